This design comes from an exercise in tuning for small area on the open sky130 flow, not from production work. At most, simulation tests tie the RTL to the original design; equivalence was not proved. The runs stand in the order in which they began. Some may have run side by side, so a run need not build on the results above it, and the first need not be the original design. Not every run is shown, and edits may drop behaviour that the tests do not exercise. Function not checked in run 5: the RTL went through the layout flow alone. Power and IR drop assume default switching activity.

===== flow/design.v =====
`timescale 1ns / 1ps
module parking_meter(
input		clk,	 
input		rst,
input		rst1,
input		rst2,
input		add1,
input		add2,
input		add3,
input		add4,
output	[3:0]	val1,		 
output	[3:0]	val2,        
output	[3:0]	val3,        
output	[3:0]	val4,        
output	reg[6:0]	led_seg,	 
output			a1,a2,a3,a4
    );
parameter idle  = 2'b00,low_180_s = 2'b01,grater_180 = 2'b10;	
reg		[1:0]	state;	
reg	[13:0]		time_counter;
reg	[6:0]		time_1s;
wire	key_en = rst2 | rst1 | add4 | add3 | add2 |add1;
always@(posedge clk )
begin
if(rst)
	begin
	state <= idle;
	end
else if(time_counter ==0)
	state <= idle;
else if(time_counter<180)
	state <= low_180_s;
else
	state <= grater_180;
end
always@(posedge clk )	
begin
if(rst)
	begin
	time_counter <= 14'd0;
	time_1s <= 0;
	end
else if(key_en)
	begin
		time_1s <= 0;
		if(rst1)
			time_counter <= 16;
		else if(rst2)
			time_counter <= 150;
		else if(add4)
			begin
			if(time_counter <= 14'd9699)
				time_counter <= time_counter + 300;
			else	
				time_counter <= 9999;
			end
		else if(add3)
			begin
			if(time_counter <= 14'd9819)
				time_counter <= time_counter + 180;
			else	
				time_counter <= 9999;
			end
		else if(add2)
			begin
			if(time_counter <= 14'd9879)
				time_counter <= time_counter + 120;
			else	
				time_counter <= 9999;
			end
		else if(add1)
			begin
			if(time_counter <= 14'd9939)
				time_counter <= time_counter + 60;
			else	
				time_counter <= 9999;
			end
	end
else 
	begin
	if(time_1s == 99)
		begin
		time_1s <=0;
		if(time_counter !=0)
			time_counter <= time_counter - 1;
		else
			time_counter <= 0;
		end
	else
		time_1s <= time_1s + 1;
	end
end
reg				seg_disp_en;	
always@(posedge clk )
begin
if(rst)
	seg_disp_en <= 1;
else if(state == idle)
	begin
	if(time_1s == 99)
		begin
		seg_disp_en <= 0;
		end
	else if(time_1s == 49)
		begin
		seg_disp_en <= 1;
		end
	end
else if(state == low_180_s)
	begin
	if(time_1s == 1)
		begin
		if(time_counter[0])
			seg_disp_en <= 0;
		else
			seg_disp_en <= 1;
		end
	end
else if(state == grater_180)
	begin
	seg_disp_en <= 1;
	end
end
wire [3:0]ones 		;
wire [3:0]tens 	    ;
wire [3:0]hundreds  ;
wire [3:0]thousands ;
assign ones 	=  time_counter% 10;
assign tens 	= (time_counter/ 10) % 10;
assign hundreds = (time_counter/ 100) % 10;
assign thousands= (time_counter/ 1000) % 10;	
assign val1=ones 	  ;
assign val2=tens 	  ;
assign val3=hundreds  ;
assign val4=thousands ;
reg	[1:0]	sen_num;
reg	[3:0]	an;
always@(posedge clk )
begin
if(rst)
	begin
	sen_num <= 0;
	an <= 4'b0;
	led_seg <= 7'b0;
	end
else
begin
sen_num <= sen_num + 1;
if(seg_disp_en)
	begin
	case(sen_num)
		0:
			begin
			an <= 4'b0111;
			led_seg <= seg(thousands);
			end
		1:
			begin
			an <= 4'b1011;
			led_seg <= seg(hundreds);
			end
		2:
			begin
			an <= 4'b1101;
			led_seg <= seg(tens);
			end
		3:
			begin
			an <= 4'b1110;
			led_seg <= seg(ones);
			end
	endcase
	end
else
	begin
	an <= 4'hf;
	end
end
end
assign {a4,a3,a2,a1} = an;
    function [6:0] seg (input [3:0] digit);
    begin
        case (digit)
            1: seg = 7'b1001111;
            2: seg = 7'b0010010;
            3: seg = 7'b0000110;
            4: seg = 7'b1001100;
            5: seg = 7'b0100100;
            6: seg = 7'b0100000;
            7: seg = 7'b0001111;
            8: seg = 7'b0000000;
            9: seg = 7'b0000100;
            default: seg = 7'b0000001; 
        endcase
    end 
    endfunction	
endmodule

===== flow/constraint.sdc =====
create_clock -name core_clock -period 12.0 [get_ports {clk}]
set_input_delay 2.4000 -clock core_clock [delete_from_list [all_inputs] [get_ports {clk}]]
set_output_delay 2.4000 -clock core_clock [all_outputs]
set_load 0.01 [all_outputs]

===== flow/config.mk =====
export PLATFORM = sky130hd
export DESIGN_NAME = parking_meter
export DESIGN_NICKNAME = parking_meter
export VERILOG_FILES = /design/flow/design.v
export SDC_FILE = /design/flow/constraint.sdc
export NUM_CORES = 4
export LEC_CHECK = 0
export CAP_MARGIN = 20
export CORE_MARGIN = 2
export CORE_UTILIZATION = 40
export SLEW_MARGIN = 20

===== flow/run.sh =====
#!/bin/bash
# synth_recipe.tcl (not shown) runs the flow's synth.tcl, then flattens the netlist and writes it again
# the make line also repeats each setting of config.mk as NAME=value (left out here)
make -C /OpenROAD-flow-scripts/flow DESIGN_CONFIG=/design/flow/config.mk WORK_HOME=/design/flow/orfs CLKGATE_MAP_FILE= SYNTH_SCRIPT=/design/flow/synth_recipe.tcl finish

==> impl_results.md, run 1 <==
* Post-detail-place hpwl at 31560 µm
* GRT Residual Overflow at 0
* RSZ-0062 raised after global routing: yes
* Top cells by area, synth: dfxtp_1, ha_1, a21oi_1
* DR WL/cell at 19.88 µm
* Worst skew pair latency at 0.30 ns
* Post-Layout Inst Area at 12840 µm²
* Sequential-to-total area share from yosys stat at 6.496%
* Number of flops mapped to enable cells by yosys at 0
* Synth unique cells at 114
* Synthesized area per cell at 6.591 µm²
* Ys flop type: dfxtp_1
* Post-DRT Antenna Nets at 0
* Die width at 172.8 µm
* Pre-antenna DRT Iters at 7
* Most common cell on crit path: buf_4
* # fillers at 2881
* Clock transition at the registers of the reported paths at 0.07 ns
* Area delta synth->final at 12.59%
* Post-synth top area share at 6.496%
* CTS Sinks at 37
* Total power at 1.998 mW
* Max Root-Sink Buffers at 2
* Rel. slew slack at 33.15%
* Worst clock skew at 0.009551 ns
* Vias in the first global route at 12880
* First-pass GRT wire length at 68250 µm
* Pin count of the biggest net entering global routing at 51
* Final hold vios at 0
* Antenna diodes at 0
* Core area at 27930 µm²
* Synth Cell Area at 11400 µm²
* Initial core utilization at 40.82%
* Final Max Tran Viols at 0
* Hold buffer count at cts at 0
* Hold/Removal Path Class: reg2reg
* Synth Instances at 1730
* Final wirelength at 42260 µm
* Share of layout cells above drive strength 1 at 12.87%
* Via count at 14010
* WP data required at 9.60 ns
* Die H at 172.8 µm
* Worst Tran Pin Value at 0.9983 ns
* PD cells at 155.7 nW/µm²
* Setup_tns at 0 ns
* H-Tree Depth at 2
* Slowest-stage cell, CP: or4b_4
* Max Cap Viol at 0
* Total GRT Usage at 26.97%
* Hold path start: time_1s[0]
* Vias per cell at 6.588
* Worst Path Class, Setup: reg2out
* Tcrit/Tclk final at 96.58%
* I/O Buffers at 34
* Root Buffer: clkbuf_16
* Startpoint Class: flop
* Num CTS Buffers at 5
* IO Pins at 35
* CTS tree: done
* Cell taking the most area after synthesis: dfxtp_1
* Critical path startpoint: time_counter[3]
* Number of synthesized register bits at 37
* Fmax at 86.29 MHz
* Outcome: complete, no violations
* Yosys warns at 1
* Antenna violations before repair at 0
* Worst Path Max Fanout at 14
* GP Congestion at 0.9618
* Max VDD drop at 0.0002293 V
* Final nets at 1812
* Min Tclk post-route at 11.59 ns
* DIE AREA at 29870 µm²
* Detailed Route Iter0 Violations at 1307
* Max incr delay on CP at 0.60 ns
* DRC Markers at 0
* Syn Nets at 1795
* P_leak at 4.791 nW
* Setup crit end kind: output port
* Crit path DAT at 9.19 ns
* DP Area at 12250 µm²
* Site Rows at 61
* Final setup fails at 0
* Post-synth ARST share at 0%
* Worst r2r src: time_counter[3]
## logic make-up (layout without fill, tap and decap cells)
group | count (synthesis) | after routing | share of synthesized area [%]
buf+inv | 166 | 183 | 5.936
fa+ha+maj | 67 | 67 | 7.144
mux | 33 | 33 | 3.029
simple gates | 696 | 697 | 30.55
xor+xnor | 74 | 74 | 5.750
compound gates | 657 | 657 | 41.10
flops | 37 | 37 | 6.496
## cells in the final DEF (no fill, tap or decap), types with 35 or more instances in the layout
cell type and instances:
dfxtp_1 35, ha_1 56, nor2_1 182, xnor2_1 59, buf_4 85, nand3_1 59
nand2_1 171, a21oi_1 138, o21ai_0 116, inv_1 43, nor3_1 66
## registers in the layout, indices dropped and copies added (netlist names)
| register | flops |
|---|---|
| sen_num | 2 |
| time_1s | 7 |
| state | 2 |
| time_counter | 14 |
| led_seg | 7 |
| an | 4 |
| seg_disp_en | 1 |
## cell usage after synthesis, types with 20 or more instances
cell and number:
dfxtp_1 37, nand4_1 22, o211ai_1 31, a31oi_1 33, nand3_1 60, clkbuf_1 72
o22ai_1 25, a21o_1 23, and3_1 23, buf_2 21, nor3_1 68, ha_1 57
and2_1 27, inv_1 44, a21oi_1 141, mux2i_1 21, nand2_1 176, o21ai_0 119
a211oi_1 21, o221ai_1 20, xnor2_1 62, or3_1 22, nor2_1 184
## worst paths after layout
check / slack [ns] / cells after the start / to
setup reg to reg: 2.24 / 35 / led_seg[1]
setup / recovery: 0.41 / 34 / val2[3]
hold reg to reg: 0.47 / 1 / time_1s[0]
hold / removal: 0.47 / 1 / time_1s[0]
## critical path, delay by kind of cell (launching register included)
kind                       cells  cell delay, ns
buffers and inverters          7            1.44
AOI/OAI and AO/OA             14            3.30
and+or+nand+nor               10            2.84
adders and majority gates      2            0.59
muxes                          1            0.30
DFF                            1            0.37
## area by class of cell
cell class	count	area (µm²)	share of cell area (%)
multi-input cells	1528	10250	79.83
clock buffers	6	138.9	1.082
repair buffers	119	978.4	7.622
inverters	56	217.7	1.696
flip-flops and latches	37	743.2	5.789
clock inverters	2	37.54	0.2924
well taps	378	473.0	3.684
## report_power, final
part           switching, mW  internal (mW)  total [mW]
logic                   1.03          0.665        1.70
clock network         0.0603          0.104       0.164
registers            0.00734          0.131       0.138
## through the flow
| step | worst slack, ns | utilization, % | instances | hold WS, ns |
|---|---|---|---|---|
| after floorplan | 1.512 | - | 1730 | 0.4334 |
| after global placement | 0.1600 | 43.86 | 2099 | 0.4437 |
| after detailed placement | -0.006593 | 43.86 | 2099 | 0.4555 |
| after CTS | 0.09817 | 44.67 | 2112 | 0.4704 |
| after global routing | -0.08337 | 45.96 | 2126 | 0.4957 |
| final | 0.4106 | 45.96 | 2126 | 0.4680 |
## layer usage
metal | vias to the layer above | GRT usage [%] | wire length (µm)
met1 | 6622 | 36.97 | 18730
met5 | - | 0 | 0
li1 | 6644 | - | -
met3 | 101 | 3.496 | 3202
met2 | 639 | 43.47 | 19110
met4 | 0 | 9.251 | 1219
## repair_timing
item | CTS | global route
gates resized for setup | 4 | 56
endpoints found under the hold margin | 0 | 0
setup endpoints to repair | 4 | 11
cloned | 0 | 1
setup buffers | 5 | 13
pin swaps | 2 | 8
==> run 2, diff against run 1 <==
==> flow/design.v (replaced) <==
module parking_meter(
input		clk,
input		rst,
input		rst1,
input		rst2,
input		add1,
input		add2,
input		add3,
input		add4,
output	[3:0]	val1,
output	[3:0]	val2,
output	[3:0]	val3,
output	[3:0]	val4,
output	[6:0]	led_seg,
output		a1,a2,a3,a4
);
reg [3:0] d0, d1, d2, d3;      
reg [6:0] p;                   
reg       hi_prev;             
reg       se;                  
reg [1:0] sen_num;
reg       en_prev;             
reg       rst_prev;            
reg [3:0] dreg;                
wire key_en = rst2 | rst1 | add4 | add3 | add2 | add1;
wire tick = (p == 7'd99);
wire z  = (d3 == 0) && (d2 == 0) && (d1 == 0) && (d0 == 0);
wire hi = (d3 != 0) || (d2 > 1) || (d2 == 1 && d1 >= 8);
reg [3:0] kt, kh;
always @* begin
	if (add4)      begin kt = 0; kh = 3; end
	else if (add3) begin kt = 8; kh = 1; end
	else if (add2) begin kt = 2; kh = 1; end
	else           begin kt = 6; kh = 0; end
end
wire [4:0] s1 = d1 + kt;
wire       c1 = s1 >= 10;
wire [3:0] n1 = c1 ? s1 - 10 : s1;
wire [4:0] s2 = d2 + kh + c1;
wire       c2 = s2 >= 10;
wire [3:0] n2 = c2 ? s2 - 10 : s2;
wire       c3 = c2 && (d3 == 9);
wire [3:0] n3 = c2 ? d3 + 1 : d3;
wire b0 = (d0 == 0);
wire b1 = b0 && (d1 == 0);
wire b2 = b1 && (d2 == 0);
wire [3:0] m0 = b0 ? 4'd9 : d0 - 1;
wire [3:0] m1 = b0 ? (d1 == 0 ? 4'd9 : d1 - 1) : d1;
wire [3:0] m2 = b1 ? (d2 == 0 ? 4'd9 : d2 - 1) : d2;
wire [3:0] m3 = b2 ? d3 - 1 : d3;
always @(posedge clk) begin
	if (rst) begin
		{d3, d2, d1, d0} <= 0;
		p <= 0;
	end else if (key_en) begin
		p <= 0;
		if (rst1)      {d3, d2, d1, d0} <= 16'h0016;
		else if (rst2) {d3, d2, d1, d0} <= 16'h0150;
		else if (c3)   {d3, d2, d1, d0} <= 16'h9999;
		else           {d3, d2, d1} <= {n3, n2, n1};
	end else if (tick) begin
		p <= 0;
		if (!z) {d3, d2, d1, d0} <= {m3, m2, m1, m0};
	end else
		p <= p + 1;
end
always @(posedge clk) begin
	if (rst) hi_prev <= 0;
	else     hi_prev <= hi;
end
always @(posedge clk) begin
	if (rst)
		se <= 1;
	else if (p == 0)
		se <= se | hi_prev;
	else if (hi)
		se <= 1;
	else if (z) begin
		if (tick) se <= 0;
		else if (p == 49) se <= 1;
	end else if (p == 1)
		se <= ~d0[0];
end
always @(posedge clk) begin
	rst_prev <= rst;
	en_prev <= se;
	if (rst) begin
		sen_num <= 0;
		dreg <= 8;
	end else begin
		sen_num <= sen_num + 1;
		if (se)
			case (sen_num)
				0: dreg <= d3;
				1: dreg <= d2;
				2: dreg <= d1;
				3: dreg <= d0;
			endcase
	end
end
wire [1:0] sp = sen_num - 1;
assign a4 = !rst_prev && !(en_prev && sp == 0);
assign a3 = !rst_prev && !(en_prev && sp == 1);
assign a2 = !rst_prev && !(en_prev && sp == 2);
assign a1 = !rst_prev && !(en_prev && sp == 3);
assign val1 = d0;
assign val2 = d1;
assign val3 = d2;
assign val4 = d3;
reg [6:0] sg;
always @* begin
	case (dreg)
		1: sg = 7'b1001111;
		2: sg = 7'b0010010;
		3: sg = 7'b0000110;
		4: sg = 7'b1001100;
		5: sg = 7'b0100100;
		6: sg = 7'b0100000;
		7: sg = 7'b0001111;
		8: sg = 7'b0000000;
		9: sg = 7'b0000100;
		default: sg = 7'b0000001;
	endcase
end
assign led_seg = sg;
endmodule
==> impl_results.md, run 2 <==
* CTS Sinks at 40 (+8.1%)
* Startpoint Class: input pin
* Min Tclk post-route at 7.329 ns (-4.260 ns)
* Antenna violations before repair at 0 (unchanged)
* Core area at 6756 µm² (-76%)
* Final wirelength at 7365 µm (-83%)
* Worst setup margin at 4.671 ns (+4.260 ns)
* Clock transition at the registers of the reported paths at 0.09 ns (+0.02 ns)
* Top cells by area, synth: dfxtp_1, ha_1, nor2_1
* Post-Place Worst Slack at 4.374 ns (+4.381 ns)
* Site Rows at 30 (-51%)
* CTS tree: done
* Root Buffer: clkbuf_8
* Initial core utilization at 40.96% (+0.15 points)
* Setup crit end kind: flop
* Buf/Inv on CP at 2 (-5)
* Vias in the first global route at 2554 (-80%)
* Syn Nets at 381 (-79%)
* Post-synth ARST share at 0% (unchanged)
* Internal at 0.2406 mW (-73%)
* Synth Instances at 346 (-80%)
* Seq pwr share at 42.9% (+36 points)
* DR WL/cell at 16.12 µm (-19%)
* Fmax at 136.4 MHz (+58%)
* Hold buffer count at cts at 0 (unchanged)
* Tcrit/Tclk final at 61.08% (-36 points)
* Crit path DAT at 7.52 ns (-1.67 ns)
* Power share of the combinational group at 22.1% (-63 points)
* GRT Residual Overflow at 0 (unchanged)
* Max Root-Sink Buffers at 2 (unchanged)
* Hold/Removal Path Class: reg2reg
* Outcome: complete, no violations
* DRC Markers at 0 (unchanged)
* Synth unique cells at 62 (-46%)
* Most common cell on crit path: fa_1
* Area delta synth->final at 18.72%
* Clock power share at 35.0% (+27 points)
* Final nets at 411 (-77%)
* Share of layout cells above drive strength 1 at 5.570% (-7.3 points)
* Worst r2r src: d1[1]
* Switching share of power at 30.16% (-25 points)
* Die width at 87.18 µm (-50%)
* # fillers at 679 (-76%)
* Number of synthesized register bits at 40 (+8.1%)
* CP Cell Sequence: clkdlybuf4s50_1 -> nor2_1 -> ha_1 -> inv_1 -> fa_1 -> ha_1 -> a22oi_1 -> a2111oi_1 -> fa_1 -> fa_1 -> or3_1 -> a22oi_1 -> o21ai_1 -> nor4b_1 -> a2111oi_0
* Num CTS Buffers at 5 (unchanged)
* Worst Path Max Fanout at 8 (-6)
* Resized cells post-CTS at 0 (-4)
* Vias per cell at 5.867 (-11%)
* Worst Tran Pin Value at 0.9188 ns (-0.07952 ns)
* Slowest-stage cell, CP: a2111oi_1
* Post-DRT Antenna Nets at 0 (unchanged)
* Cell taking the most area after synthesis: dfxtp_1
* Max VDD drop at 0.00005166 V (-77%)
* First-pass GRT wire length at 12310 µm (-82%)
* Synthesized area per cell at 7.999 µm² (+21%)
* Die H at 87.18 µm (-50%)
* Total GRT Usage at 20.32% (-6.7 points)
* Pre-antenna DRT Iters at 5 (-2)
* Yosys warns at 1 (unchanged)
* Sequential-to-total area share from yosys stat at 28.93% (+22 points)
* IO Pins at 35 (unchanged)
* Hold path start: sen_num[0]
* Post-detail-place hpwl at 5411 µm (-83%)
* Worst clock skew at 0.008783 ns (-0.0007683 ns)
* Final Max Tran Viols at 0 (unchanged)
* P_leak at 1.221 nW (-75%)
* Final setup fails at 0 (unchanged)
* Via count at 2681 (-81%)
* Synth cell count leaders: dfxtp_1, nor2_1, nand2_1
* WP data required at 12.19 ns (+2.59 ns)
* Synth Cell Area at 2768 µm² (-76%)
* Setup_tns at 0 ns (unchanged)
* Pin count of the biggest net entering global routing at 25 (-51%)
* Worst Path Class, Setup: in2reg
* H-Tree Depth at 2 (unchanged)
* Final hold vios at 0 (unchanged)
* Antenna diodes at 0 (unchanged)
* DIE AREA at 7600 µm² (-75%)
* Post-CTS setup buffer count at 0 (-5)
* I/O Buffers at 34 (unchanged)
* Most frequent cells in the layout: nor2_1, dfxtp_1, clkdlybuf4s50_1
* Sw Pwr at 0.1039 mW (-91%)
* Worst skew pair latency at 0.30 ns (about the same)
* PD cells at 104.9 nW/µm² (-33%)
* Max Cap Viol at 0 (unchanged)
* Max incr delay on CP at 0.84 ns (+0.24 ns)
* GP Congestion at 0.9030 (-6.1%)
* CP top delay family: adder cells
* Critical path startpoint: add4
* Detailed Route Iter0 Violations at 236 (-82%)
* Ys flop type: dfxtp_1
* Rel. slew slack at 38.59% (+5.4 points)
* Post-synth top area share at 28.93% (+22 points)
* RSZ-0062 raised after global routing: no
* Number of flops mapped to enable cells by yosys at 0 (unchanged)
run 2: logic make-up (layout without fill, tap and decap cells):
kind of cell    Yosys count  in the layout  synth area share [%]
flops                    40             40                 28.93
fa+ha+maj                27             27                 13.02
xor+xnor                 10             10                 3.164
mux                       8              8                 2.893
simple gates            129            129                 23.69
buf+inv                  38             69                 5.515
compound gates           94             94                 22.79
run 2: power by group through the flow:
stage	clock (mW)	sequential (mW)	combinational, mW
floorplan	0	0.149	0.0501
global placement	0	0.151	0.0747
detailed placement	0	0.151	0.0754
CTS	0.122	0.148	0.0759
global route	0.127	0.149	0.0858
finish	0.121	0.148	0.0763
run 2: routing by layer:
metal	share of wire (%)	global-route usage, %
met5	0	0
met1	47	27.46
met4	1.6	6.014
met3	6.4	4.171
met2	45	32.76
run 2: path summary, 6_finish.rpt:
kind	endpoint	slack, ns	cells past startpoint
setup / recovery	d2[0]	4.67	15
hold / removal	sen_num[0]	0.46	1
setup reg to reg	d2[0]	6.91	13
hold reg to reg	sen_num[0]	0.46	1
run 2: metrics by stage:
stage / hold slack (ns) / utilization, % / cell area (µm²) / total power [mW] / std cells
floorplan: 0.3290 / - / 2768 / 0.1987 / 346
global placement: 0.4388 / 46.83 / 3164 / 0.2254 / 449
detailed placement: 0.4559 / 46.83 / 3164 / 0.2261 / 449
CTS: 0.4656 / 48.63 / 3286 / 0.3450 / 457
global route: 0.5211 / 48.63 / 3286 / 0.3620 / 457
finish: 0.4615 / 48.63 / 3286 / 0.3445 / 457
run 2: layout make-up:
type / instances / area, µm² / share of cell area (%)
clock buffers: 6 / 82.58 / 2.513
clock inverters: 2 / 38.79 / 1.181
inverters: 25 / 93.84 / 2.856
multi-input cells: 268 / 1814 / 55.22
flip-flops and latches: 40 / 800.8 / 24.37
well taps: 80 / 100.1 / 3.046
repair buffers: 36 / 355.3 / 10.81
run 2: worst register-to-register path: stages (launching register included):
cell and delay (ns):
dfxtp_1 0.52, ha_1 0.25, inv_1 0.07, fa_1 0.57, ha_1 0.24, a22oi_1 0.12
a2111oi_1 0.84, fa_1 0.37, fa_1 0.49, or3_1 0.42, a22oi_1 0.20, o21ai_1 0.28
nor4b_1 0.24, a2111oi_0 0.36
==> run 3, diff against run 2 <==
==> flow/design.v (replaced) <==
module parking_meter(
input		clk,
input		rst,
input		rst1,
input		rst2,
input		add1,
input		add2,
input		add3,
input		add4,
output	[3:0]	val1,
output	[3:0]	val2,
output	[3:0]	val3,
output	[3:0]	val4,
output	[6:0]	led_seg,
output		a1,a2,a3,a4
);
reg [3:0] d0, d1, d2, d3;      
reg [6:0] p;                   
reg       hi_prev;             
reg       se;                  
reg [1:0] sen_num;
reg       en_prev;             
reg       rst_prev;            
reg [3:0] dreg;                
wire key_en = rst2 | rst1 | add4 | add3 | add2 | add1;
wire p99 = p[6] & p[5] & p[1] & p[0];
wire p49 = ~p[6] & p[5] & p[4] & ~p[3] & ~p[2] & ~p[1] & p[0];
wire p0  = ~|p;
wire p1  = ~|p[6:1] & p[0];
wire z   = ~|{d3, d2, d1, d0};
wire hi  = |d3 | d2[3] | d2[2] | d2[1] | (d2[0] & d1[3]);
reg [3:0] n1; reg c1;
always @* begin
	if (add4)      {c1, n1} = {1'b0, d1};
	else if (add3) case (d1)
		0: {c1, n1} = 5'h08; 1: {c1, n1} = 5'h09; 2: {c1, n1} = 5'h10; 3: {c1, n1} = 5'h11;
		4: {c1, n1} = 5'h12; 5: {c1, n1} = 5'h13; 6: {c1, n1} = 5'h14; 7: {c1, n1} = 5'h15;
		8: {c1, n1} = 5'h16; default: {c1, n1} = 5'h17; endcase
	else if (add2) case (d1)
		0: {c1, n1} = 5'h02; 1: {c1, n1} = 5'h03; 2: {c1, n1} = 5'h04; 3: {c1, n1} = 5'h05;
		4: {c1, n1} = 5'h06; 5: {c1, n1} = 5'h07; 6: {c1, n1} = 5'h08; 7: {c1, n1} = 5'h09;
		8: {c1, n1} = 5'h10; default: {c1, n1} = 5'h11; endcase
	else case (d1)
		0: {c1, n1} = 5'h06; 1: {c1, n1} = 5'h07; 2: {c1, n1} = 5'h08; 3: {c1, n1} = 5'h09;
		4: {c1, n1} = 5'h10; 5: {c1, n1} = 5'h11; 6: {c1, n1} = 5'h12; 7: {c1, n1} = 5'h13;
		8: {c1, n1} = 5'h14; default: {c1, n1} = 5'h15; endcase
end
wire [1:0] kh = add4 ? 2'd3 : (add3 | add2) ? 2'd1 : 2'd0;
reg [3:0] n2; reg c2;
always @* begin
	case ({kh, c1})
		3'b000: {c2, n2} = {1'b0, d2};
		3'b001, 3'b010: {c2, n2} = inc(d2);
		3'b011: {c2, n2} = inc2(d2);
		3'b110: {c2, n2} = inc3(d2);
		default: {c2, n2} = inc4(d2);
	endcase
end
wire [4:0] t3 = inc(d3);
wire c3 = c2 & t3[4];
wire [3:0] n3 = c2 ? t3[3:0] : d3;
function [4:0] inc (input [3:0] d);
	case (d)
		0: inc = 5'h01; 1: inc = 5'h02; 2: inc = 5'h03; 3: inc = 5'h04; 4: inc = 5'h05;
		5: inc = 5'h06; 6: inc = 5'h07; 7: inc = 5'h08; 8: inc = 5'h09; default: inc = 5'h10;
	endcase
endfunction
function [4:0] inc2 (input [3:0] d);
	case (d)
		0: inc2 = 5'h02; 1: inc2 = 5'h03; 2: inc2 = 5'h04; 3: inc2 = 5'h05; 4: inc2 = 5'h06;
		5: inc2 = 5'h07; 6: inc2 = 5'h08; 7: inc2 = 5'h09; 8: inc2 = 5'h10; default: inc2 = 5'h11;
	endcase
endfunction
function [4:0] inc3 (input [3:0] d);
	case (d)
		0: inc3 = 5'h03; 1: inc3 = 5'h04; 2: inc3 = 5'h05; 3: inc3 = 5'h06; 4: inc3 = 5'h07;
		5: inc3 = 5'h08; 6: inc3 = 5'h09; 7: inc3 = 5'h10; 8: inc3 = 5'h11; default: inc3 = 5'h12;
	endcase
endfunction
function [4:0] inc4 (input [3:0] d);
	case (d)
		0: inc4 = 5'h04; 1: inc4 = 5'h05; 2: inc4 = 5'h06; 3: inc4 = 5'h07; 4: inc4 = 5'h08;
		5: inc4 = 5'h09; 6: inc4 = 5'h10; 7: inc4 = 5'h11; 8: inc4 = 5'h12; default: inc4 = 5'h13;
	endcase
endfunction
function [3:0] dec (input [3:0] d);
	dec = {d[0] ? d[3] : ~|d[3:1],
	       d[0] ? d[2] : (d[3] | d[2] & d[1]),
	       d[0] ? d[1] : (~d[1] & (d[3] | d[2])),
	       ~d[0]};
endfunction
wire b0 = ~|d0;
wire b1 = b0 & ~|d1;
wire b2 = b1 & ~|d2;
always @(posedge clk) begin
	if (rst) begin
		{d3, d2, d1, d0} <= 0;
	end else if (key_en) begin
		if (rst1)      {d3, d2, d1, d0} <= 16'h0016;
		else if (rst2) {d3, d2, d1, d0} <= 16'h0150;
		else if (c3)   {d3, d2, d1, d0} <= 16'h9999;
		else           {d3, d2, d1} <= {n3, n2, n1};
	end else if (p99 & ~z) begin
		d0 <= dec(d0);
		if (b0) d1 <= dec(d1);
		if (b1) d2 <= dec(d2);
		if (b2) d3 <= dec(d3);
	end
end
wire [6:0] pinc = {p[6] ^ &p[5:0], p[5] ^ &p[4:0], p[4] ^ &p[3:0], p[3] ^ &p[2:0],
                   p[2] ^ &p[1:0], p[1] ^ p[0], ~p[0]};
always @(posedge clk) begin
	if (rst | key_en | p99) p <= 0;
	else p <= pinc;
end
always @(posedge clk) begin
	if (rst) hi_prev <= 0;
	else     hi_prev <= hi;
end
always @(posedge clk) begin
	if (rst)
		se <= 1;
	else if (p0)
		se <= se | hi_prev;
	else if (hi)
		se <= 1;
	else if (z) begin
		if (p99) se <= 0;
		else if (p49) se <= 1;
	end else if (p1)
		se <= ~d0[0];
end
always @(posedge clk) begin
	rst_prev <= rst;
	en_prev <= se;
	if (rst) begin
		sen_num <= 0;
		dreg <= 8;
	end else begin
		sen_num <= {sen_num[1] ^ sen_num[0], ~sen_num[0]};
		if (se)
			dreg <= sen_num[1] ? (sen_num[0] ? d0 : d1) : (sen_num[0] ? d2 : d3);
	end
end
assign a4 = ~rst_prev & ~(en_prev & ~sen_num[1] &  sen_num[0]);
assign a3 = ~rst_prev & ~(en_prev &  sen_num[1] & ~sen_num[0]);
assign a2 = ~rst_prev & ~(en_prev &  sen_num[1] &  sen_num[0]);
assign a1 = ~rst_prev & ~(en_prev & ~sen_num[1] & ~sen_num[0]);
assign val1 = d0;
assign val2 = d1;
assign val3 = d2;
assign val4 = d3;
wire [3:0] q = dreg;
wire i3 = ~q[3] & ~q[2] & ~q[1];
assign led_seg[0] = i3 | q[2] & q[1] & q[0];
assign led_seg[1] = ~q[3] & ~q[2] & (q[1] | q[0]) | q[1] & q[0];
assign led_seg[2] = q[0] | q[2] & ~q[1];
assign led_seg[3] = i3 & q[0] | q[2] & ~q[1] & ~q[0] | q[2] & q[1] & q[0];
assign led_seg[4] = ~q[2] & q[1] & ~q[0];
assign led_seg[5] = q[2] & (q[1] ^ q[0]);
assign led_seg[6] = i3 & q[0] | q[2] & ~q[1] & ~q[0];
endmodule
==> impl_results.md, run 3 <==
* Max reg flops at 7
* Worst Tran Pin Value at 0.8769 ns (-0.04186 ns)
* Vias in the first global route at 2245 (-12%)
* Reg with most FFs: p
* Die width at 84.16 µm (-3.5%)
* Final Max Tran Viols at 0 (unchanged)
* Die H at 84.16 µm (-3.5%)
* Share of layout cells above drive strength 1 at 7.471% (+1.9 points)
* Worst clock skew at 0.002107 ns (-0.006676 ns)
* CTS Sinks at 33 (-18%)
* Reg2reg setup slack at 9.00 ns (+2.09 ns)
* Antenna diodes at 0 (unchanged)
* Critical path startpoint: add4
* GRT Residual Overflow at 0 (unchanged)
* Max Root-Sink Buffers at 2 (unchanged)
* Antenna violations before repair at 0 (unchanged)
* Setup crit end kind: flop
* Synthesized area per cell at 7.932 µm² (-0.84%)
* Hold/Removal Path Class: reg2reg
* Post-detail-place hpwl at 4919 µm (-9.1%)
* Startpoint Class: input pin
* Post-synth top area share at 25.71% (-3.2 points)
* Final hold vios at 0 (unchanged)
* DRC Markers at 0 (unchanged)
* PD cells at 91.28 nW/µm² (-13%)
* WHS at 0.5052 ns (+0.04364 ns)
* Post-CTS setup buffer count at 0 (unchanged)
* Most common cell after layout, fill and taps aside: nor2_1
* Cell taking the most area after synthesis: dfxtp_1
* Final setup fails at 0 (unchanged)
* Detailed Route Iter0 Violations at 279 (+18%)
* Crit path DAT at 5.25 ns (-2.27 ns)
* Worst setup margin at 6.920 ns (+2.250 ns)
* Site Rows at 29 (-3.3%)
* CTS tree: done
* Most frequent cell after synthesis: nor2_1
* Max Cap Viol at 0 (unchanged)
* DR WL/cell at 15.83 µm (-1.8%)
* H-Tree Depth at 2 (unchanged)
* Resized cells post-CTS at 0 (unchanged)
* Min Tclk post-route at 5.080 ns (-2.250 ns)
* Initial core utilization at 40.94% (about the same)
* Core area at 6277 µm² (-7.1%)
* Hold buffer count at cts at 0 (unchanged)
* Setup_tns at 0 ns (unchanged)
* Post-DRT Antenna Nets at 0 (unchanged)
* Worst Path Class, Setup: in2reg
* Root Buffer: clkbuf_8
* Via count at 2506 (-6.5%)
* I/O Buffers at 34 (unchanged)
* Fmax at 196.9 MHz (+44%)
* Ys flop type: dfxtp_1
* GP Congestion at 0.8808 (-2.5%)
* Area delta synth->final at 18.01%
* Synth Instances at 324 (-6.4%)
* Post-synth ARST share at 0% (unchanged)
* Worst r2r src: d1[1]
* P_leak at 1.149 nW (-5.8%)
* Outcome: complete, no violations
* Number of flops mapped to enable cells by yosys at 0 (unchanged)
* IO Pins at 35 (unchanged)
* Final wirelength at 6726 µm (-8.7%)
* Sequential-to-total area share from yosys stat at 25.71% (-3.2 points)
* Total GRT Usage at 19.38% (-0.94 points)
* Tcrit/Tclk final at 42.33% (-19 points)
* Final nets at 374 (-9.0%)
* Synth Cell Area at 2570 µm² (-7.1%)
* Number of synthesized register bits at 33 (-18%)
* Max VDD drop at 0.00006518 V (+26%)
* RSZ-0062 raised after global routing: no
* Vias per cell at 5.896 (+0.51%)
* First-pass GRT wire length at 11340 µm (-7.9%)
* Top cells by area, synth: dfxtp_1, ha_1, nor2_1
* Synth cell count leaders: nor2_1, dfxtp_1, inv_1, a21oi_1
* Rel. slew slack at 41.54% (+2.9 points)
* Pin count of the biggest net entering global routing at 26 (+4.0%)
* Hold path start: p[0]
* Post-Place Worst Slack at 6.672 ns (+2.298 ns)
* Yosys warns at 1 (unchanged)
* Synth unique cells at 66 (+6.5%)
* Worst Path Max Fanout at 14 (+6)
* Worst skew pair latency at 0.28 ns (-0.02 ns)
* Num CTS Buffers at 5 (unchanged)
* Syn Nets at 350 (-8.1%)
* DIE AREA at 7082 µm² (-6.8%)
* Pre-antenna DRT Iters at 5 (unchanged)
* Clock transition at the registers of the reported paths at 0.06 ns (-0.03 ns)
* WP data required at 12.17 ns (-0.02 ns)
* Most frequent cells in the layout: nor2_1, clkdlybuf4s50_1, dfxtp_1
* # fillers at 648 (-4.6%)
-- run 3: cell count changes in the layout (fill, tap and decap cells not counted), sizes merged, moves of 5 or more --
cell,delta
ha,-6
o21ai,-5
nand2,-10
a211oi,-6
dfxtp,-7
nand3,-5
a31oi,+9
-- run 3: final timing paths --
path / to / depth (start not counted)
max: d1[1] / 6
min: p[0] / 1
max reg2reg: d1[1] / 8
min reg2reg: p[0] / 1
-- run 3: cell families after synthesis --
family | after synthesis | share of synthesized area [%]
XOR/XNOR | 4 | 1.363
AND/OR/NAND/NOR | 126 | 25.12
adder cells (fa/ha/maj) | 18 | 8.764
multiplexers | 14 | 7.449
flip-flops | 33 | 25.71
buffers and inverters | 39 | 6.378
AO/OA/AOI/OAI | 90 | 25.22
-- run 3: critical path, cell delays in order --
cell and delay, ns:
clkdlybuf4s50_1 0.68, nor4_4 0.84, nand2_1 0.36, a31oi_1 0.59
a31oi_4 0.04, mux2_1 0.34
-- run 3: final cells by class --
class                           instances  area, µm²  area share [%]
Timing Repair Buffer                   35      347.8           11.47
Multi-Input combinational cell        252       1745           57.55
Sequential cell                        33      660.6           21.78
Clock buffer                            5      68.82           2.269
Tap cell                               77      96.34           3.177
Clock inverter                          2      35.03           1.155
Inverter                               21      78.83           2.599
-- run 3: power breakdown --
group	internal (mW)	switching, mW
Sequential	0.113	0.00857
Clock	0.0603	0.0396
Combinational	0.0260	0.0292
Total	0.199	0.0774
-- run 3: per-stage QoR --
step	cells	power [mW]	instance area, µm²	utilization, %
2_1_floorplan	324	0.1580	2570	-
3_3_place_gp	418	0.1789	2929	46.66
3_5_place_dp	418	0.1787	2929	46.66
4_1_cts	425	0.2789	3033	48.32
5_1_grt	425	0.2897	3033	48.32
6_report	425	0.2768	3033	48.32
-- run 3: layer usage --
metal  global-route usage [%]  share of wire (%)  vias up
met1                    28.41                 48     1172
met3                    3.441                5.0        9
met5                        0                  0        -
li1                         -                  -     1244
met2                    29.80                 46       81
met4                    4.252               0.92        0
==> run 4, diff against run 3 <==
==> flow/flow/run.sh (new file) <==
#!/bin/bash
# Standard ORFS layout with two changes: the port buffers are the smallest
# buffer, and CTS inserts no dummy loads and uses small clock buffers.
set -euo pipefail
cd "$(dirname "$0")/.."
export BUFFER_PORTS_ARGS="-buffer_cell sky130_fd_sc_hd__buf_1"
export CTS_ARGS="-sink_clustering_enable -repair_clock_nets -dont_use_dummy_load -buf_list sky130_fd_sc_hd__clkbuf_4 -root_buf sky130_fd_sc_hd__clkbuf_4"
bash standard.sh > standard.log 2>&1
==> flow/standard.sh (new file) <==
#!/bin/bash
# synth_recipe.tcl (not shown) runs the flow's synth.tcl, then flattens the netlist and writes it again
# the make line also repeats each setting of config.mk as NAME=value (left out here)
make -C /OpenROAD-flow-scripts/flow DESIGN_CONFIG=/design/flow/config.mk WORK_HOME=/design/flow/orfs CLKGATE_MAP_FILE= SYNTH_SCRIPT=/design/flow/synth_recipe.tcl "${@:-finish}"
removed: flow/run.sh
==> impl_results.md, run 4 <==
* Outcome: complete, no violations
* Most frequent cells in the layout: nor2_1, buf_1, dfxtp_1
* Fmax at 217.7 MHz (+11%)
* Area delta synth->final at 7.157%
* Worst setup margin at 7.407 ns (+0.4868 ns)
* CTS tree: done
* IO Pins at 35 (unchanged)
* Final hold vios at 0 (unchanged)
* I/O Buffers at 34 (unchanged)
* Yosys warns at 1 (unchanged)
* Synth unique cells at 66 (unchanged)
* Final Max Tran Viols at 0 (unchanged)
* Vias in the first global route at 2290 (+2.0%)
* Site Rows at 29 (unchanged)
* Slowest-stage cell, CP: nor4_4
* Final nets at 374 (unchanged)
* Pre-antenna DRT Iters at 4 (-1)
* Number of flops mapped to enable cells by yosys at 0 (unchanged)
* Max reg flops at 7 (unchanged)
* PD cells at 80.78 nW/µm² (-12%)
* Max Root-Sink Buffers at 2 (unchanged)
* Ys flop type: dfxtp_1
* DR WL/cell at 15.74 µm (-0.51%)
* H-Tree Depth at 2 (unchanged)
* Worst Path Class, Setup: in2reg
* Share of layout cells above drive strength 1 at 6.936% (-0.53 points)
* Detailed Route Iter0 Violations at 186 (-33%)
* Post-route non-filler standard cell count at 423 (-0.47%)
* Worst Path Max Fanout at 14 (unchanged)
* Post-DRT Antenna Nets at 0 (unchanged)
* Startpoint Class: input pin
* CP Cell Sequence: buf_1 -> nor4_4 -> nand2_1 -> o41ai_1 -> o21bai_1 -> mux2i_1 -> nor2_1
* Most frequent cell after synthesis: nor2_1
* WHS at 0.5133 ns (+0.008126 ns)
* Rel. slew slack at 44.11% (+2.6 points)
* Die H at 84.16 µm (unchanged)
* GRT Residual Overflow at 0 (unchanged)
* WP data required at 12.20 ns (+0.03 ns)
* Num CTS Buffers at 5 (unchanged)
* Clock transition at the registers of the reported paths at 0.11 ns (+0.05 ns)
* Min Tclk post-route at 4.593 ns (-0.4868 ns)
* Initial core utilization at 40.94% (unchanged)
* Post-CTS setup buffer count at 0 (unchanged)
* Tcrit/Tclk final at 38.28% (-4.1 points)
* DP Area at 2716 µm² (-7.3%)
* Worst Tran Pin Value at 0.8383 ns (-0.03858 ns)
* Synth Cell Area at 2570 µm² (unchanged)
* Post-synthesis mux area share at 7.449% (unchanged)
* Antenna diodes at 0 (unchanged)
* Post-Synth Adder-Cell Area at 8.763% (unchanged)
* Number of synthesized register bits at 33 (unchanged)
* P_leak at 1.036 nW (-9.9%)
* Post-Layout Inst Area at 2754 µm² (-9.2%)
* DRC Markers at 0 (unchanged)
* Synth cell count leaders: nor2_1, dfxtp_1, inv_1, a21oi_1
* Hold buffer count at cts at 0 (unchanged)
* CTS Sinks at 33 (unchanged)
* Post-synth ARST share at 0% (unchanged)
* Reg with most FFs: p
* GP Congestion at 0.8637 (-1.9%)
* DP Cell Count at 418 (unchanged)
* Max VDD drop at 0.00004269 V (-35%)
* Post-Synth XOR/XNOR Area at 1.363% (unchanged)
* Via count at 2480 (-1.0%)
* RSZ-0062 raised after global routing: no
* Vias per cell at 5.863 (-0.57%)
* Top cells by area, synth: dfxtp_1, ha_1, nor2_1
* Cell taking the most area after synthesis: dfxtp_1
* Most common cell after layout, fill and taps aside: nor2_1
* Post-synth top area share at 25.71% (unchanged)
* Worst clock skew at 0.03081 ns (+0.02870 ns)
* CP top delay family: simple AND/OR/NAND/NOR gates
* Synthesized area per cell at 7.932 µm² (unchanged)
* Sequential-to-total area share from yosys stat at 25.71% (unchanged)
* Resized cells post-CTS at 0 (unchanged)
* Post-detail-place hpwl at 4835 µm (-1.7%)
* Compound-Gate Fraction of Synth Area at 25.22% (unchanged)
* Die width at 84.16 µm (unchanged)
* Core area at 6277 µm² (unchanged)
* Post-Place Worst Slack at 7.122 ns (+0.4503 ns)
* Setup crit end kind: flop
* First-pass GRT wire length at 11100 µm (-2.1%)
* Pin count of the biggest net entering global routing at 26 (unchanged)
* Max Cap Viol at 0 (unchanged)
* Syn Nets at 350 (unchanged)
* Setup_tns at 0 ns (unchanged)
* Largest family of logic cells by synthesized area: compound AO/OA/AOI/OAI gates
* Max incr delay on CP at 0.81 ns (-0.03 ns)
* Antenna violations before repair at 0 (unchanged)
* DIE AREA at 7082 µm² (unchanged)
* Post-synthesis simple-gate area fraction at 25.12% (unchanged)
* Total power at 0.2225 mW (-20%)
* Synth Instances at 324 (unchanged)
* Final setup fails at 0 (unchanged)
* Root Buffer: clkbuf_4
* Buf/Inv on CP at 1 (unchanged)
* Crit path DAT at 4.79 ns (-0.46 ns)
* Utilization of the core after routing at 43.87% (-4.4 points)
* Final wirelength at 6660 µm (-0.98%)
* Hold/Removal Path Class: reg2reg
* Total GRT Usage at 18.91% (-0.47 points)
* Worst skew pair latency at 0.34 ns (+0.06 ns)
==> run 4: cell counts after synthesis <==
No cell type changed its count.
==> run 4: final timing paths <==
path	start	endpoint	slack [ns]	cells past startpoint
worst max-delay path	add4	d3[2]	7.41	7
worst min-delay path	p[0]	p[0]	0.51	1
worst max register to register	d1[1]	d1[1]	9.03	8
worst min register to register	p[0]	p[0]	0.51	1
==> run 4: layer usage <==
layer  vias to the layer above  global-route usage [%]  wire length [µm]
met4                         0                   3.666                38
met3                         4                   3.441               300
li1                       1243                       -                 -
met2                        68                   31.67              3142
met1                      1165                   25.67              3179
met5                         -                       0                 0
==> run 4: kinds of logic after synthesis <==
logic type,count (synthesis)
and+or+nand+nor,126
AOI/OAI and AO/OA,90
buffers and inverters,39
DFF,33
adders and majority gates,18
muxes,14
xor gates and xnor gates,4
==> run 4: final cells by class <==
type                       instances  area, µm²
clock buffer                       5      37.54
fill                             656       3523
inverter                          21      78.83
multi-input combinational        252       1745
sequential                        33      660.6
tap                               77      96.34
timing repair buffer              35      135.1
==> run 4: where the power goes <==
group          switching [mW]  internal, mW  leakage, nW  total [mW]
clock                  0.0332        0.0195       0.0230      0.0527
combinational          0.0290        0.0191        0.744      0.0481
sequential            0.00850         0.113        0.269       0.122
total                  0.0707         0.152         1.04       0.222
==> run 5, diff against run 4 <==
==> flow/design.v (replaced) <==
module parking_meter(
input		clk,
input		rst,
input		rst1,
input		rst2,
input		add1,
input		add2,
input		add3,
input		add4,
output	[3:0]	val1,
output	[3:0]	val2,
output	[3:0]	val3,
output	[3:0]	val4,
output	[6:0]	led_seg,
output		a1,a2,a3,a4
);
reg [3:0] d0, d1, d2, d3;      
reg [6:0] p;                   
reg       hi_prev;             
reg       se;                  
reg [1:0] sen_num;
reg       en_prev;             
reg       rst_prev;            
reg [3:0] dreg;                
function [3:0] up1 (input [2:0] h);
	up1 = {h[2], h[1] & h[0], h[1] ^ h[0], ~h[2] & ~h[0]};
endfunction
function [3:0] up2 (input [2:0] h);
	up2 = {h[2] | h[1] & h[0], h[1] & ~h[0], ~h[2] & ~h[1], h[2] | h[0] & ~h[1]};
endfunction
function [3:0] up3 (input [2:0] h);
	up3 = {h[2] | h[1], h[0] & ~h[1], h[2] | ~h[1] & ~h[0], ~h[2] & ~(h[1] ^ h[0])};
endfunction
function [3:0] dn1 (input [2:0] h);      
	dn1 = {h[2] | h[1] | h[0], ~h[2] & ~h[1] & ~h[0], h[2] | h[1] & h[0], h[2] | h[1] & ~h[0]};
endfunction
wire key_en = rst2 | rst1 | add4 | add3 | add2 | add1;
wire p99 = p[6] & p[5] & p[1] & p[0];
wire p49 = ~p[6] & p[5] & p[4] & ~p[3] & ~p[2] & ~p[1] & p[0];
wire p0  = ~|p;
wire p1  = ~|p[6:1] & p[0];
wire zd0 = ~|d0, zd1 = ~|d1, zd2 = ~|d2, zd3 = ~|d3;
wire z   = zd0 & zd1 & zd2 & zd3;
wire hi  = |d3 | d2[3] | d2[2] | d2[1] | (d2[0] & d1[3]);
wire dec = ~key_en & p99 & ~z;
wire [2:0] hC = d1[3:1];
wire [3:0] uC1 = up1(hC), uC3 = up3(hC), mC = dn1(hC);
wire decC = dec & zd0;                          
wire mC_sel = add3 | (decC & ~d1[0]);
wire [3:0] nC = add4 ? {1'b0, hC} : mC_sel ? mC : add2 ? uC1 : add1 ? uC3 : {1'b0, hC};
wire c1 = ~add4 & nC[3] & (add3 | add2 | add1);
wire a32 = add3 | add2;
wire [1:0] nB = add4 ? 2'd3 : {a32 & c1, a32 ^ c1};
wire [2:0] hB = d2[3:1];
wire [2:0] tB = d2[0] + nB;                     
wire decB = decC & zd1;
wire [3:0] uB1 = up1(hB), uB2 = up2(hB), dB = dn1(hB);
wire [3:0] sB = (decB & ~d2[0]) ? dB : (tB[2:1] == 1) ? uB1 : (tB[2:1] == 2) ? uB2 : {1'b0, hB};
wire c2 = sB[3] & ~decB;
wire [2:0] hA = d3[3:1];
wire decA = decB & zd2;
wire [3:0] uA1 = up1(hA), dA = dn1(hA);
wire [3:0] dA0 = dn1(d0[3:1]);
wire c3 = c2 & d3[3] & d3[0];
wire [2:0] sA = (decA & ~d3[0]) ? dA[2:0] : (c2 & d3[0]) ? uA1[2:0] : hA;
always @(posedge clk) begin
	if (rst) begin
		{d3, d2, d1, d0} <= 0;
	end else if (rst1) begin
		{d3, d2, d1, d0} <= 16'h0016;
	end else if (rst2) begin
		{d3, d2, d1, d0} <= 16'h0150;
	end else if (c3) begin
		{d3, d2, d1, d0} <= 16'h9999;
	end else begin
		if (dec) d0 <= {d0[0] ? d0[3:1] : dA0[2:0], ~d0[0]};
		d1 <= {nC[2:0], d1[0] ^ decC};
		d2 <= {sB[2:0], d2[0] ^ (decB | nB[0])};
		d3 <= {sA, d3[0] ^ (decA | c2)};
	end
end
wire [6:0] pinc = {p[6] ^ &p[5:0], p[5] ^ &p[4:0], p[4] ^ &p[3:0], p[3] ^ &p[2:0],
                   p[2] ^ &p[1:0], p[1] ^ p[0], ~p[0]};
always @(posedge clk) begin
	if (rst | key_en | p99) p <= 0;
	else p <= pinc;
end
always @(posedge clk) begin
	if (rst) hi_prev <= 0;
	else     hi_prev <= hi;
end
always @(posedge clk) begin
	if (rst)
		se <= 1;
	else if (p0)
		se <= se | hi_prev;
	else if (hi)
		se <= 1;
	else if (z) begin
		if (p99) se <= 0;
		else if (p49) se <= 1;
	end else if (p1)
		se <= ~d0[0];
end
always @(posedge clk) begin
	rst_prev <= rst;
	en_prev <= se;
	if (rst) begin
		sen_num <= 0;
		dreg <= 8;
	end else begin
		sen_num <= {sen_num[1] ^ sen_num[0], ~sen_num[0]};
		if (se)
			dreg <= sen_num[1] ? (sen_num[0] ? d0 : d1) : (sen_num[0] ? d2 : d3);
	end
end
assign a4 = ~rst_prev & ~(en_prev & ~sen_num[1] &  sen_num[0]);
assign a3 = ~rst_prev & ~(en_prev &  sen_num[1] & ~sen_num[0]);
assign a2 = ~rst_prev & ~(en_prev &  sen_num[1] &  sen_num[0]);
assign a1 = ~rst_prev & ~(en_prev & ~sen_num[1] & ~sen_num[0]);
assign val1 = d0;
assign val2 = d1;
assign val3 = d2;
assign val4 = d3;
wire [3:0] q = dreg;
wire i3 = ~q[3] & ~q[2] & ~q[1];
assign led_seg[0] = i3 | q[2] & q[1] & q[0];
assign led_seg[1] = ~q[3] & ~q[2] & (q[1] | q[0]) | q[1] & q[0];
assign led_seg[2] = q[0] | q[2] & ~q[1];
assign led_seg[3] = i3 & q[0] | q[2] & ~q[1] & ~q[0] | q[2] & q[1] & q[0];
assign led_seg[4] = ~q[2] & q[1] & ~q[0];
assign led_seg[5] = q[2] & (q[1] ^ q[0]);
assign led_seg[6] = i3 & q[0] | q[2] & ~q[1] & ~q[0];
endmodule
==> flow/flow/run.sh (replaced) <==
#!/bin/bash
# Standard ORFS layout with three changes:
#  - synthesis is the standard synthesis except that abc maps the logic
#    with an area-oriented script (flow/area.abc); registers are untouched;
#  - the port buffers are the smallest buffer;
#  - CTS inserts no dummy loads and uses small clock buffers.
set -euo pipefail
cd "$(dirname "$0")/.."
W=$PWD
{
  echo "proc abc {args} {"
  echo "  set i [lsearch -exact \$args -script]"
  echo "  if {\$i >= 0} { lset args [expr {\$i + 1}] $W/flow/area.abc }"
  echo "  yosys abc {*}\$args"
  echo "}"
  cat synth_recipe.tcl
} > area_synth.tcl
sed "s#SYNTH_SCRIPT=[^ ]*#SYNTH_SCRIPT=$W/area_synth.tcl#" standard.sh > area_standard.sh
grep -q "SYNTH_SCRIPT=$W/area_synth.tcl" area_standard.sh
export BUFFER_PORTS_ARGS="-buffer_cell sky130_fd_sc_hd__buf_1"
export CTS_ARGS="-sink_clustering_enable -repair_clock_nets -dont_use_dummy_load -buf_list sky130_fd_sc_hd__clkbuf_4 -root_buf sky130_fd_sc_hd__clkbuf_4"
bash area_standard.sh > standard.log 2>&1
==> flow/flow/area.abc (new file) <==
strash
&get -n
&deepsyn -I 4 -J 50
&put
dch -f
map -a
topo
==> impl_results.md, run 5 <==
* Fmax at 145.5 MHz (-33%)
* Initial core utilization at 41.01% (+0.073 points)
* Min Tclk post-route at 6.872 ns (+2.279 ns)
* CTS Sinks at 33 (unchanged)
* Final hold vios at 0 (unchanged)
* CTS tree: done
* Synthesized area per cell at 7.180 µm² (-9.5%)
* Die H at 73.36 µm (-13%)
* Most common cell on crit path: nor2_1
* Multi-input logic area at 1091 µm² (-37%)
* Tcrit/Tclk final at 57.27% (+19 points)
* Die width at 73.36 µm (-13%)
* DIE AREA at 5382 µm² (-24%)
* Most frequent cell after synthesis: clkinv_1
* Core area at 4692 µm² (-25%)
* Hold/Removal Path Class: reg2reg
* Synth Cell Area at 1924 µm² (-25%)
* Setup crit end kind: flop
* Clock transition at the registers of the reported paths at 0.10 ns (about the same)
* Antenna violations before repair at 0 (unchanged)
* DP Cell Count at 356 (-15%)
* GRT Residual Overflow at 0 (unchanged)
* Outcome: complete, no violations
* Post-synth top area share at 34.33% (+8.6 points)
* Internal at 0.1452 mW (-4.3%)
* Final wirelength at 4795 µm (-28%)
* DR WL/cell at 13.28 µm (-16%)
* Synth Instances at 268 (-17%)
* Final nets at 335 (-10%)
* Resized cells post-CTS at 0 (unchanged)
* Worst Path Max Fanout at 7 (-7)
* Worst clock skew at 0.01071 ns (-0.02010 ns)
* Detailed Route Iter0 Violations at 102 (-45%)
* Site Rows at 25 (-14%)
* Setup_tns at 0 ns (unchanged)
* Pre-antenna DRT Iters at 4 (unchanged)
* Post-synth ARST share at 0% (unchanged)
* P_leak at 0.7869 nW (-24%)
* # fillers at 492 (-25%)
* Buf/Inv on CP at 5 (+4)
* Max incr delay on CP at 0.32 ns (-0.49 ns)
* Synth cell count leaders: clkinv_1, nor2_1, dfxtp_1, nand2_1, a21oi_1
* CP top delay family: simple AND/OR/NAND/NOR gates
* Reg with most FFs: p
* Hold buffer count at cts at 0 (unchanged)
* Max Cap Viol at 0 (unchanged)
* Worst Tran Pin Value at 0.5953 ns (-0.2431 ns)
* Sequential Area at 660.6 µm² (unchanged)
* H-Tree Depth at 2 (unchanged)
* Final Max Tran Viols at 0 (unchanged)
* Vias per cell at 5.260 (-10%)
* Post-DRT Antenna Nets at 0 (unchanged)
* Rel. slew slack at 59.90% (+16 points)
* Post-route non-filler standard cell count at 361 (-15%)
* Num CTS Buffers at 5 (unchanged)
* Switching share of power at 29.66% (-2.1 points)
* Ys flop type: dfxtp_1
* Top cells by area, synth: dfxtp_1, ha_1, clkinv_1
* Power share of the combinational group at 17.4% (-4.2 points)
* First-pass GRT wire length at 8086 µm (-27%)
* Max VDD drop at 0.00005205 V (+22%)
* Post-CTS setup buffer count at 0 (unchanged)
* Crit path DAT at 7.09 ns (+2.30 ns)
* Pin count of the biggest net entering global routing at 13 (-50%)
* Most common cell after layout, fill and taps aside: clkinv_1
* DRC Markers at 0 (unchanged)
* Root Buffer: clkbuf_4
* Seq pwr share at 56.9% (+2.2 points)
* Cell taking the most area after synthesis: dfxtp_1
* Area delta synth->final at 12.09%
* Total GRT Usage at 19.54% (+0.63 points)
* Yosys warns at 1 (unchanged)
* IO Pins at 35 (unchanged)
* PD cells at 95.68 nW/µm² (+18%)
* WP data required at 12.22 ns (+0.02 ns)
* Startpoint Class: input pin
* Sw Pwr at 0.06121 mW (-13%)
* WHS at 0.3880 ns (-0.1253 ns)
* Antenna diodes at 0 (unchanged)
* Via count at 1899 (-23%)
* Synth unique cells at 29 (-56%)
* Final setup fails at 0 (unchanged)
* Number of synthesized register bits at 33 (unchanged)
* Syn Nets at 294 (-16%)
* Slowest-stage cell, CP: or2_2
* Vias in the first global route at 1794 (-22%)
* RSZ-0062 raised after global routing: no
* Worst Path Class, Setup: in2reg
* Number of flops mapped to enable cells by yosys at 0 (unchanged)
* I/O Buffers at 34 (unchanged)
* Most frequent cells in the layout: clkinv_1, nor2_1, buf_1
* Sequential-to-total area share from yosys stat at 34.33% (+8.6 points)
* Max Root-Sink Buffers at 2 (unchanged)
* Worst skew pair latency at 0.33 ns (about the same)
* Total power at 0.2064 mW (-7.2%)
* Clock power share at 25.7% (+2.0 points)
* GP Congestion at 0.9155 (+6.0%)
* Post-detail-place hpwl at 3837 µm (-21%)
* Max reg flops at 7 (unchanged)
* Share of layout cells above drive strength 1 at 3.257% (-3.7 points)
[run 5: layout make-up]
type                       instances  share of cell area (%)
clock buffer                       5                   1.740
timing repair buffer              34                   5.916
sequential                        33                   30.63
inverter                          46                   8.005
tap                               54                   3.132
multi-input combinational        189                   50.58
[run 5: power groups by stage]
| stage | registers, mW | logic (mW) | clock network [mW] |
|---|---|---|---|
| final | 0.118 | 0.0358 | 0.0530 |
| after global routing | 0.118 | 0.0410 | 0.0594 |
| after CTS | 0.118 | 0.0356 | 0.0558 |
| after detailed placement | 0.120 | 0.0355 | 0 |
| after global placement | 0.120 | 0.0357 | 0 |
| after floorplan | 0.120 | 0.0240 | 0 |
[run 5: through the flow]
step	setup slack [ns]	area, µm²	util, %
finish	5.128	2157	45.97
CTS	5.207	2157	45.97
global placement	5.065	2120	45.17
global route	4.346	2157	45.97
floorplan	5.753	1924	-
detailed placement	4.872	2120	45.17
[run 5: kinds of logic after synthesis]
| group | synth area share, % |
|---|---|
| and+or+nand+nor | 23.08 |
| AOI/OAI and AO/OA | 20.55 |
| buffers and inverters | 8.973 |
| DFF | 34.33 |
| adders and majority gates | 11.70 |
| xor gates and xnor gates | 1.366 |
[run 5: final timing paths]
| kind | slack (ns) | startpoint | end | cells after the start |
|---|---|---|---|---|
| worst max-delay path | 5.13 | add2 | d3[2] | 28 |
| worst min-delay path | 0.39 | se | en_prev | 0 |
| worst max register to register | 7.11 | d1[3] | d3[2] | 27 |
| worst min register to register | 0.39 | se | en_prev | 0 |
[run 5: routing by layer]
| metal | vias to the layer above | routed length [µm] | global-route usage [%] |
|---|---|---|---|
| li1 | 996 | - | - |
| met1 | 854 | 2406 | 26.49 |
| met2 | 42 | 2153 | 31.13 |
| met3 | 7 | 179 | 4.115 |
| met4 | 0 | 55 | 6.061 |
| met5 | - | 0 | 0 |
==> run 6, diff against run 5 <==
--- a/flow/design.v
+++ b/flow/design.v
@@ -36,8 +36,8 @@
 endfunction
 wire key_en = rst2 | rst1 | add4 | add3 | add2 | add1;
-wire p99 = p[6] & p[5] & p[1] & p[0];
-wire p49 = ~p[6] & p[5] & p[4] & ~p[3] & ~p[2] & ~p[1] & p[0];
-wire p0  = ~|p;
-wire p1  = ~|p[6:1] & p[0];
+wire p0  = ~p[6] & ~p[4] & ~p[2] & ~p[1] & ~p[0];
+wire p1  = ~p[6] & ~p[5] & ~p[3] & ~p[2] & ~p[1] & p[0];
+wire p49 = ~p[6] & p[5] & ~p[4] & ~p[2] & p[1];
+wire p99 = p[6] & ~p[5] & ~p[4] & p[3] & ~p[2] & p[1] & p[0];
 wire zd0 = ~|d0, zd1 = ~|d1, zd2 = ~|d2, zd3 = ~|d3;
 wire z   = zd0 & zd1 & zd2 & zd3;
@@ -80,9 +80,7 @@
 	end
 end
-wire [6:0] pinc = {p[6] ^ &p[5:0], p[5] ^ &p[4:0], p[4] ^ &p[3:0], p[3] ^ &p[2:0],
-                   p[2] ^ &p[1:0], p[1] ^ p[0], ~p[0]};
 always @(posedge clk) begin
 	if (rst | key_en | p99) p <= 0;
-	else p <= pinc;
+	else p <= {p[5:0], ~(p[6] ^ p[5])};
 end
 always @(posedge clk) begin
==> flow/flow/run.sh (replaced) <==
#!/bin/bash
# Standard ORFS layout (standard.sh) with these changes:
#  - synthesis is the standard synthesis, except that abc maps the logic
#    with an area-oriented script (flow/area.abc) and yosys does not map
#    adders to half/full-adder cells first; registers are untouched;
#  - the port buffers are the smallest buffer (buf_1);
#  - CTS inserts no dummy loads and uses clkbuf_4 clock buffers.
# Each tool's full output stays in the ORFS logs under orfs/logs/, and the
# make output in standard.log.
set -euo pipefail
cd "$(dirname "$0")/.."
W=$PWD
{
  cat <<'TCL'
# point the abc call of ORFS's synth.tcl at flow/area.abc
proc _area_abc_args {name1 name2 op} {
  upvar #0 abc_args a
  set i [lsearch -exact $a -script]
  if {$i >= 0 && [lindex $a [expr {$i + 1}]] ne $::env(AREA_ABC_SCRIPT)} {
    lset a [expr {$i + 1}] $::env(AREA_ABC_SCRIPT)
  }
}
trace add variable ::abc_args write _area_abc_args
TCL
  cat synth_recipe.tcl
} > area_synth.tcl
sed "s#SYNTH_SCRIPT=[^ ]*#SYNTH_SCRIPT=$W/area_synth.tcl ADDER_MAP_FILE=#" standard.sh > area_standard.sh
grep -q "SYNTH_SCRIPT=$W/area_synth.tcl ADDER_MAP_FILE=" area_standard.sh
export AREA_ABC_SCRIPT="$W/flow/area.abc"
export BUFFER_PORTS_ARGS="-buffer_cell sky130_fd_sc_hd__buf_1"
export CTS_ARGS="-sink_clustering_enable -repair_clock_nets -dont_use_dummy_load -buf_list sky130_fd_sc_hd__clkbuf_4 -root_buf sky130_fd_sc_hd__clkbuf_4"
bash area_standard.sh > standard.log 2>&1
grep -q "abc -script $W/flow/area.abc" orfs/logs/*/parking_meter/base/1_2_yosys.log
==> flow/flow/area.abc (replaced) <==
strash
&get -n
&deepsyn -I 4 -J 50
&put
dch -f
amap -m -F 200 -A 50
topo
==> impl_results.md, run 6 <==
* Outcome: complete, no violations
* Most frequent cells in the layout: clkinv_1, nor2_1, buf_1
* DIE AREA at 4729 µm² (-12%)
* Vias per cell at 5.476 (+4.1%)
* Yosys warns at 1 (unchanged)
* Initial core utilization at 41.65% (+0.63 points)
* Final Max Tran Viols at 0 (unchanged)
* First-pass GRT wire length at 6430 µm (-20%)
* Clock transition at the registers of the reported paths at 0.10 ns (about the same)
* Startpoint Class: input pin
* IO Pins at 35 (unchanged)
* Compound-Gate Fraction of Synth Area at 28.41% (+7.9 points)
* Hold path start: se
* Vias in the first global route at 1416 (-21%)
* Utilization of the core after routing at 47.30% (+1.3 points)
* Synth cell count leaders: clkinv_1, nor2_1, dfxtp_1, nand2_1, a21oi_1
* Site Rows at 23 (-8.0%)
* Post-CTS setup buffer count at 0 (unchanged)
* DR WL/cell at 13.00 µm (-2.1%)
* # fillers at 432 (-12%)
* Root Buffer: clkbuf_4
* Post-Place Worst Slack at 5.389 ns (+0.5169 ns)
* PD cells at 103.5 nW/µm² (+8.1%)
* Antenna diodes at 0 (unchanged)
* Final setup fails at 0 (unchanged)
* Resized cells post-CTS at 0 (unchanged)
* Max Cap Viol at 0 (unchanged)
* Ys flop type: dfxtp_1
* Worst skew pair latency at 0.33 ns (about the same)
* Sequential-to-total area share from yosys stat at 39.37% (+5.0 points)
* Worst r2r src: d1[2]
* Multi-input logic area at 874.6 µm² (-20%)
* Hold buffer count at cts at 0 (unchanged)
* RSZ-0062 raised after global routing: no
* Synthesized area per cell at 7.295 µm² (+1.6%)
* Min Tclk post-route at 6.318 ns (-0.5535 ns)
* Post-route non-filler standard cell count at 319 (-12%)
* Antenna violations before repair at 0 (unchanged)
* Worst Path Max Fanout at 5 (-2)
* Max VDD drop at 0.00004610 V (-11%)
* Max Root-Sink Buffers at 2 (unchanged)
* Pre-antenna DRT Iters at 4 (unchanged)
* GRT Residual Overflow at 0 (unchanged)
* Worst clock skew at 0.01990 ns (+0.009190 ns)
* Core area at 4029 µm² (-14%)
* CTS Sinks at 33 (unchanged)
* Post-synth top area share at 39.37% (+5.0 points)
* Post-synthesis mux area share at 0% (unchanged)
* Syn Nets at 238 (-19%)
* Top cells by area, synth: dfxtp_1, clkinv_1, nor2_1
* Post-DRT Antenna Nets at 0 (unchanged)
* Critical path startpoint: add2
* Crit path DAT at 6.55 ns (-0.54 ns)
* Synth Instances at 230 (-14%)
* Post-synth ARST share at 0% (unchanged)
* Reg with most FFs: p
* Reg2reg setup slack at 7.28 ns (+0.17 ns)
* Fmax at 158.3 MHz (+8.8%)
* Pin count of the biggest net entering global routing at 13 (unchanged)
* GP Congestion at 0.8607 (-6.0%)
* Tcrit/Tclk final at 52.65% (-4.6 points)
* Die H at 68.77 µm (-6.3%)
* Share of layout cells above drive strength 1 at 1.859% (-1.4 points)
* H-Tree Depth at 2 (unchanged)
* Post-Synth Adder-Cell Area at 0% (-12 points)
* P_leak at 0.6163 nW (-22%)
* Setup crit end kind: flop
* Number of synthesized register bits at 33 (unchanged)
* Total GRT Usage at 18.61% (-0.93 points)
* Final nets at 279 (-17%)
* Synth Cell Area at 1678 µm² (-13%)
* Die width at 68.77 µm (-6.3%)
* Via count at 1747 (-8.0%)
* Detailed Route Iter0 Violations at 103 (+0.98%)
* Final hold vios at 0 (unchanged)
* Number of flops mapped to enable cells by yosys at 0 (unchanged)
* Max reg flops at 7 (unchanged)
* Sequential Area at 660.6 µm² (unchanged)
* Cell taking the most area after synthesis: dfxtp_1
* Worst setup margin at 5.682 ns (+0.5535 ns)
* Area delta synth->final at 13.57%
* Post-detail-place hpwl at 3214 µm (-16%)
* Post-synthesis simple-gate area fraction at 23.71% (+0.63 points)
* Rel. slew slack at 62.92% (+3.0 points)
* Post-Synth XOR/XNOR Area at 0% (-1.4 points)
* Num CTS Buffers at 5 (unchanged)
* DP Cell Count at 314 (-12%)
* I/O Buffers at 34 (unchanged)
* Hold/Removal Path Class: reg2reg
* DRC Markers at 0 (unchanged)
* Final wirelength at 4147 µm (-14%)
* Worst Path Class, Setup: in2reg
* CTS tree: done
* Setup_tns at 0 ns (unchanged)
* Synth unique cells at 29 (unchanged)
* Total power at 0.1972 mW (-4.5%)
* WP data required at 12.23 ns (about the same)
* Largest family of logic cells by synthesized area: compound AO/OA/AOI/OAI gates
* Worst Tran Pin Value at 0.5515 ns (-0.04380 ns)
==> run 6: cell types whose count changed after synthesis, moves of 4 or more <==
| cell | delta |
|---|---|
| a21oi_1 | -7 |
| a221oi_1 | +6 |
| a22oi_1 | -4 |
| clkinv_1 | -8 |
| ha_1 | -18 |
| nand2_1 | -9 |
| nand4_1 | -4 |
| nor2b_1 | +6 |
| nor3_1 | -7 |
| o21a_1 | +7 |
| o21ai_0 | -8 |
| o22ai_1 | +7 |
| or3_1 | +5 |
==> run 6: logic make-up after synthesis <==
kind of cell | Yosys count
simple gates | 88
compound gates | 71
buf+inv | 38
flops | 33
==> run 6: where the power goes <==
group / switching (mW) / total [mW] / leakage (nW) / internal (mW)
clock network: 0.0341 / 0.0536 / 0.0230 / 0.0196
logic: 0.0176 / 0.0275 / 0.324 / 0.00990
registers: 0.00357 / 0.116 / 0.269 / 0.113
==> run 6: area by class of cell <==
| type | instances | area share, % |
|---|---|---|
| Multi-Input combinational cell | 159 | 45.90 |
| Tap cell | 50 | 3.283 |
| Sequential cell | 33 | 34.67 |
| Timing Repair Buffer | 34 | 6.697 |
| Inverter | 38 | 7.485 |
| Clock buffer | 5 | 1.970 |
==> run 6: path summary, 6_finish.rpt <==
| kind | to | cells after the start |
|---|---|---|
| setup reg to reg | d1[2] | 23 |
| hold reg to reg | en_prev | 0 |
| setup / recovery | d1[2] | 25 |
| hold / removal | en_prev | 0 |
==> run 6: worst max-delay path, stage by stage <==
cell and delay [ns]:
buf_1 0.09, nor2_1 0.19, clkinv_1 0.12, or3_1 0.42, nor3b_1 0.25, nand2_1 0.16, clkinv_1 0.09, nand4_1 0.15
nor2_1 0.25, nor2_1 0.13, clkinv_1 0.09, nor2_1 0.05, a21oi_1 0.26, nand3_1 0.11, o2111ai_1 0.14, o21ai_0 0.13
a31oi_1 0.28, o21ai_0 0.18, nor2_1 0.20, clkinv_1 0.11, nor2_1 0.28, clkinv_1 0.17, nand2_1 0.08, a21oi_1 0.04
o21a_1 0.18
==> run 6: stage by stage <==
stage | hold WS [ns] | instance area, µm²
after global placement | 0.3943 | 1868
after global routing | 0.4344 | 1906
after detailed placement | 0.4013 | 1868
final | 0.4172 | 1906
after floorplan | 0.3674 | 1678
after CTS | 0.4173 | 1906
==> run 6: layer usage <==
metal / up-vias / track usage (%) / part of all wire, % / routed length [µm]
li1: 915 / - / - / -
met1: 776 / 24.50 / 50 / 2088
met2: 47 / 29.21 / 42 / 1761
met3: 9 / 5.195 / 5.5 / 230
met4: 0 / 6.373 / 1.6 / 67
met5: - / 0 / 0 / 0
==> run 7, diff against run 6 <==
--- a/flow/flow/run.sh
+++ b/flow/flow/run.sh
@@ -29,5 +29,5 @@
 export AREA_ABC_SCRIPT="$W/flow/area.abc"
 export BUFFER_PORTS_ARGS="-buffer_cell sky130_fd_sc_hd__buf_1"
-export CTS_ARGS="-sink_clustering_enable -repair_clock_nets -dont_use_dummy_load -buf_list sky130_fd_sc_hd__clkbuf_4 -root_buf sky130_fd_sc_hd__clkbuf_4"
+export CTS_ARGS="-sink_clustering_enable -repair_clock_nets -dont_use_dummy_load -sink_clustering_size 50 -sink_clustering_max_diameter 500 -buf_list sky130_fd_sc_hd__clkbuf_8 -root_buf sky130_fd_sc_hd__clkbuf_8"
 bash area_standard.sh > standard.log 2>&1
 grep -q "abc -script $W/flow/area.abc" orfs/logs/*/parking_meter/base/1_2_yosys.log
==> impl_results.md, run 7 <==
* Outcome: complete, no violations
* Post-Synth XOR/XNOR Area at 0% (unchanged)
* Slowest-stage cell, CP: or3_1
* Post-DRT Antenna Nets at 0 (unchanged)
* CTS Sinks at 33 (unchanged)
* Yosys warns at 1 (unchanged)
* Post-synth top area share at 39.37% (unchanged)
* Vias per cell at 5.417 (-1.1%)
* Pin count of the biggest net entering global routing at 13 (unchanged)
* Via count at 1728 (-1.1%)
* Die H at 68.77 µm (unchanged)
* Post-Synth Adder-Cell Area at 0% (unchanged)
* Setup crit end: d1[2]
* Synth Cell Area at 1678 µm² (unchanged)
* Worst clock skew at 0.01270 ns (-0.007199 ns)
* Synthesized area per cell at 7.295 µm² (unchanged)
* Setup_tns at 0 ns (unchanged)
* Final hold vios at 0 (unchanged)
* Resized cells post-CTS at 0 (unchanged)
* Clock transition at the registers of the reported paths at 0.07 ns (-0.03 ns)
* Num CTS Buffers at 5 (unchanged)
* Reg with most FFs: p
* Cell taking the most area after synthesis: dfxtp_1
* Hold/Removal Path Class: reg2reg
* Startpoint Class: input pin
* Share of layout cells above drive strength 1 at 1.859% (unchanged)
* Area delta synth->final at 15.44%
* Worst Tran Pin Value at 0.5515 ns (+0.00004953 ns)
* Number of synthesized register bits at 33 (unchanged)
* Total GRT Usage at 18.78% (+0.17 points)
* Worst Path Max Fanout at 5 (unchanged)
* Worst skew pair latency at 0.28 ns (-0.05 ns)
* Compound-Gate Fraction of Synth Area at 28.41% (unchanged)
* Max Root-Sink Buffers at 2 (unchanged)
* Ys flop type: dfxtp_1
* Largest family of logic cells by synthesized area: compound AO/OA/AOI/OAI gates
* Max Cap Viol at 0 (unchanged)
* DRC Markers at 0 (unchanged)
* IO Pins at 35 (unchanged)
* Tcrit/Tclk final at 52.98% (+0.32 points)
* Root Buffer: clkbuf_8
* Crit Reg-Reg Endpoint: d1[2]
* DR WL/cell at 12.88 µm (-0.92%)
* Post-detail-place hpwl at 3214 µm (unchanged)
* Max incr delay on CP at 0.41 ns (about the same)
* Worst Path Class, Setup: in2reg
* Synth unique cells at 29 (unchanged)
* GRT Residual Overflow at 0 (unchanged)
* Synth cell count leaders: clkinv_1, nor2_1, dfxtp_1, nand2_1, a21oi_1
* Sequential-to-total area share from yosys stat at 39.37% (unchanged)
* Min Tclk post-route at 6.357 ns (+0.03893 ns)
* P_leak at 0.6292 nW (+2.1%)
* Vias in the first global route at 1406 (-0.71%)
* Antenna violations before repair at 0 (unchanged)
* Detailed Route Iter0 Violations at 95 (-7.8%)
* Max reg flops at 7 (unchanged)
* Most common cell on crit path: nor2_1
* Top cells by area, synth: dfxtp_1, clkinv_1, nor2_1
* Pre-antenna DRT Iters at 4 (unchanged)
* Critical path startpoint: add2
* Post-synthesis simple-gate area fraction at 23.71% (unchanged)
* R2R depth at 23 (unchanged)
* Max VDD drop at 0.00005603 V (+22%)
* Setup crit end kind: flop
* Number of flops mapped to enable cells by yosys at 0 (unchanged)
* WP data required at 12.18 ns (-0.05 ns)
* # fillers at 426 (-1.4%)
* Fmax at 157.3 MHz (-0.61%)
* Core area at 4029 µm² (unchanged)
* Initial core utilization at 41.65% (unchanged)
* Post-synthesis mux area share at 0% (unchanged)
* Final nets at 279 (unchanged)
* First-pass GRT wire length at 6403 µm (-0.42%)
* DIE AREA at 4729 µm² (unchanged)
* Crit path DAT at 6.53 ns (-0.02 ns)
* Most frequent cells in the layout: clkinv_1, nor2_1, buf_1
* Final setup fails at 0 (unchanged)
* Worst r2r src: d1[2]
* Syn Nets at 238 (unchanged)
* GP Congestion at 0.8607 (unchanged)
* Site Rows at 23 (unchanged)
* Hold buffer count at cts at 0 (unchanged)
* Utilization of the core after routing at 48.07% (+0.78 points)
* Post-CTS setup buffer count at 0 (unchanged)
* CTS tree: done
* Final Max Tran Viols at 0 (unchanged)
* H-Tree Depth at 2 (unchanged)
* Die width at 68.77 µm (unchanged)
* Post-synth ARST share at 0% (unchanged)
* Final wirelength at 4109 µm (-0.92%)
* Rel. slew slack at 62.92% (about the same)
* PD cells at 111.8 nW/µm² (+8.0%)
* Reg2reg setup slack at 7.33 ns (+0.05 ns)
* I/O Buffers at 34 (unchanged)
* Antenna diodes at 0 (unchanged)
* RSZ-0062 raised after global routing: no
* Synth Instances at 230 (unchanged)
[run 7: how the worst min path moves through the flow]
stage,slack (ns),startpoint,cells past startpoint,to
2_1_floorplan,0.37,se,0,en_prev
4_1_cts,0.41,se,0,en_prev
5_1_grt,0.43,se,0,en_prev
3_5_place_dp,0.40,se,0,en_prev
6_report,0.41,se,0,en_prev
3_3_place_gp,0.39,se,0,en_prev
[run 7: per-stage QoR]
| stage | worst slack (ns) | hold slack [ns] | cells | power [mW] | instance area [µm²] |
|---|---|---|---|---|---|
| 2_1_floorplan | 6.115 | 0.3674 | 230 | 0.1369 | 1678 |
| 3_3_place_gp | 5.573 | 0.3943 | 314 | 0.1459 | 1868 |
| 3_5_place_dp | 5.389 | 0.4013 | 314 | 0.1457 | 1868 |
| 4_1_cts | 5.676 | 0.4127 | 319 | 0.2201 | 1937 |
| 5_1_grt | 4.971 | 0.4288 | 319 | 0.2287 | 1937 |
| 6_report | 5.643 | 0.4128 | 319 | 0.2166 | 1937 |
[run 7: cell type report]
type / instances / area (µm²) / share of cell area [%]
Timing Repair Buffer: 34 / 127.6 / 6.589
Tap cell: 50 / 62.56 / 3.230
Inverter: 38 / 142.6 / 7.364
Multi-Input combinational cell: 159 / 874.6 / 45.15
Clock buffer: 5 / 68.82 / 3.553
Sequential cell: 33 / 660.6 / 34.11
[run 7: worst max-delay path: cells and delay by family]
kind,cells,cell delay [ns]
and+or+nand+nor,12,2.25
AOI/OAI and AO/OA,7,1.19
buffers and inverters,6,0.67
[run 7: routing by layer]
layer / up-vias / global-route usage [%] / wire (µm)
met5: - / 0 / 0
met4: 0 / 8.088 / 63
met3: 7 / 6.169 / 266
met2: 53 / 28.13 / 1707
met1: 758 / 24.60 / 2072
li1: 910 / - / -
[run 7: power by group]
group	internal (mW)	switching, mW	total, mW
sequential	0.113	0.00359	0.116
combinational	0.00990	0.0175	0.0274
clock	0.0373	0.0357	0.0729
total	0.160	0.0567	0.217
[run 7: kinds of logic after synthesis]
kind of cell	count (synthesis)
and+or+nand+nor	88
AOI/OAI and AO/OA	71
buffers and inverters	38
DFF	33
==> run 8, diff against run 7 <==
==> flow/design.v (replaced) <==
module parking_meter(
input		clk,
input		rst,
input		rst1,
input		rst2,
input		add1,
input		add2,
input		add3,
input		add4,
output	[3:0]	val1,
output	[3:0]	val2,
output	[3:0]	val3,
output	[3:0]	val4,
output	[6:0]	led_seg,
output		a1,a2,a3,a4
);
reg [3:0] d0, d1, d2, d3;      
reg [6:0] p;                   
reg       hi_prev;             
reg       se;                  
reg [1:0] sen_num;
reg       en_prev;             
reg       rst_prev;            
reg [3:0] dreg;                
wire p0  = ~p[6] & ~p[4] & ~p[2] & ~p[1] & ~p[0];
wire p1  = ~p[6] & ~p[5] & ~p[3] & ~p[2] & ~p[1] & p[0];
wire p49 = ~p[6] & p[5] & ~p[4] & ~p[2] & p[1];
wire p99 = p[6] & ~p[5] & ~p[4] & p[3] & ~p[2] & p[1] & p[0];
wire zd0 = ~|d0, zd1 = ~|d1, zd2 = ~|d2, zd3 = ~|d3;
wire z   = zd0 & zd1 & zd2 & zd3;
wire hi  = |d3 | d2[3] | d2[2] | d2[1] | (d2[0] & d1[3]);
wire key_en = rst2 | rst1 | add4 | add3 | add2 | add1;
wire dec = ~key_en & p99 & ~z;
wire A4 = add4;
wire A3 = ~add4 & add3;
wire A2 = ~add4 & ~add3 & add2;
wire A1 = ~add4 & ~add3 & ~add2 & add1;
wire [3:0] D = d0;
wire eD = dec & ~D[0];
wire [3:0] tD = {eD & ~D[1] & ~D[2], eD & ~D[1] & (D[2] | D[3]), eD & (D[1] | D[2] | D[3]), dec};
wire [3:0] C = d1;
wire decC = dec & zd0;
wire eC = decC & ~C[0];
wire mC = A3 | eC;
wire nzC = C[3] | C[2] | C[1];
wire [3:0] tC;
assign tC[0] = decC;
assign tC[1] = (A2 & ~C[3]) | (A1 & ~C[3] & ~C[2]) | (mC & nzC);
assign tC[2] = (A2 & C[1]) | (A1 & (~C[1] | C[2])) | (A3 & (C[3] | C[2] & ~C[1])) | (eC & ~C[1] & (C[2] | C[3]));
assign tC[3] = (A2 & (C[3] | C[2] & C[1])) | (A1 & (C[3] | ~C[2] & C[1])) | (mC & ~C[2] & ~C[1]);
wire c1 = (A2 & C[3]) | (A1 & (C[3] | C[2])) | (A3 & nzC);
wire [3:0] B = d2;
wire decB = decC & zd1;
wire eB = decB & ~B[0];
wire q3 = A4;
wire q2 = (A3 | A2) & c1;
wire q1 = ((A3 | A2) & ~c1) | (A1 & c1);
wire [3:0] tB;
assign tB[0] = q1 | q3 | decB;
assign tB[1] = (q1 & B[0] & ~B[3]) | (q2 & ~B[3]) | (q3 & ((~B[0] & ~B[3]) | (B[2] & B[1]) | (B[3] & B[0]))) | (eB & (B[1] | B[2] | B[3]));
assign tB[2] = (q1 & B[0] & B[1]) | (q2 & B[1]) | (q3 & ~B[3] & (B[0] | B[1])) | (eB & ~B[1] & (B[2] | B[3]));
assign tB[3] = (q1 & B[0] & (B[3] | B[2] & B[1])) | (q2 & (B[3] | B[2] & B[1])) | (q3 & (B[3] | B[2] & (B[0] ^ B[1]))) | (eB & ~B[1] & ~B[2]);
wire c2 = (q1 & B[3] & B[0]) | (q2 & B[3]) | (q3 & (B[3] | B[2] & B[1] & B[0]));
wire [3:0] A = d3;
wire decA = decB & zd2;
wire eA = decA & ~A[0];
wire [3:0] tA;
assign tA[0] = c2 | decA;
assign tA[1] = (c2 & A[0] & ~A[3]) | (eA & (A[1] | A[2] | A[3]));
assign tA[2] = (c2 & A[0] & A[1]) | (eA & ~A[1] & (A[2] | A[3]));
assign tA[3] = (c2 & A[0] & (A[3] | A[2] & A[1])) | (eA & ~A[1] & ~A[2]);
wire c3 = c2 & A[3] & A[0];
wire ld = rst | rst1 | rst2 | c3;
wire s9 = ~rst & ~rst1 & ~rst2;
wire l1 = ~rst & rst1;
wire l2 = ~rst & ~rst1 & rst2;
wire [15:0] K = {s9, 2'b00, s9,  s9, 2'b00, l2 | s9,  s9, l2, 1'b0, ~rst,  s9, l1, l1, s9};
always @(posedge clk)
	{d3, d2, d1, d0} <= ld ? K : {A ^ tA, B ^ tB, C ^ tC, D ^ tD};
always @(posedge clk) begin
	if (rst | key_en | p99) p <= 0;
	else p <= {p[5:0], ~(p[6] ^ p[5])};
end
always @(posedge clk) begin
	if (rst) hi_prev <= 0;
	else     hi_prev <= hi;
end
always @(posedge clk) begin
	if (rst)
		se <= 1;
	else if (p0)
		se <= se | hi_prev;
	else if (hi)
		se <= 1;
	else if (z) begin
		if (p99) se <= 0;
		else if (p49) se <= 1;
	end else if (p1)
		se <= ~d0[0];
end
always @(posedge clk) begin
	rst_prev <= rst;
	en_prev <= se;
	if (rst) begin
		sen_num <= 0;
		dreg <= 8;
	end else begin
		sen_num <= {sen_num[1] ^ sen_num[0], ~sen_num[0]};
		if (se)
			dreg <= sen_num[1] ? (sen_num[0] ? d0 : d1) : (sen_num[0] ? d2 : d3);
	end
end
assign a4 = ~rst_prev & ~(en_prev & ~sen_num[1] &  sen_num[0]);
assign a3 = ~rst_prev & ~(en_prev &  sen_num[1] & ~sen_num[0]);
assign a2 = ~rst_prev & ~(en_prev &  sen_num[1] &  sen_num[0]);
assign a1 = ~rst_prev & ~(en_prev & ~sen_num[1] & ~sen_num[0]);
assign val1 = d0;
assign val2 = d1;
assign val3 = d2;
assign val4 = d3;
wire [3:0] q = dreg;
wire i3 = ~q[3] & ~q[2] & ~q[1];
assign led_seg[0] = i3 | q[2] & q[1] & q[0];
assign led_seg[1] = ~q[3] & ~q[2] & (q[1] | q[0]) | q[1] & q[0];
assign led_seg[2] = q[0] | q[2] & ~q[1];
assign led_seg[3] = i3 & q[0] | q[2] & ~q[1] & ~q[0] | q[2] & q[1] & q[0];
assign led_seg[4] = ~q[2] & q[1] & ~q[0];
assign led_seg[5] = q[2] & (q[1] ^ q[0]);
assign led_seg[6] = i3 & q[0] | q[2] & ~q[1] & ~q[0];
endmodule
--- a/flow/flow/run.sh
+++ b/flow/flow/run.sh
@@ -29,5 +29,5 @@
 export AREA_ABC_SCRIPT="$W/flow/area.abc"
 export BUFFER_PORTS_ARGS="-buffer_cell sky130_fd_sc_hd__buf_1"
-export CTS_ARGS="-sink_clustering_enable -repair_clock_nets -dont_use_dummy_load -sink_clustering_size 50 -sink_clustering_max_diameter 500 -buf_list sky130_fd_sc_hd__clkbuf_8 -root_buf sky130_fd_sc_hd__clkbuf_8"
+export CTS_ARGS="-sink_clustering_enable -repair_clock_nets -dont_use_dummy_load -buf_list sky130_fd_sc_hd__clkbuf_4 -root_buf sky130_fd_sc_hd__clkbuf_4"
 bash area_standard.sh > standard.log 2>&1
 grep -q "abc -script $W/flow/area.abc" orfs/logs/*/parking_meter/base/1_2_yosys.log
==> impl_results.md, run 8 <==
* Crit Reg-Reg Endpoint: d1[2]
* Setup_tns at 0 ns (unchanged)
* P_leak at 0.6355 nW (+0.99%)
* Power share of the combinational group at 16.2% (+3.6 points)
* DP Cell Count at 308 (-1.9%)
* DRC Markers at 0 (unchanged)
* Hold path start: se
* DP Area at 1834 µm² (-1.8%)
* Post-Layout Inst Area at 1872 µm² (-3.4%)
* Share of layout cells above drive strength 1 at 2.281% (+0.42 points)
* Fmax at 208.2 MHz (+32%)
* Pin count of the biggest net entering global routing at 13 (unchanged)
* Multi-input logic area at 829.5 µm² (-5.2%)
* Startpoint Class: input pin
* DIE AREA at 4619 µm² (-2.3%)
* Vias per cell at 5.310 (-2.0%)
* Internal at 0.1454 mW (-9.0%)
* Min Tclk post-route at 4.803 ns (-1.555 ns)
* Clock transition at the registers of the reported paths at 0.10 ns (+0.03 ns)
* Sequential-to-total area share from yosys stat at 40.37% (+0.99 points)
* Root Buffer: clkbuf_4
* PD cells at 109.7 nW/µm² (-1.9%)
* Number of flops mapped to enable cells by yosys at 0 (unchanged)
* Synth cell count leaders: clkinv_1, nor2_1, dfxtp_1, a21oi_1
* First-pass GRT wire length at 6458 µm (+0.86%)
* Sequential Area at 660.6 µm² (unchanged)
* Final wirelength at 4119 µm (+0.24%)
* Most frequent cell after synthesis: clkinv_1
* Max Cap Viol at 0 (unchanged)
* Final hold vios at 0 (unchanged)
* Synth Instances at 223 (-3.0%)
* Vias in the first global route at 1416 (+0.71%)
* Post-synth ARST share at 0% (unchanged)
* Most frequent cells in the layout: clkinv_1, nor2_1, buf_1
* Num CTS Buffers at 5 (unchanged)
* Post-detail-place hpwl at 3179 µm (-1.1%)
* Detailed Route Iter0 Violations at 149 (+57%)
* Top cells by area, synth: dfxtp_1, clkinv_1, nor2_1
* Worst setup margin at 7.197 ns (+1.555 ns)
* Synth Cell Area at 1637 µm² (-2.5%)
* Die H at 67.97 µm (-1.2%)
* Crit path DAT at 4.99 ns (-1.54 ns)
* Die width at 67.97 µm (-1.2%)
* Reg2reg setup slack at 8.77 ns (+1.44 ns)
* Worst clock skew at 0.01960 ns (+0.006898 ns)
* Final Max Tran Viols at 0 (unchanged)
* Site Rows at 23 (unchanged)
* Total GRT Usage at 18.94% (+0.16 points)
* Cell taking the most area after synthesis: dfxtp_1
* Reg with most FFs: p
* Worst Tran Pin Value at 0.5804 ns (+0.02894 ns)
* WP data required at 12.19 ns (about the same)
* Resized cells post-CTS at 0 (unchanged)
* Yosys warns at 1 (unchanged)
* Hold/Removal Path Class: reg2reg
* CTS tree: done
* R2R depth at 15 (-35%)
* Rel. slew slack at 61.30% (-1.6 points)
* Max Root-Sink Buffers at 2 (unchanged)
* Area delta synth->final at 14.37%
* Antenna diodes at 0 (unchanged)
* Tcrit/Tclk final at 40.02% (-13 points)
* Clock power share at 26.3% (-7.4 points)
* Worst skew pair latency at 0.33 ns (+0.05 ns)
* Post-Place Worst Slack at 6.884 ns (+1.495 ns)
* GP Congestion at 0.9257 (+7.6%)
* Final nets at 273 (-2.2%)
* Post-CTS setup buffer count at 0 (unchanged)
* GRT Residual Overflow at 0 (unchanged)
* Via count at 1662 (-3.8%)
* Worst Path Class, Setup: in2reg
* Switching share of power at 29.16% (+3.0 points)
* H-Tree Depth at 2 (unchanged)
* Number of synthesized register bits at 33 (unchanged)
* Antenna violations before repair at 0 (unchanged)
* Outcome: complete, no violations
* Worst Path Max Fanout at 5 (unchanged)
* Initial core utilization at 41.21% (-0.44 points)
* Hold depth at 0 (unchanged)
* IO Pins at 35 (unchanged)
* I/O Buffers at 34 (unchanged)
* Setup crit end kind: flop
* Ys flop type: dfxtp_1
* CTS Sinks at 33 (unchanged)
* Synth unique cells at 33 (+14%)
* Pre-antenna DRT Iters at 4 (unchanged)
* Post-DRT Antenna Nets at 0 (unchanged)
* Synthesized area per cell at 7.339 µm² (+0.60%)
* Max VDD drop at 0.00005604 V (about the same)
* Final setup fails at 0 (unchanged)
* Hold Path End: en_prev
* Max reg flops at 7 (unchanged)
* Most common cell after layout, fill and taps aside: clkinv_1
* Utilization of the core after routing at 47.13% (-0.94 points)
* Worst r2r src: d1[3]
* Seq pwr share at 57.5% (+3.8 points)
* # fillers at 434 (+1.9%)
* Syn Nets at 231 (-2.9%)
* Post-synth top area share at 40.37% (+0.99 points)
* Post-route non-filler standard cell count at 313 (-1.9%)
* DR WL/cell at 13.16 µm (+2.2%)
* Sw Pwr at 0.05986 mW (+5.5%)
* RSZ-0062 raised after global routing: no
* Core area at 3971 µm² (-1.4%)
* Hold buffer count at cts at 0 (unchanged)
-- run 8: cell types whose count changed after synthesis, sizes merged, moves of 4 or more --
| cell | before | now |
|---|---|---|
| a21oi | 14 | 20 |
| a221oi | 7 | 2 |
| nor2 | 38 | 34 |
| nor2b | 6 | 2 |
| nor3 | 10 | 14 |
| o22ai | 11 | 7 |
-- run 8: cells by family after synthesis --
logic type / share of synthesized area, %
AND/OR/NAND/NOR: 21.10
flip-flops: 40.37
buffers and inverters: 8.945
AO/OA/AOI/OAI: 28.90
multiplexers: 0.6880
-- run 8: worst max-delay path by stage --
stage | from | endpoint | slack [ns]
detailed placement | add2 | d1[2] | 6.88
CTS | add2 | d1[2] | 7.20
finish | add2 | d1[2] | 7.20
global placement | add2 | d1[2] | 6.97
global route | add2 | d1[2] | 6.77
floorplan | add2 | d1[2] | 7.38
-- run 8: cell type report --
cell class / instances / share of cell area [%]
Clock buffer: 5 / 2.005
Inverter: 39 / 7.821
Multi-Input combinational cell: 151 / 44.32
Sequential cell: 33 / 35.29
Tap cell: 50 / 3.342
Timing Repair Buffer: 35 / 7.219
-- run 8: power by group through the flow --
| stage | clock [mW] | sequential (mW) | combinational (mW) |
|---|---|---|---|
| floorplan | 0 | 0.120 | 0.0223 |
| global placement | 0 | 0.121 | 0.0332 |
| detailed placement | 0 | 0.121 | 0.0333 |
| CTS | 0.0542 | 0.118 | 0.0334 |
| global route | 0.0589 | 0.119 | 0.0379 |
| finish | 0.0539 | 0.118 | 0.0333 |
-- run 8: worst max-delay path, cell delays in order --
cell and delay [ns]:
buf_1 0.11, nor2_1 0.16, clkinv_1 0.09, nor3_1 0.37, o211ai_1 0.21, nor2_1 0.18
nand2_1 0.12, nor3_1 0.22, clkinv_1 0.12, nor2_1 0.17, a21oi_1 0.11, a211oi_1 0.27
a31o_1 0.17, o21ai_0 0.08, a31oi_1 0.16, nor3_1 0.06
-- run 8: stage by stage --
step / hold WS [ns] / power, mW
detailed placement: 0.3903 / 0.1539
floorplan: 0.3641 / 0.1425
global placement: 0.3874 / 0.1539
CTS: 0.4040 / 0.2057
finish: 0.4073 / 0.2053
global route: 0.4156 / 0.2155
-- run 8: metal layers --
metal  global-route usage (%)  vias to the layer above  wire length (µm)
met5                        0                        -                 0
met1                    24.62                      726              2012
met4                    6.000                        0                57
li1                         -                      891                 -
met3                    4.934                        6               199
met2                    30.58                       39              1850
==> run 9, diff against run 8 <==
==> flow/flow/area.abc (replaced) <==
strash
&get -n
&deepsyn -I 8 -J 100
&dch -f
&nf -p -R 1000 -F 8 -A 8
&put
topo
==> impl_results.md, run 9 <==
* Tcrit/Tclk final at 44.53% (+4.5 points)
* Most common cell after layout, fill and taps aside: buf_1
* Initial core utilization at 41.03% (-0.18 points)
* CTS tree: done
* Final nets at 243 (-11%)
* DP Cell Count at 278 (-9.7%)
* Root Buffer: clkbuf_4
* WHS at 0.4299 ns (+0.02257 ns)
* Post-synth top area share at 40.84% (+0.47 points)
* Core area at 3943 µm² (-0.72%)
* Rel. slew slack at 46.73% (-15 points)
* WP data required at 12.20 ns (about the same)
* Synth Instances at 194 (-13%)
* Internal at 0.1429 mW (-1.8%)
* Crit path DAT at 5.54 ns (+0.55 ns)
* Most frequent cell after synthesis: dfxtp_1
* Vias in the first global route at 1371 (-3.2%)
* RSZ-0062 raised after global routing: no
* Worst Path Class, Setup: in2reg
* Via count at 1572 (-5.4%)
* IO Pins at 35 (unchanged)
* Area delta synth->final at 14.08%
* Die width at 67.60 µm (-0.54%)
* Worst skew pair latency at 0.33 ns (about the same)
* Detailed Route Iter0 Violations at 58 (-61%)
* PD cells at 106.0 nW/µm² (-3.3%)
* Most common cell on crit path: a21oi_1
* Final hold vios at 0 (unchanged)
* DIE AREA at 4569 µm² (-1.1%)
* DP Area at 1808 µm² (-1.4%)
* Clock transition at the registers of the reported paths at 0.10 ns (about the same)
* Top cells by area, synth: dfxtp_1, a21oi_1, mux4_2
* Post-CTS setup buffer count at 0 (unchanged)
* Outcome: complete, no violations
* Resized cells post-CTS at 0 (unchanged)
* Min Tclk post-route at 5.343 ns (+0.5404 ns)
* Max Root-Sink Buffers at 2 (unchanged)
* Worst Path Max Fanout at 11 (+6)
* Synthesized area per cell at 8.339 µm² (+14%)
* Number of synthesized register bits at 33 (unchanged)
* CTS Sinks at 33 (unchanged)
* Synth unique cells at 33 (unchanged)
* Slowest-stage cell, CP: nor4_1
* GP Congestion at 0.8014 (-13%)
* P_leak at 0.6543 nW (+3.0%)
* DRC Markers at 0 (unchanged)
* Synth cell count leaders: dfxtp_1, nor2_1, a21oi_1, nor3_1, o21ai_0
* Cell taking the most area after synthesis: dfxtp_1
* Hold buffer count at cts at 0 (unchanged)
* Yosys warns at 1 (unchanged)
* Power share of the combinational group at 12.6% (-3.6 points)
* GRT Residual Overflow at 0 (unchanged)
* Worst Tran Pin Value at 0.7917 ns (+0.2113 ns)
* I/O Buffers at 34 (unchanged)
* Hold/Removal Path Class: reg2reg
* Reg with most FFs: p
* Antenna diodes at 0 (unchanged)
* H-Tree Depth at 2 (unchanged)
* Site Rows at 23 (unchanged)
* Switching share of power at 27.00% (-2.2 points)
* Final setup fails at 0 (unchanged)
* Vias per cell at 5.555 (+4.6%)
* First-pass GRT wire length at 6575 µm (+1.8%)
* DR WL/cell at 14.11 µm (+7.2%)
* Number of flops mapped to enable cells by yosys at 0 (unchanged)
* Ys flop type: dfxtp_1
* Post-route non-filler standard cell count at 283 (-9.6%)
* Die H at 67.60 µm (-0.54%)
* Pre-antenna DRT Iters at 4 (unchanged)
* Total GRT Usage at 19.35% (+0.41 points)
* Sequential-to-total area share from yosys stat at 40.84% (+0.47 points)
* Max incr delay on CP at 0.74 ns (+0.37 ns)
* Setup crit end kind: flop
* Num CTS Buffers at 5 (unchanged)
* Seq pwr share at 60.8% (+3.3 points)
* Startpoint Class: input pin
* Post-DRT Antenna Nets at 0 (unchanged)
* Post-Layout Inst Area at 1846 µm² (-1.4%)
* Post-synth ARST share at 0% (unchanged)
* Share of layout cells above drive strength 1 at 3.863% (+1.6 points)
* Pin count of the biggest net entering global routing at 15 (+2)
* Most frequent cells in the layout: buf_1, dfxtp_1, nor2_1
* Max reg flops at 7 (unchanged)
* Max Cap Viol at 0 (unchanged)
* Post-detail-place hpwl at 2965 µm (-6.7%)
* Final Max Tran Viols at 0 (unchanged)
* Final wirelength at 3994 µm (-3.0%)
* CP Cell Sequence: buf_1 -> nor4_1 -> o211ai_1 -> or3_1 -> nand2b_1 -> nor2_1 -> a21oi_1 -> or3_1 -> o21a_1 -> a21oi_1 -> o21ai_0 -> a21oi_1 -> nor3_1
* Setup_tns at 0 ns (unchanged)
* Worst clock skew at 0.01354 ns (-0.006054 ns)
* Antenna violations before repair at 0 (unchanged)
* Fmax at 187.2 MHz (-10%)
* Synth Cell Area at 1618 µm² (-1.1%)
* Max VDD drop at 0.00003901 V (-30%)
* Clock power share at 26.6% (+0.3 points)
* Syn Nets at 202 (-13%)
* Sw Pwr at 0.05284 mW (-12%)
run 9: changes by cell type after synthesis, moves of 4 or more:
cell / delta
clkinv_1: -29
nor2_1: -10
o22ai_1: -7
and2_0: +6
nand2_1: -5
mux4_2: +4
run 9: power by group through the flow:
stage                     combinational, mW  clock [mW]  sequential (mW)
final                                0.0248      0.0520            0.119
after global routing                 0.0278      0.0593            0.120
after CTS                            0.0248      0.0549            0.119
after detailed placement             0.0247           0            0.122
after global placement               0.0246           0            0.122
after floorplan                      0.0163           0            0.120
run 9: layout make-up:
cell class	instances	area [µm²]
Tap cell	50	62.56
Timing Repair Buffer	34	127.6
Sequential cell	33	660.6
Multi-Input combinational cell	151	919.6
Inverter	10	37.54
Clock buffer	5	37.54
Fill cell	404	2097
run 9: kinds of logic after synthesis:
group                  after synthesis  share of synthesized area (%)
XOR/XNOR                             5                          2.707
multiplexers                         4                          5.569
AO/OA/AOI/OAI                       60                          22.74
AND/OR/NAND/NOR                     82                          25.83
flip-flops                          33                          40.84
buffers and inverters               10                          2.320
run 9: final timing paths:
path	start	to	slack [ns]	cells after the start
worst max-delay path	add4	d2[0]	6.66	13
worst min-delay path	se	en_prev	0.43	0
worst max register to register	d1[2]	d2[0]	8.75	14
worst min register to register	se	en_prev	0.43	0
run 9: stage by stage:
step | utilization [%] | worst slack, ns | power [mW]
5_1_grt | 46.81 | 6.382 | 0.2069
6_report | 46.81 | 6.657 | 0.1957
3_3_place_gp | 45.86 | 6.287 | 0.1462
4_1_cts | 46.81 | 6.689 | 0.1988
3_5_place_dp | 45.86 | 6.333 | 0.1463
2_1_floorplan | - | 7.131 | 0.1368
run 9: worst max-delay path: cells and delay by family:
family,cells,cell delay [ns]
buffers and inverters,1,0.20
AO/OA/AOI/OAI,6,1.02
AND/OR/NAND/NOR,6,1.93
run 9: per-layer routing:
metal / global-route usage, % / routed length, µm / vias to the layer above
li1: - / - / 796
met1: 26.29 / 1944 / 719
met2: 29.90 / 1769 / 53
met3: 5.000 / 238 / 4
met4: 6.122 / 40 / 0
met5: 0 / 0 / -

afterwards: timing with drivers on the ports:
The results above use ideal ports. As a check the final layouts listed here were re-extracted and re-timed, cells and wires unchanged. Step 1 sets driving cells, clkbuf_16 on the clock port and buf_2 on the other inputs (assumed; they add their load-dependent delay and slew). Step 2 times the ports against the registers' clock, not the clock port: input delays grow and output delays shrink by t, the midpoint of the rising clock arrivals with the driver on. Three values: ideal, step 1, step 2; two values: the first two.
run | t, ns | setup slack, ns | worst setup path after step 2 | worst data-port slew with drivers (ns) | pins driven straight from the clock port
run 1 | 0.337 | 0.411 / 0.370 / 0.707 | register to output | 0.05 | 1
run 2 | 0.322 | 4.671 / 4.674 / 4.352 | input to register | 0.03 | 1
run 3 | 0.311 | 6.920 / 6.927 / 6.616 | input to register | 0.03 | 1
run 4 | 0.351 | 7.407 / 7.412 / 7.062 | input to register | 0.03 | 1
run 5 | 0.348 | 5.128 / 5.132 / 4.784 | input to register | 0.03 | 1
run 6 | 0.343 | 5.682 / 5.685 / 5.342 | input to register | 0.03 | 1
run 7 | 0.297 | 5.643 / 5.648 / 5.351 | input to register | 0.03 | 1
run 8 | 0.348 | 7.197 / 7.200 / 6.852 | input to register | 0.03 | 1
run 9 | 0.344 | 6.657 / 6.663 / 6.319 | input to register | 0.03 | 1
After both steps every run listed still meets setup and hold.
